Source: an optimization exercise on an open RTL-to-GDS flow (aim: small area and a short achievable clock period). Production flows keep margins and buffers that such runs may drop. Only simulation tests tie the RTL to the original design; equivalence was not proved. Runs are listed by start time; runs that overlapped did not see each other's results, and the first one shown may already differ from the original design. Not every run is shown, and edits may drop behaviour that the tests do not exercise. In runs 7 to 10 the design's own scripts or RTL, not TritonCTS, make the clock network. The flow treats the clock pin as an ideal source. Dropping or thinning the clock tree relies on that and would not hold on a real chip.

File: design/flow/design.v
module INTERFAZ_PSPL #(
    parameter   DATA_WIDTH=32,
    parameter   BUFFER_IN_WIDTH=16,
    parameter   BUFFER_OUT_WIDTH=16
    ) (
    input                           clock,
    input                           rst,         
    input[7:0]                      ctrl_in,     
    output reg[7:0]                 ctrl_out,    
    input[DATA_WIDTH-1:0]           data_in,     
    output reg[DATA_WIDTH-1:0]      data_out,    
    output reg                      sync,       
    input                           ack,         
    output reg[BUFFER_IN_WIDTH-1:0] buffer_in,   
    input[BUFFER_OUT_WIDTH-1:0]     buffer_out   
    );
    reg[3:0] state;
    reg[1:0] busy_frontend;
    reg[1:0] busy_backend;
    reg[7:0] ctrl_in_reg;
    reg[DATA_WIDTH-1:0] data_in_reg;
    reg[7:0] contador_std;
    always @(posedge clock) begin
        if(rst) begin
            ctrl_in_reg <= 0;
            data_in_reg <= 0;
        end
        else begin
            ctrl_in_reg <= ctrl_in;
            data_in_reg <= data_in;
        end
    end
    always @(posedge clock) begin
        if(rst) begin
            busy_frontend <= 2'b00;
            sync <= 0;
        end
        else begin
        busy_frontend[1] <= busy_frontend[0];
        case (state)
            1: begin
                if(!sync && !ack) busy_frontend[0] <= 1;
                else busy_frontend[0] <= 0;
                sync <= 0;
            end
            2: begin
                if(ack) busy_frontend[0] <= 1;
                else busy_frontend[0] <= 0;
                sync <= 1;
            end
        endcase
        end
    end
    always @(posedge clock) begin
        if(rst) begin
            state <= 1;
            busy_backend <= 2'b00;
            ctrl_out <= 0;
            data_out <= 0;
            buffer_in <= 0;
            contador_std <= 0;
        end
        else begin
        busy_backend[1] <= busy_backend[0];  
        case(state)
            1: begin
                ctrl_out <= 1;
                contador_std <= 0;
                case(ctrl_in_reg)
                    2: begin
                        state <= 2;
                        busy_backend[0] <= 0;
                    end
                    4: begin
                        state <= 4;
                        busy_backend[0] <= 0;
                    end
                    6: begin
                        state <= 6;
                        busy_backend[0] <= 0;
                    end
                    default: begin
                        state <= 1;
                        busy_backend[0] <= 1;
                    end
                endcase
            end
            2: begin
                if(busy_frontend==2'b11 && busy_backend==2'b11) begin
                    state <= 3;
                    busy_backend[0] <= 0;
                end
                else begin
                    state <= 2;
                    busy_backend[0] <= 1;
                end             
            end
            3: begin
                ctrl_out <= 3;
                if(ctrl_in_reg==0) begin
                    state <= 1;
                    busy_backend[0] <= 0;
                end
                else begin
                    state <= 3;
                    busy_backend[0] <= 1;
                end
            end
            4: begin
                ctrl_out <= 4;
                if(ctrl_in_reg==5) begin
                        buffer_in <= data_in;
                    state <= 5;
                    busy_backend[0] <= 0;
                end
                else begin
                    state <= 4;
                    busy_backend[0] <= 1;
                end
            end
            5: begin
                ctrl_out <= 5;
                if(ctrl_in_reg==0) begin
                    state <= 1;
                    busy_backend[0] <= 0;
                end
                else if(ctrl_in_reg==4) begin
                    state <= 4;
                    contador_std <= contador_std + 1;
                    busy_backend[0] <= 0;
                end
                else begin
                    state <= 5;
                    busy_backend[0] <= 1;
                end
            end
            6: begin
                ctrl_out <= 6;
                    data_out <= buffer_out;
                if(ctrl_in_reg==7) begin
                    state <= 7;
                    busy_backend[0] <= 0;
                end
                else begin
                    state <= 6;
                    busy_backend[0] <= 1;
                end
            end
            7: begin
                ctrl_out <= 7;
                if(ctrl_in_reg==0) begin
                    state <= 1;
                    busy_backend[0] <= 0;
                end
                else if(ctrl_in_reg==6) begin
                    state <= 6;
                    contador_std <= contador_std + 1;
                    busy_backend[0] <= 0;
                end
                else begin
                    state <= 7;
                    busy_backend[0] <= 1;
                end
            end
        endcase
        end
    end
endmodule
module CLOCK_DIVIDER (
	input clock_in,
	input rst,
	input[4:0] fdiv,  
	output reg clock_out,
	output tick
);
	reg[31:0] contador;
	assign tick = !clock_out && !(contador<(32'b1<<fdiv));
	always @(posedge clock_in) begin
		if(rst) begin
			clock_out <= 0;
			contador <= 1;
		end
		else if(contador<(32'b1<<fdiv))
			contador <= contador+1;
		else begin
			clock_out <= ~clock_out;
			contador <= 1;
		end
	end
endmodule
module MEDIDOR_BIAS #(
    parameter OUT_WIDTH=32
) (
    input                       clock,
    input                       rst,
    input                       tick,
    input                       enable,
    input                       muestra,
    input[4:0]                  resol,
    output reg                  lock,
    output reg[OUT_WIDTH-1:0]   out
);
    reg[31:0] contador;
    reg[31:0] contador_b;
    always @(posedge clock) begin
        if(rst) begin
            contador <= 0;
            contador_b <= 0;
            lock <= 0;
            out <= 0;
        end
        else if(tick) begin
        if(enable) begin
            if(contador[resol]==1'b0) begin
                contador <= contador+32'b1;
                if(muestra)
                    contador_b <= contador_b+32'b1;
            end
            else begin
                out <= contador_b;
                lock <= 1;
            end
        end
        else begin
            contador <= 0;
            contador_b <= 0;
            lock <= 0;      
        end
        end
    end
endmodule
module garo_bias (
    input           clock,
    input           rst,
    input[7:0]      ctrl_in,
    output[7:0]     ctrl_out,
    input[31:0]     data_in,
    output[31:0]    data_out,
    input[15:0]     ro_out
);
    wire[13:0] buffer_in;
    wire[31:0] buffer_out;
    wire sync;
    wire ack;
    wire out_ro;
    wire clock_s;
    wire tick_s;
    reg enable_medidor;
    reg[15:0] out_sampled;
    wire lock;
    assign ack = lock;
    always @(posedge clock) begin
        if(rst)
            enable_medidor <= 0;
        else
        case ({sync,ack})
            2'b10:
                enable_medidor <= 1;
            default:
                enable_medidor <= 0;
        endcase
    end
    INTERFAZ_PSPL #(
        .DATA_WIDTH(32),
        .BUFFER_IN_WIDTH(14),
        .BUFFER_OUT_WIDTH(32)
    ) interfaz_pspl (
        .clock(clock),
        .rst(rst),
        .ctrl_in(ctrl_in),
        .ctrl_out(ctrl_out),
        .data_in(data_in),
        .data_out(data_out),
        .sync(sync),
        .ack(ack),
        .buffer_in(buffer_in),
        .buffer_out(buffer_out)
    );
    CLOCK_DIVIDER clock_divider (
        .clock_in(clock),
        .rst(rst),
        .fdiv(buffer_in[13:9]),
        .clock_out(clock_s),
        .tick(tick_s)
    );
    always @(posedge clock) begin
        if(rst)
            out_sampled <= 0;
        else if(tick_s)
            out_sampled <= ro_out;
    end
    assign out_ro = out_sampled[buffer_in[3:0]];
    MEDIDOR_BIAS #(
        .OUT_WIDTH(32)
    ) medidor_bias (
        .clock(clock),
        .rst(rst),
        .tick(tick_s),
        .enable(enable_medidor),
        .muestra(out_ro),
        .resol(buffer_in[8:4]),
        .lock(lock),
        .out(buffer_out[31:0])
    );
endmodule
File: design/flow/run.sh
#!/bin/bash
# synth_recipe.tcl (not shown) runs the flow's synth.tcl, then flattens the netlist and writes it again
# the make line also repeats each setting of config.mk as NAME=value (left out here)
make -C /OpenROAD-flow-scripts/flow DESIGN_CONFIG=/design/flow/config.mk WORK_HOME=/design/flow/orfs CLKGATE_MAP_FILE= SYNTH_SCRIPT=/design/flow/synth_recipe.tcl finish
File: design/flow/config.mk
export PLATFORM = sky130hd
export DESIGN_NAME = garo_bias
export DESIGN_NICKNAME = garo_bias
export VERILOG_FILES = /design/flow/design.v
export SDC_FILE = /design/flow/constraint.sdc
export NUM_CORES = 4
export LEC_CHECK = 0
export CAP_MARGIN = 20
export CORE_MARGIN = 2
export CORE_UTILIZATION = 40
export PLACE_DENSITY = 0.6
export SLEW_MARGIN = 20
File: design/flow/constraint.sdc
create_clock -name core_clock -period 10.0 [get_ports {clock}]
set_input_delay 2.0000 -clock core_clock [delete_from_list [all_inputs] [get_ports {clock}]]
set_output_delay 2.0000 -clock core_clock [all_outputs]
set_load 0.01 [all_outputs]
==> reports/metrics.csv, run 1 <==
stage,metric,value,unit
status,run_status,timing/DRC/antenna clean,
routing,drt-wirelength-per-cell,16.3,µm
yosys,synth_area_per_cell,8.08,µm²
clock_network,clkLatencyLatePin,0.52,ns
final_layout,layout-area-overhead-vs-synth,16.1,%
die,rows,59,
final_layout,layout_common_cells,"sky130_fd_sc_hd__dfxtp_1, sky130_fd_sc_hd__nand2_1, sky130_fd_sc_hd__a21oi_1, sky130_fd_sc_hd__nor2_1, sky130_fd_sc_hd__nand3_1",
timing,hold_viol,0,
routing,wirelength,27.4,mm
clock_network,cts-buffers-inserted,25,
setup_path,critical_path.max_stage_delay,0.60,ns
timing,fin_setup_tns,0,ns
setup_path,cp-end-kind,flip-flop,
placed_design,buffer_ports.inserted,74,
final_layout,nNetsFinal,1419,
yosys,postSynthRegisterBits,212,
die,chipHeight,166,µm
clock_network,clk_transition_reported_paths,0.06,ns
clock_network,ctsResizeCount,0,
setup_path,required,10.41,ns
clock_network,cts_hold_buffers,0,
final_layout,antenna_cells_inserted,0,
clock_network,clock_sinks,212,
routing,routed_via_density,5.63,
worst_hold_path,hp-class,flip-flop to flip-flop,
setup_path,critical_path.most_common_cell,sky130_fd_sc_hd__nand2_1,
yosys,ys_seq_area_frac,0.402,
setup_path,worst_path_dominant_cell_family,simple AND/OR/NAND/NOR gates,
timing,setup_repair_after_global_routing_missed_its_margin,false,
setup_path,worst-setup-path-type,flip-flop to flip-flop,
yosys,synth_area_leader_cell,sky130_fd_sc_hd__dfxtp_1,
global_routing,grt_pass1_vias,8935,
routing,routed-via-count,9449,
yosys,synth_area,10600,µm²
setup_path,crit_buf_inv,1,
clock_network,cts_tree,done,
setup_path,timing.critical_path.cells,nor3b_1 -> nand2_1 -> ha_1 -> nand4_1 -> nor4_1 -> nand2_1 -> a21oi_1 -> o21a_2 -> buf_4 -> nand3_2 -> o32ai_1,
global_routing,grt_pass1_wl,46.1,mm
yosys,post_syn_instances,1307,
routing,postRouteAntennaNets,0,
global_routing,grt_start_max_net_pins,90,
routing,drt_iter0_markers,768,
yosys,ys_dominant_reg_cell,sky130_fd_sc_hd__dfxtp_1,
yosys,number_of_distinct_standard_cells_referenced_by_the_synthesized_netlist,71,
clock_network,cts_htree_levels,1,
die,floorplan.initialDensity,0.406,
setup_path,cp.arrival,5.23,ns
clock_network,post-cts-setup-buffers,0,
global_routing,grt_overflow,0,
routing,drc,0,
timing,fmax,208,MHz
timing,maximum_clock_skew_at_final_layout,0.0108,ns
yosys,synth_enable_flop_cells,0,
setup_path,cp_slowest_cell,sky130_fd_sc_hd__o21a_2,
setup_path,worstPathMaxFanout,53,
clock_network,clockBufferDepth,3,
yosys,synth.yosys.warnings,4,
die,fp.coreArea,26000,µm²
yosys,netlist_top_cells_area,"sky130_fd_sc_hd__dfxtp_1, sky130_fd_sc_hd__nand2_1, sky130_fd_sc_hd__a21oi_1",
clock_network,clock-root-buffer,sky130_fd_sc_hd__clkbuf_16,
timing,tightestPinTransition,1.07,ns
placed_design,place_congestion,0.826,
global_routing,grt_util_all_layers,0.194,
yosys,synth.top_cell.area_share,0.402,
routing,drt-pass1-iter-count,5,
timing,setup_viol,0,
final_layout,final_common_cell,sky130_fd_sc_hd__dfxtp_1,
timing,layout_worst_path_cycle_share,0.481,
yosys,postSynth.asyncResetShare,0,
placed_design,place.detailed.hpwl,17.5,mm
timing,slew_headroom,0.286,
global_routing,antenna_violations_before_repair,0,
die,die-area,27700,µm²
setup_path,start_kind,flip-flop,
die,io-pin-count,98,
flow_run,drv_cap,0,
timing,timing_max_transition_violations_final,0,
die,fp.dieW,166,µm
final_layout,drive_gt1_frac,0.0655,
timing,finalCriticalPeriod,4.81,ns
[final cells by class]
class | instances | area, µm²
Timing Repair Buffer | 85 | 841
Clock inverter | 11 | 93.8
Clock buffer | 33 | 696
Fill cell | 2582 | 13700
Inverter | 19 | 71.3
Multi-Input combinational cell | 984 | 5890
Sequential cell | 212 | 4240
Tap cell | 335 | 419
[cell usage after synthesis (4+ instances only)]
| cell | n |
|---|---|
| sky130_fd_sc_hd__o2bb2ai_1 | 10 |
| sky130_fd_sc_hd__nand3_1 | 82 |
| sky130_fd_sc_hd__nor2_1 | 103 |
| sky130_fd_sc_hd__o22ai_1 | 5 |
| sky130_fd_sc_hd__a31oi_1 | 8 |
| sky130_fd_sc_hd__nand4_1 | 29 |
| sky130_fd_sc_hd__o31ai_1 | 9 |
| sky130_fd_sc_hd__buf_2 | 25 |
| sky130_fd_sc_hd__a31o_2 | 4 |
| sky130_fd_sc_hd__nor4_1 | 7 |
| sky130_fd_sc_hd__clkbuf_1 | 58 |
| sky130_fd_sc_hd__and3_1 | 30 |
| sky130_fd_sc_hd__and2_1 | 12 |
| sky130_fd_sc_hd__o21ai_0 | 62 |
| sky130_fd_sc_hd__a211oi_1 | 23 |
| sky130_fd_sc_hd__nor3b_1 | 4 |
| sky130_fd_sc_hd__ha_1 | 34 |
| sky130_fd_sc_hd__a21oi_1 | 121 |
| sky130_fd_sc_hd__o211ai_1 | 5 |
| sky130_fd_sc_hd__or3_1 | 5 |
| sky130_fd_sc_hd__dfxtp_1 | 212 |
| sky130_fd_sc_hd__nor3_1 | 24 |
| sky130_fd_sc_hd__o32ai_1 | 12 |
| sky130_fd_sc_hd__mux4_2 | 4 |
| sky130_fd_sc_hd__xor2_1 | 20 |
| sky130_fd_sc_hd__o311ai_0 | 16 |
| sky130_fd_sc_hd__mux2i_1 | 36 |
| sky130_fd_sc_hd__and4_1 | 5 |
| sky130_fd_sc_hd__buf_1 | 5 |
| sky130_fd_sc_hd__o41ai_1 | 8 |
| sky130_fd_sc_hd__inv_1 | 19 |
| sky130_fd_sc_hd__buf_4 | 7 |
| sky130_fd_sc_hd__xnor2_1 | 12 |
| sky130_fd_sc_hd__o21a_1 | 5 |
| sky130_fd_sc_hd__a22oi_1 | 5 |
| sky130_fd_sc_hd__nor2b_1 | 16 |
| sky130_fd_sc_hd__nand2_1 | 213 |
[path summary, 6_finish.rpt]
path                                from                           to  slack (ns)  cells past startpoint
min            clock_divider.contador[0]    clock_divider.contador[0]        0.44                      1
max reg2reg  interfaz_pspl.buffer_in[12]  medidor_bias.contador_b[21]        5.19                     11
min reg2reg    clock_divider.contador[0]    clock_divider.contador[0]        0.44                      1
max          interfaz_pspl.buffer_in[12]  medidor_bias.contador_b[21]        5.19                     11
[cells by family (layout without fill, tap and decap cells)]
family / after synthesis / count (layout) / synth area share
AND/OR/NAND/NOR: 555 / 555 / 0.250
AO/OA/AOI/OAI: 317 / 317 / 0.190
flip-flops: 212 / 212 / 0.402
buffers and inverters: 115 / 148 / 0.0465
multiplexers: 41 / 41 / 0.0437
adder cells (fa/ha/maj): 34 / 34 / 0.0403
XOR/XNOR: 32 / 32 / 0.0266
other: 1 / 5 / 0.000355
[through the flow]
stage,instances,hold WS (ns),setup slack [ns],area (µm²),util
after floorplan,1311,0.398,6.81,10600,-
after global placement,1633,0.423,5.18,11400,0.440
after detailed placement,1633,0.428,5.15,11400,0.440
after CTS,1677,0.443,5.22,12200,0.470
after global routing,1679,0.465,4.75,12300,0.472
final,1679,0.441,5.19,12300,0.472
[layer usage]
metal  GRT usage  vias to the layer above  share of wire  wire, µm
met5           0                        -              0         0
met3      0.0278                       34          0.048      1310
li1            -                     4742              -         -
met1       0.285                     4458           0.50     13700
met4      0.0465                        0          0.013       362
met2       0.301                      215           0.44     12000
Power of run 1 is not shown: the default activity estimate is doubtful for this run.
==> inputs of run 2 (changes only) <==
==> design/flow/design.v (replaced) <==
module garo_bias (
    input           clock,
    input           rst,
    input[7:0]      ctrl_in,
    output[7:0]     ctrl_out,
    input[31:0]     data_in,
    output[31:0]    data_out,
    input[15:0]     ro_out
);
    localparam S_IDLE       = 3'd1;
    localparam S_CALC       = 3'd2;
    localparam S_CALC_SWAP  = 3'd3;
    localparam S_SCAN       = 3'd4;
    localparam S_SCAN_SWAP  = 3'd5;
    localparam S_PRINT      = 3'd6;
    localparam S_PRINT_SWAP = 3'd7;
    reg[7:0]  cmd;           
    reg[2:0]  state;
    reg[2:0]  status;        
    reg       sync;
    reg       f0, f1;        
    reg[13:0] cfg;
    reg       clock_s;
    reg[31:0] div_cnt;
    reg[15:0] sampled;
    reg       enable;
    reg[31:0] cnt;           
    reg[31:0] cnt_b;         
    reg[31:0] result;
    reg       lock;
    reg       pend;          
    wire[3:0] sel_ro = cfg[3:0];
    wire[4:0] resol  = cfg[8:4];
    wire[4:0] fdiv   = cfg[13:9];
    assign ctrl_out = {5'b0, status};
    assign data_out = result;
    wire cmd0 = cmd == 8'd0;
    always @(posedge clock) begin
        cmd    <= rst ? 8'd0 : ctrl_in;
        status <= (state == S_CALC) ? 3'd1 : state;
        f0     <= (state == S_CALC) & lock;
        f1     <= f0;
        enable <= !rst & sync & !lock;
        if(rst) begin
            state <= S_IDLE;
            sync  <= 0;
            cfg   <= 0;
        end
        else case(state)
            S_IDLE: begin
                sync <= 0;
                if(cmd == 8'd2)      state <= S_CALC;
                else if(cmd == 8'd4) state <= S_SCAN;
                else if(cmd == 8'd6) state <= S_PRINT;
            end
            S_CALC: begin
                sync <= 1;
                if(f0 & f1) state <= S_CALC_SWAP;
            end
            S_CALC_SWAP:
                if(cmd0) state <= S_IDLE;
            S_SCAN:
                if(cmd == 8'd5) begin
                    cfg   <= data_in[13:0];
                    state <= S_SCAN_SWAP;
                end
            S_SCAN_SWAP:
                if(cmd0)             state <= S_IDLE;
                else if(cmd == 8'd4) state <= S_SCAN;
            S_PRINT:
                if(cmd == 8'd7) state <= S_PRINT_SWAP;
            S_PRINT_SWAP:
                if(cmd0)             state <= S_IDLE;
                else if(cmd == 8'd6) state <= S_PRINT;
            default: ;
        endcase
    end
    reg[31:0] fdiv_mask;
    integer i;
    always @* for(i = 0; i < 32; i = i + 1) fdiv_mask[i] = (i >= fdiv);
    wire div_end = |(div_cnt & fdiv_mask);
    wire tick = !clock_s & div_end;
    always @(posedge clock) begin
        if(rst) begin
            clock_s <= 0;
            div_cnt <= 32'd1;
        end
        else if(div_end) begin
            clock_s <= !clock_s;
            div_cnt <= 32'd1;
        end
        else
            div_cnt <= div_cnt + 32'd1;
    end
    always @(posedge clock)
        if(tick) sampled <= ro_out;
    wire muestra = sampled[sel_ro];
    wire done = cnt[resol];
    wire complete = tick & enable & done;
    wire printing = state[2] & state[1];                   
    wire resolve = pend & (state == S_PRINT || state == S_IDLE);
    always @(posedge clock) begin
        if(tick) begin
            if(enable) begin
                if(!done) begin
                    cnt <= cnt + 32'd1;
                    if(muestra) cnt_b <= cnt_b + 32'd1;
                end
                else
                    lock <= 1;
            end
            else begin
                cnt  <= 0;
                lock <= 0;
                if(!pend) cnt_b <= 0;
            end
        end
        if(resolve) cnt_b <= 0;
    end
    always @(posedge clock) begin
        if(rst) begin
            result <= 0;
            pend   <= 0;
        end
        else if(complete) begin
            if(printing) pend   <= 1;
            else         result <= cnt_b;
        end
        else if(resolve) begin
            result <= cnt_b;
            pend   <= 0;
        end
    end
endmodule
==> run 2 against run 1 <==
Synthesized cell count down 31%. Non-clock buffer count decreased by 4. Register-to-register slack better by 1.2 ns. Highest routed layer is now met5. Hold slack worse by 0.085 ns. Die area fell by 19%. Fmax is 32% higher. Routed wire length decreased by 35%.
==> reports/metrics.csv, run 2 <==
stage,metric,value,unit,change
clock_network,ctsResizeCount,0,,unchanged
yosys,synth.yosys.warnings,1,,-3
yosys,number_of_distinct_standard_cells_referenced_by_the_synthesized_netlist,65,,-8.5%
timing,maximum_clock_skew_at_final_layout,0.0184,ns,+0.00763 ns
die,io-pin-count,98,,unchanged
clock_network,clkLatencyLatePin,0.44,ns,-0.08 ns
setup_path,required,10.37,ns,-0.04 ns
routing,drt-pass1-iter-count,5,,unchanged
routing,drc,0,,unchanged
yosys,netlist_top_cells_area,"sky130_fd_sc_hd__dfxtp_1, sky130_fd_sc_hd__edfxtp_1, sky130_fd_sc_hd__mux2i_1",,
final_layout,layout_common_cells,"sky130_fd_sc_hd__dfxtp_1, sky130_fd_sc_hd__nor2_1, sky130_fd_sc_hd__clkdlybuf4s50_1, sky130_fd_sc_hd__nand2b_1, sky130_fd_sc_hd__mux2i_1",,
global_routing,grt_start_max_net_pins,96,,+6.7%
clock_network,clock_sinks,179,,-16%
timing,finalCriticalPeriod,3.63,ns,-1.18 ns
status,run_status,timing/DRC/antenna clean,,
setup_path,cp-end-kind,flip-flop,,
clock_network,cts_hold_buffers,0,,unchanged
clock_network,cts_tree,done,,
setup_path,start_kind,flip-flop,,
routing,postRouteAntennaNets,0,,unchanged
global_routing,grt_pass1_wl,29.5,mm,-36%
yosys,synth_area_per_cell,9.52,µm²,+18%
timing,setup_viol,0,,unchanged
global_routing,grt_overflow,0,,unchanged
setup_path,cp.arrival,4.00,ns,-1.23 ns
final_layout,layout-area-overhead-vs-synth,17.5,%,
clock_network,post-cts-setup-buffers,0,,unchanged
die,fp.coreArea,21000,µm²,-19%
global_routing,globalRouteMet2Util,0.259,,-0.0422
timing,tightestPinTransition,1.00,ns,-0.0641 ns
yosys,synth.most_common_cell,sky130_fd_sc_hd__dfxtp_1,,
timing,hold_viol,0,,unchanged
placed_design,place.detailed.hpwl,11.8,mm,-33%
die,floorplan.initialDensity,0.407,,+0.000772
clock_network,clockBufferDepth,2,,-1
routing,routed-via-count,6412,,-32%
yosys,postSynth.asyncResetShare,0,,unchanged
worst_hold_path,hp-class,flip-flop to flip-flop,,
yosys,synth_area,8530,µm²,-19%
global_routing,grtUsageMet1,0.224,,-0.0615
clock_network,cts_htree_levels,4,,+3
global_routing,global_route.usage.met3,0.0375,,+0.00970
setup_path,worstPathMaxFanout,29,,-45%
die,die-area,22500,µm²,-19%
routing,routed_via_density,5.18,,-8.0%
placed_design,place_congestion,0.789,,-4.4%
setup_path,cp_slowest_cell,sky130_fd_sc_hd__dfxtp_1,,
global_routing,antenna_violations_before_repair,2,,+2
yosys,synth.top_cell.area_share,0.305,,-0.0969
setup_path,critical_path.most_common_cell,sky130_fd_sc_hd__nand3_1,,
final_layout,final_common_cell,sky130_fd_sc_hd__dfxtp_1,,
routing,wirelength,17.8,mm,-35%
placed_design,buffer_ports.inserted,74,,unchanged
timing,setup_repair_after_global_routing_missed_its_margin,false,,
yosys,post_syn_instances,896,,-31%
timing,slew_headroom,0.330,,+0.0447
die,fp.dieW,150,µm,-9.9%
global_routing,grt_pass1_vias,5939,,-34%
die,chipHeight,150,µm,-9.9%
global_routing,grt_busiest_layer,met2,,
clock_network,cts-buffers-inserted,17,,-32%
yosys,synth_area_leader_cell,sky130_fd_sc_hd__dfxtp_1,,
setup_path,worst-setup-path-type,flip-flop to flip-flop,,
clock_network,clock-root-buffer,sky130_fd_sc_hd__clkbuf_16,,
yosys,ys_seq_area_frac,0.478,,+0.0756
timing,layout_worst_path_cycle_share,0.363,,-0.118
final_layout,nFillCells,2043,,-21%
final_layout,nNetsFinal,1010,,-29%
yosys,post_synth_most_frequent_cells,"sky130_fd_sc_hd__dfxtp_1, sky130_fd_sc_hd__nor2_1, sky130_fd_sc_hd__nand2b_1",,
timing,timing_max_transition_violations_final,0,,unchanged
setup_path,timing.critical_path.cells,mux2i_1 -> a211oi_1 -> nand3_1 -> and4_1 -> a31o_2 -> nand3_1 -> or4_1 -> a21oi_1,,
die,rows,53,,-10%
routing,drt-wirelength-per-cell,14.4,µm,-12%
timing,fin_setup_tns,0,ns,unchanged
routing,drt_iter0_markers,445,,-42%
yosys,ys_dominant_reg_cell,sky130_fd_sc_hd__dfxtp_1,,
clock_network,clk_transition_reported_paths,0.08,ns,+0.02 ns
timing,fmax,275,MHz,+32%
setup_path,critical_path.max_stage_delay,0.95,ns,+0.35 ns
global_routing,grt_util_all_layers,0.164,,-0.0305
final_layout,drive_gt1_frac,0.0593,,-0.00622
yosys,synth_enable_flop_cells,49,,+49
yosys,postSynthRegisterBits,179,,-16%
flow_run,drv_cap,0,,unchanged
-- run 2: logic make-up after synthesis --
| family | count (synthesis) | share of synthesized area |
|---|---|---|
| AOI/OAI and AO/OA | 128 | 0.0940 |
| xor gates and xnor gates | 61 | 0.0626 |
| adders and majority gates | 4 | 0.00558 |
| buffers and inverters | 69 | 0.0357 |
| DFF | 179 | 0.478 |
| muxes | 67 | 0.0860 |
| other | 1 | 0.000440 |
| and+or+nand+nor | 387 | 0.238 |
-- run 2: area by class of cell --
| class | count | area (µm²) | share of cell area |
|---|---|---|---|
| clock inverter | 15 | 139 | 0.0139 |
| inverter | 18 | 67.6 | 0.00674 |
| clock buffer | 17 | 425 | 0.0424 |
| multi-input combinational | 652 | 4170 | 0.416 |
| tap | 275 | 344 | 0.0343 |
| antenna | 1 | 2.50 | 0.000250 |
| timing repair buffer | 81 | 796 | 0.0794 |
| sequential | 179 | 4070 | 0.406 |
-- run 2: worst max-delay path: cells and delay by family, from the launching register on --
kind            cells  cell delay, ns
mux                 1            0.30
simple gates        4            1.82
flops               1            0.95
compound gates      3            0.49
-- run 2: layer usage --
layer / up-vias / wire length (µm)
met2: 100 / 8300
li1: 3267 / -
met3: 18 / 659
met4: 4 / 219
met5: - / 27
met1: 3023 / 8630
-- run 2: through the flow --
stage / hold slack (ns) / std cells / cell area (µm²) / setup WS (ns) / util
global placement: 0.340 / 1204 / 9440 / 6.34 / 0.451
global route: 0.373 / 1237 / 10000 / 5.95 / 0.478
detailed placement: 0.342 / 1204 / 9440 / 6.25 / 0.451
finish: 0.356 / 1238 / 10000 / 6.37 / 0.478
floorplan: 0.331 / 900 / 8540 / 6.31 / -
CTS: 0.356 / 1236 / 10000 / 6.25 / 0.477
-- run 2: final timing paths --
check	start	endpoint	slack (ns)	depth (start not counted)
worst max-delay path	cfg[5]	cnt_b[25]	6.37	8
worst min-delay path	f0	f1	0.36	0
worst max register to register	cfg[5]	cnt_b[25]	6.37	8
worst min register to register	f0	f1	0.36	0
Power of run 2 is not shown: the default activity estimate is doubtful for this run.
==> inputs of run 3 (changes only) <==
==> design/flow/design.v (replaced) <==
module garo_bias (
    input           clock,
    input           rst,
    input[7:0]      ctrl_in,
    output[7:0]     ctrl_out,
    input[31:0]     data_in,
    output[31:0]    data_out,
    input[15:0]     ro_out
);
    localparam S_IDLE       = 3'd1;
    localparam S_CALC       = 3'd2;
    localparam S_CALC_SWAP  = 3'd3;
    localparam S_SCAN       = 3'd4;
    localparam S_SCAN_SWAP  = 3'd5;
    localparam S_PRINT      = 3'd6;
    localparam S_PRINT_SWAP = 3'd7;
    reg       rst_q;
    reg[2:0]  cmd;           
    reg[2:0]  state;
    reg[2:0]  status;        
    reg       sync;
    reg       f0, f1;        
    reg[13:0] cfg;
    reg       clock_s;
    reg[31:0] div_cnt;
    reg[15:0] sampled;
    reg       enable;
    reg[31:0] cnt;           
    reg[31:0] cnt_b;         
    reg[31:0] result;
    reg       lock;
    reg       pend;          
    reg       done;          
    reg       muestra;       
    wire[3:0] sel_ro = cfg[3:0];
    wire[4:0] resol  = cfg[8:4];
    wire[4:0] fdiv   = cfg[13:9];
    assign ctrl_out = {5'b0, status};
    assign data_out = result;
    wire cmd_other = |ctrl_in[7:3];
    always @(posedge clock) begin
        rst_q  <= rst;
        cmd    <= cmd_other ? 3'd3 : ctrl_in[2:0];
        status <= (rst_q || state == S_CALC) ? 3'd1 : state;
        f0     <= (state == S_CALC) & lock;
        f1     <= f0;
        enable <= !rst_q & sync & !lock;
        if(rst_q) begin
            state <= S_IDLE;
            sync  <= 0;
            cfg   <= 0;
        end
        else case(state)
            S_IDLE: begin
                sync <= 0;
                if(cmd == 3'd2)      state <= S_CALC;
                else if(cmd == 3'd4) state <= S_SCAN;
                else if(cmd == 3'd6) state <= S_PRINT;
            end
            S_CALC: begin
                sync <= 1;
                if(f0 & f1) state <= S_CALC_SWAP;
            end
            S_CALC_SWAP:
                if(cmd == 3'd0) state <= S_IDLE;
            S_SCAN:
                if(cmd == 3'd5) begin
                    cfg   <= data_in[13:0];
                    state <= S_SCAN_SWAP;
                end
            S_SCAN_SWAP:
                if(cmd == 3'd0)      state <= S_IDLE;
                else if(cmd == 3'd4) state <= S_SCAN;
            S_PRINT:
                if(cmd == 3'd7) state <= S_PRINT_SWAP;
            S_PRINT_SWAP:
                if(cmd == 3'd0)      state <= S_IDLE;
                else if(cmd == 3'd6) state <= S_PRINT;
            default: ;
        endcase
    end
    reg[31:0] fdiv_mask;
    integer i;
    always @* for(i = 0; i < 32; i = i + 1) fdiv_mask[i] = (i >= fdiv);
    wire div_end = |(div_cnt & fdiv_mask);
    wire tick = !clock_s & div_end;
    wire[31:0] div_inc = div_cnt + 32'd1;
    always @(posedge clock) begin
        if(rst_q) begin
            clock_s <= 1;                
            div_cnt <= 32'd1;
        end
        else if(div_end) begin
            clock_s <= !clock_s;
            div_cnt <= 32'd1;
        end
        else
            div_cnt <= div_inc;
    end
    always @(posedge clock)
        if(tick) sampled <= ro_out;
    always @(posedge clock) begin
        muestra <= sampled[sel_ro];
        done    <= cnt[resol];
    end
    wire count    = tick & enable & !done;
    wire complete = tick & enable & done;
    wire clear    = tick & !enable;
    wire printing = state[2] & state[1];                   
    wire resolve  = pend & (state == S_PRINT || state == S_IDLE);
    wire[31:0] cnt_inc   = cnt + 32'd1;
    wire[31:0] cnt_b_inc = cnt_b + 32'd1;
    always @(posedge clock) begin
        if(clear)      cnt <= 0;
        else if(count) cnt <= cnt_inc;
        if(clear & !pend | resolve) cnt_b <= 0;
        else if(count & muestra)    cnt_b <= cnt_b_inc;
        if(clear | rst_q)  lock <= 0;
        else if(complete)  lock <= 1;
    end
    always @(posedge clock) begin
        if(rst_q) begin
            result <= 0;
            pend   <= 0;
        end
        else if(complete) begin
            if(printing) pend   <= 1;
            else         result <= cnt_b;
        end
        else if(resolve) begin
            result <= cnt_b;
            pend   <= 0;
        end
    end
endmodule
==> run 3 against run 2 <==
Routed wire length decreased by 6.0%. Global-route usage decreased by 0.44 points. Fmax decreased by 10%. Clock skew decreased by 0.0096 ns. Cell count decreased by 0.81%. Non-clock buffer count decreased by 2. Sequential cell count decreased by 2. Worst setup slack got worse by 0.43 ns. Die area decreased by 1.8%. Final area decreased by 1.8%. Synthesized area decreased by 1.9%.
==> reports/metrics.csv, run 3 <==
stage,metric,value,unit,change
die,fp.coreArea,20400,µm²,-2.8%
timing,hold_viol,0,,unchanged
setup_path,cp_slowest_cell,sky130_fd_sc_hd__o41ai_4,,
timing,fmax,246,MHz,-10%
worst_hold_path,hold_path_depth,0,,unchanged
setup_path,timing.critical_path.cells,nand3_1 -> o311ai_1 -> o211ai_1 -> or4_4 -> o41ai_4 -> buf_4 -> o31ai_4 -> buf_4 -> nor3_1 -> a21o_1,,
placed_design,detailedPlace.worstSlack,5.94,ns,-0.308 ns
die,die-area,22100,µm²,-1.8%
clock_network,cts_hold_buffers,0,,unchanged
setup_path,reg2reg_slack,5.94,ns,-0.43 ns
setup_path,cp.arrival,4.43,ns,+0.43 ns
placed_design,place_congestion,0.869,,+10%
final_layout,layout_common_cells,"sky130_fd_sc_hd__dfxtp_1, sky130_fd_sc_hd__nor2_1, sky130_fd_sc_hd__clkdlybuf4s50_1, sky130_fd_sc_hd__nand2b_1, sky130_fd_sc_hd__xnor2_1",,
yosys,synth_area_leader_cell,sky130_fd_sc_hd__dfxtp_1,,
setup_path,cp-end-kind,flip-flop,,
die,floorplan.initialDensity,0.411,,+0.00400
global_routing,antenna_violations_before_repair,0,,-2
timing,finalCriticalPeriod,4.06,ns,+0.425 ns
yosys,synth_area,8370,µm²,-1.9%
final_layout,final_common_cell,sky130_fd_sc_hd__dfxtp_1,,
yosys,synth.top_cell.area_share,0.385,,+0.0799
clock_network,post-cts-setup-buffers,0,,unchanged
placed_design,place.detailed.hpwl,11.1,mm,-5.7%
yosys,postSynth.asyncResetShare,0,,unchanged
routing,drt-pass1-iter-count,5,,unchanged
setup_path,worst_path_dominant_cell_family,compound AO/OA/AOI/OAI gates,,
worst_hold_path,hp-class,flip-flop to flip-flop,,
routing,routed-via-count,6215,,-3.1%
yosys,synth.yosys.warnings,1,,unchanged
yosys,synth-compound-area-share,0.0599,,-0.0341
yosys,postSynthRegisterBits,177,,-1.1%
clock_network,cts_htree_levels,4,,unchanged
timing,maximum_clock_skew_at_final_layout,0.00889,ns,-0.00956 ns
clock_network,cts-buffers-inserted,17,,unchanged
worst_hold_path,timing.hold.worst.start,f0,,
setup_path,start_kind,flip-flop,,
yosys,synth_enable_flop_cells,16,,-67%
setup_path,crit_buf_inv,2,,+2
yosys,synthSimpleGateAreaFrac,0.256,,+0.0178
global_routing,grt_start_max_net_pins,91,,-5.2%
yosys,largest_family_of_logic_cells_by_synthesized_area,simple AND/OR/NAND/NOR gates,,
yosys,netlist_top_cells_area,"sky130_fd_sc_hd__dfxtp_1, sky130_fd_sc_hd__xnor2_1, sky130_fd_sc_hd__mux2i_1",,
timing,setup_repair_after_global_routing_missed_its_margin,false,,
die,rows,52,,-1.9%
final_layout,antenna_cells_inserted,0,,-1
routing,postRouteAntennaNets,0,,unchanged
yosys,synthMuxAreaShare,0.103,,+0.0167
routing,drt-wirelength-per-cell,13.7,µm,-5.2%
setup_path,worst_r2r_startpoint,cfg[11],,
setup_path,regToRegEndpoint,cnt_b[29],,
yosys,post_syn_instances,897,,+0.11%
die,fp.dieW,149,µm,-0.91%
placed_design,cell_area_after_placement,9250,µm²,-2.0%
setup_path,critical_path.max_stage_delay,0.90,ns,-0.05 ns
final_layout,layout-area-overhead-vs-synth,17.5,%,about the same
final_layout,nNetsFinal,1006,,-0.40%
yosys,synth-adder-area-share,0.00568,,+0.000106
placed_design,buffer_ports.inserted,74,,unchanged
yosys,ys_dominant_reg_cell,sky130_fd_sc_hd__dfxtp_1,,
setup_path,worstPathMaxFanout,44,,+52%
clock_network,cts_tree,done,,
clock_network,clk_transition_reported_paths,0.07,ns,about the same
yosys,ys_seq_area_frac,0.443,,-0.0352
flow_run,drv_cap,0,,unchanged
yosys,number_of_distinct_standard_cells_referenced_by_the_synthesized_netlist,64,,-1.5%
setup_path,required,10.37,ns,about the same
timing,fin_setup_tns,0,ns,unchanged
yosys,synthXorXnorAreaFrac,0.0890,,+0.0263
timing,slew_headroom,0.381,,+0.0509
setup_path,critical_path.most_common_cell,sky130_fd_sc_hd__buf_4,,
timing,setup_viol,0,,unchanged
yosys,post_synth_most_frequent_cells,"sky130_fd_sc_hd__dfxtp_1, sky130_fd_sc_hd__nor2_1, sky130_fd_sc_hd__nand2b_1",,
die,chipHeight,149,µm,-0.91%
clock_network,clock_sinks,177,,-1.1%
timing,fin_ws,5.94,ns,-0.425 ns
timing,tightestPinTransition,0.925,ns,-0.0766 ns
clock_network,clkLatencyLatePin,0.42,ns,-0.02 ns
final_layout,drive_gt1_frac,0.0647,,+0.00547
routing,wirelength,16.8,mm,-6.0%
yosys,synth_area_per_cell,9.33,µm²,-2.0%
setup_path,worst-setup-path-type,flip-flop to flip-flop,,
worst_hold_path,worst_hold_path.endpoint,f1,,
routing,routed_via_density,5.06,,-2.3%
timing,layout_worst_path_cycle_share,0.406,,+0.0425
die,io-pin-count,98,,unchanged
clock_network,ctsResizeCount,0,,unchanged
routing,drc,0,,unchanged
global_routing,grt_pass1_wl,29.0,mm,-1.8%
global_routing,grt_overflow,0,,unchanged
timing,timing_max_transition_violations_final,0,,unchanged
clock_network,clockBufferDepth,2,,unchanged
setup_path,number_of_cells_on_the_worst_reg_to_reg_path,10,,+2
global_routing,grt_pass1_vias,5903,,-0.61%
clock_network,clock-root-buffer,sky130_fd_sc_hd__clkbuf_16,,
routing,drt_iter0_markers,400,,-10%
status,run_status,timing/DRC/antenna clean,,
global_routing,grt_util_all_layers,0.159,,-0.00440
final_layout,finalInstanceArea,9840,µm²,-1.8%
yosys,synth.most_common_cell,sky130_fd_sc_hd__dfxtp_1,,
-- run 3: changes by cell type in the layout (fill, tap and decap cells not counted), sizes merged, moves of 19 or more --
cell,change
xnor2,+43
nor2,+19
nor3,+20
xor2,-19
nor4,+21
a21oi,-29
edfxtp,-33
dfxtp,+31
-- run 3: cells by family (layout without fill, tap and decap cells) --
| family | count (synthesis) | after routing |
|---|---|---|
| AOI/OAI and AO/OA | 72 | 72 |
| xor gates and xnor gates | 85 | 85 |
| adders and majority gates | 4 | 4 |
| buffers and inverters | 81 | 138 |
| DFF | 177 | 177 |
| muxes | 67 | 67 |
| other | 1 | 5 |
| and+or+nand+nor | 410 | 410 |
-- run 3: metal layers --
layer	global-route usage	routed length [µm]	up-vias
met2	0.241	7440	118
li1	-	-	3196
met5	0	0	-
met3	0.0322	596	15
met4	0.0490	210	0
met1	0.230	8530	2886
-- run 3: per-stage QoR --
stage	instances	hold slack, ns	util
final	1228	0.353	0.483
after global routing	1228	0.373	0.483
after CTS	1228	0.353	0.483
after detailed placement	1196	0.341	0.454
after global placement	1196	0.336	0.454
after floorplan	901	0.331	-
-- run 3: final cells by class --
| type | count | area (µm²) |
|---|---|---|
| clock inverters | 7 | 98.8 |
| inverters | 27 | 101 |
| repair buffers | 79 | 778 |
| fillers | 1949 | 10500 |
| clock buffers | 25 | 487 |
| well taps | 270 | 338 |
| flip-flops and latches | 177 | 3700 |
| multi-input cells | 643 | 4330 |
-- run 3: worst max path at each step --
| stage | startpoint | end | slack (ns) | cells past startpoint |
|---|---|---|---|---|
| floorplan | ctrl_in[3] | cmd[0] | 7.04 | 2 |
| global placement | cfg[10] | cnt_b[29] | 5.97 | 10 |
| detailed placement | cfg[11] | cnt_b[29] | 5.94 | 10 |
| CTS | cfg[11] | cnt_b[29] | 5.93 | 10 |
| global route | cfg[11] | cnt_b[29] | 5.62 | 10 |
| finish | cfg[11] | cnt_b[29] | 5.94 | 10 |
Power of run 3 is not shown: the default activity estimate is doubtful for this run.
==> inputs of run 4 (changes only) <==
--- a/design/flow/config.mk
+++ b/design/flow/config.mk
@@ -5,8 +5,10 @@
 export SDC_FILE = /design/flow/constraint.sdc
 export NUM_CORES = 4
 export LEC_CHECK = 0
+export ABC_CLOCK_PERIOD_IN_PS = 2500
 export CAP_MARGIN = 20
 export CORE_MARGIN = 2
 export CORE_UTILIZATION = 40
 export PLACE_DENSITY = 0.6
+export SETUP_SLACK_MARGIN = 5
 export SLEW_MARGIN = 20
==> run 4 against run 3 <==
First-iteration DRC count stayed put. Utilization did not move. Synthesized area unchanged. Die area is the same. Register-to-register slack is essentially flat. Cell count unchanged. Clock skew is the same. Critical endpoint unchanged.
==> reports/metrics.csv, run 4 <==
stage,metric,value,unit,change
clock_network,cts-buffers-inserted,17,,unchanged
setup_path,number_of_cells_on_the_worst_reg_to_reg_path,10,,unchanged
timing,tightestPinTransition,0.925,ns,unchanged
global_routing,grt_start_max_net_pins,91,,unchanged
clock_network,clockBufferDepth,2,,unchanged
global_routing,grt_busiest_layer,met2,,
worst_hold_path,hold_path_depth,0,,unchanged
clock_network,clock_sinks,177,,unchanged
clock_network,post-cts-setup-buffers,0,,unchanged
routing,wirelength,16.8,mm,unchanged
final_layout,layout-area-overhead-vs-synth,17.5,%,unchanged
timing,hold-worst-slack,0.353,ns,unchanged
timing,layout_worst_path_cycle_share,0.406,,unchanged
final_layout,final_cell_count_no_fill,1228,,unchanged
placed_design,place.detailed.hpwl,11.1,mm,unchanged
routing,drt-wirelength-per-cell,13.7,µm,unchanged
yosys,post_syn_instances,897,,unchanged
flow_run,drv_cap,0,,unchanged
die,fp.dieW,149,µm,unchanged
placed_design,dpl.cell_count,1196,,unchanged
placed_design,buffer_ports.inserted,74,,unchanged
yosys,postSynthRegisterBits,177,,unchanged
routing,routed_via_density,5.06,,unchanged
worst_hold_path,timing.hold.worst.start,f0,,
status,run_status,timing/DRC/antenna clean,,
final_layout,nNetsFinal,1006,,unchanged
timing,fin_setup_tns,0,ns,unchanged
global_routing,global_route.usage.met3,0.0322,,unchanged
timing,timing_max_transition_violations_final,0,,unchanged
clock_network,cts_hold_buffers,0,,unchanged
setup_path,worst_r2r_startpoint,cfg[11],,
setup_path,worst-setup-path-type,flip-flop to flip-flop,,
worst_hold_path,worst_hold_path.endpoint,f1,,
yosys,synth.yosys.warnings,1,,unchanged
timing,setup_repair_after_global_routing_missed_its_margin,false,,
setup_path,cp-end-kind,flip-flop,,
routing,drt_iter0_markers,400,,unchanged
clock_network,ctsResizeCount,0,,unchanged
final_layout,final_common_cell,sky130_fd_sc_hd__dfxtp_1,,
setup_path,worstPathMaxFanout,44,,unchanged
yosys,ys_dominant_reg_cell,sky130_fd_sc_hd__dfxtp_1,,
timing,slew_headroom,0.381,,unchanged
clock_network,cts_htree_levels,4,,unchanged
timing,maximum_clock_skew_at_final_layout,0.00889,ns,unchanged
placed_design,place_congestion,0.869,,unchanged
clock_network,cts_tree,done,,
yosys,netlist_top_cells_area,"sky130_fd_sc_hd__dfxtp_1, sky130_fd_sc_hd__xnor2_1, sky130_fd_sc_hd__mux2i_1",,
die,chipHeight,149,µm,unchanged
die,floorplan.initialDensity,0.411,,unchanged
die,io-pin-count,98,,unchanged
global_routing,globalRouteMet2Util,0.241,,unchanged
global_routing,grtUsageMet1,0.230,,unchanged
yosys,post_synth_most_frequent_cells,"sky130_fd_sc_hd__dfxtp_1, sky130_fd_sc_hd__nor2_1, sky130_fd_sc_hd__nand2b_1",,
timing,setup_viol,0,,unchanged
final_layout,drive_gt1_frac,0.0647,,unchanged
routing,postRouteAntennaNets,0,,unchanged
yosys,synth_enable_flop_cells,16,,unchanged
yosys,number_of_distinct_standard_cells_referenced_by_the_synthesized_netlist,64,,unchanged
setup_path,regToRegEndpoint,cnt_b[29],,
global_routing,grt_pass1_wl,29.0,mm,unchanged
final_layout,layout_common_cells,"sky130_fd_sc_hd__dfxtp_1, sky130_fd_sc_hd__nor2_1, sky130_fd_sc_hd__clkdlybuf4s50_1, sky130_fd_sc_hd__nand2b_1, sky130_fd_sc_hd__xnor2_1",,
worst_hold_path,hp-class,flip-flop to flip-flop,,
final_layout,antenna_cells_inserted,0,,unchanged
global_routing,grt_overflow,0,,unchanged
setup_path,cp.arrival,4.43,ns,about the same
global_routing,grt_pass1_vias,5903,,unchanged
timing,hold_viol,0,,unchanged
final_layout,fin_util,0.483,,unchanged
global_routing,antenna_violations_before_repair,0,,unchanged
yosys,postSynth.asyncResetShare,0,,unchanged
die,rows,52,,unchanged
timing,fmax,246,MHz,unchanged
setup_path,start_kind,flip-flop,,
clock_network,clock-root-buffer,sky130_fd_sc_hd__clkbuf_16,,
setup_path,required,10.37,ns,about the same
clock_network,clk_transition_reported_paths,0.07,ns,about the same
yosys,synth_area_leader_cell,sky130_fd_sc_hd__dfxtp_1,,
routing,routed-via-count,6215,,unchanged
routing,drt-pass1-iter-count,5,,unchanged
global_routing,grt_util_all_layers,0.159,,unchanged
setup_path,reg2reg_slack,5.94,ns,about the same
timing,finalCriticalPeriod,4.06,ns,unchanged
yosys,synth.most_common_cell,sky130_fd_sc_hd__dfxtp_1,,
die,fp.coreArea,20400,µm²,unchanged
yosys,ys_seq_area_frac,0.443,,unchanged
yosys,synth_area,8370,µm²,unchanged
yosys,synth.top_cell.area_share,0.385,,unchanged
yosys,synth_area_per_cell,9.33,µm²,unchanged
routing,drc,0,,unchanged
die,die-area,22100,µm²,unchanged
clock_network,clkLatencyLatePin,0.42,ns,about the same
run 4: cell counts after synthesis:
Identical to the previous run, type by type.
run 4: worst max-delay path: stages (launching register included):
cell                       delay (ns)
sky130_fd_sc_hd__dfxtp_1         0.71
sky130_fd_sc_hd__nand3_1         0.14
sky130_fd_sc_hd__o311ai_1        0.28
sky130_fd_sc_hd__o211ai_1        0.14
sky130_fd_sc_hd__or4_4           0.61
sky130_fd_sc_hd__o41ai_4         0.90
sky130_fd_sc_hd__buf_4           0.56
sky130_fd_sc_hd__o31ai_4         0.07
sky130_fd_sc_hd__buf_4           0.25
sky130_fd_sc_hd__nor3_1          0.21
sky130_fd_sc_hd__a21o_1          0.10
run 4: metrics by stage:
step / worst slack [ns] / instance area [µm²]
CTS: 5.93 / 9840
finish: 5.94 / 9840
global placement: 5.97 / 9250
global route: 5.62 / 9840
detailed placement: 5.94 / 9250
floorplan: 7.04 / 8380
run 4: metal layers:
| metal | share of wire | wire length [µm] | vias up |
|---|---|---|---|
| li1 | - | - | 3196 |
| met5 | 0 | 0 | - |
| met2 | 0.44 | 7440 | 118 |
| met3 | 0.036 | 596 | 15 |
| met1 | 0.51 | 8530 | 2886 |
| met4 | 0.013 | 210 | 0 |
run 4: worst max-delay path by stage:
stage               startpoint   endpoint  slack, ns  cells after the start
detailed placement     cfg[11]  cnt_b[29]       5.94                     10
global placement       cfg[10]  cnt_b[29]       5.97                     10
global route           cfg[11]  cnt_b[29]       5.62                     10
floorplan           ctrl_in[3]     cmd[0]       7.04                      2
finish                 cfg[11]  cnt_b[29]       5.94                     10
CTS                    cfg[11]  cnt_b[29]       5.93                     10
run 4: cell families after synthesis:
group,Yosys count,share of synthesized area
flip-flops,177,0.443
multiplexers,67,0.103
AO/OA/AOI/OAI,72,0.0600
buffers and inverters,81,0.0440
other,1,0.000448
adder cells (fa/ha/maj),4,0.00568
XOR/XNOR,85,0.0890
AND/OR/NAND/NOR,410,0.256
run 4: area by class of cell:
| class | count | area [µm²] |
|---|---|---|
| inverters | 27 | 101 |
| multi-input cells | 643 | 4330 |
| flip-flops and latches | 177 | 3700 |
| clock buffers | 25 | 487 |
| fillers | 1949 | 10500 |
| repair buffers | 79 | 778 |
| well taps | 270 | 338 |
| clock inverters | 7 | 98.8 |
Power of run 4 is not shown: the default activity estimate is doubtful for this run.
==> inputs of run 5 (changes only) <==
==> design/flow/flow/run.sh (new file) <==
#!/bin/bash
# Layout flow: the standard ORFS flow (standard.sh, unchanged synthesis,
# SDC, floorplan, power grid, CTS and routing) with two changes:
#  * ports are buffered with buf_2 cells;
#  * repair_timing aims for a setup slack of SETUP_SLACK_MARGIN ns against the
#    10 ns clock, i.e. it keeps improving paths down to a ~3 ns period.
# Each step's full output is in synth.log / layout.log here and in orfs/logs.
set -euo pipefail
export BUFFER_PORTS_ARGS="-buffer_cell sky130_fd_sc_hd__buf_2"
export SETUP_SLACK_MARGIN=7
bash standard.sh synth > synth.log 2>&1
bash standard.sh > layout.log 2>&1
==> design/flow/standard.sh (new file) <==
#!/bin/bash
# synth_recipe.tcl (not shown) runs the flow's synth.tcl, then flattens the netlist and writes it again
# the make line also repeats each setting of config.mk as NAME=value (left out here)
make -C /OpenROAD-flow-scripts/flow DESIGN_CONFIG=/design/flow/config.mk WORK_HOME=/design/flow/orfs CLKGATE_MAP_FILE= SYNTH_SCRIPT=/design/flow/synth_recipe.tcl "${@:-finish}"
==> design/flow/config.mk (replaced) <==
export PLATFORM = sky130hd
export DESIGN_NAME = garo_bias
export DESIGN_NICKNAME = garo_bias
export VERILOG_FILES = /design/flow/design.v
export SDC_FILE = /design/flow/constraint.sdc
export NUM_CORES = 4
export LEC_CHECK = 0
export CAP_MARGIN = 20
export CORE_MARGIN = 2
export CORE_UTILIZATION = 40
export PLACE_DENSITY = 0.6
export SLEW_MARGIN = 20
removed: design/flow/run.sh
==> run 5 against run 4 <==
Clock skew grew 0.00052 ns. Highest routed layer unchanged. Global-route usage rose by 0.92 points. Fmax is 36% higher. Routed wire length grew 9.6%. Worst setup slack better by 1.1 ns. Synthesized cell count did not move. Cell count up 2.4%. Register-to-register slack improved by 1.1 ns. Non-clock buffer count rose by 30. Via count up 5.3%. Synthesized area stayed put. Sequential cell count is the same.
==> reports/metrics.csv, run 5 <==
stage,metric,value,unit,change
timing,hold_viol,0,,unchanged
yosys,ys_seq_area_frac,0.443,,unchanged
timing,fmax,335,MHz,+36%
yosys,synth_enable_flop_cells,16,,unchanged
setup_path,worstPathMaxFanout,5,,-89%
yosys,number_of_distinct_standard_cells_referenced_by_the_synthesized_netlist,64,,unchanged
timing,slew_headroom,0.413,,+0.0323
final_layout,antenna_cells_inserted,0,,unchanged
clock_network,clockBufferDepth,2,,unchanged
die,die-area,22100,µm²,unchanged
yosys,post_syn_instances,897,,unchanged
flow_run,drv_cap,0,,unchanged
placed_design,place.detailed.hpwl,11.2,mm,+0.49%
yosys,post_synth_most_frequent_cells,"sky130_fd_sc_hd__dfxtp_1, sky130_fd_sc_hd__nor2_1, sky130_fd_sc_hd__nand2b_1",,
clock_network,clock-root-buffer,sky130_fd_sc_hd__clkbuf_16,,
placed_design,buffer_ports.inserted,74,,unchanged
setup_path,required,10.36,ns,about the same
routing,postRouteAntennaNets,0,,unchanged
timing,finalCriticalPeriod,2.99,ns,-1.07 ns
setup_path,timing.critical_path.cells,buf_4 -> a21boi_1 -> a31oi_1 -> or3_1 -> a41oi_4 -> o41ai_4 -> buf_12 -> buf_4 -> or3_4 -> or4_1 -> a21oi_1,,
die,fp.coreArea,20400,µm²,unchanged
timing,setup_viol,0,,unchanged
yosys,synth_area,8370,µm²,unchanged
routing,drc,0,,unchanged
clock_network,cts-buffers-inserted,17,,unchanged
timing,layout_worst_path_cycle_share,0.299,,-0.107
yosys,synth_area_leader_cell,sky130_fd_sc_hd__dfxtp_1,,
global_routing,grt_overflow,0,,unchanged
clock_network,cts_htree_levels,4,,unchanged
die,fp.dieW,149,µm,unchanged
setup_path,cp_slowest_cell,sky130_fd_sc_hd__or4_1,,
clock_network,clk_transition_reported_paths,0.07,ns,about the same
routing,drt-pass1-iter-count,7,,+2
clock_network,cts_hold_buffers,0,,unchanged
worst_hold_path,hp-class,flip-flop to flip-flop,,
status,run_status,timing/DRC/antenna clean,,
final_layout,layout-area-overhead-vs-synth,19.1,%,
clock_network,clkLatencyLatePin,0.43,ns,about the same
yosys,synth.most_common_cell,sky130_fd_sc_hd__dfxtp_1,,
routing,wirelength,18.4,mm,+9.6%
routing,drt-wirelength-per-cell,14.6,µm,+7.0%
setup_path,critical_path.max_stage_delay,0.48,ns,-0.42 ns
timing,maximum_clock_skew_at_final_layout,0.00942,ns,+0.000523 ns
global_routing,grt_start_max_net_pins,91,,unchanged
die,rows,52,,unchanged
yosys,ys_dominant_reg_cell,sky130_fd_sc_hd__dfxtp_1,,
yosys,synth_area_per_cell,9.33,µm²,unchanged
routing,drt_iter0_markers,441,,+10%
yosys,postSynthRegisterBits,177,,unchanged
clock_network,clock_sinks,177,,unchanged
timing,timing_max_transition_violations_final,0,,unchanged
final_layout,fin_util,0.490,,+0.00651
routing,routed-via-count,6545,,+5.3%
setup_path,reg2reg_slack,7.01,ns,+1.07 ns
global_routing,antenna_violations_before_repair,0,,unchanged
placed_design,place_congestion,0.856,,-1.5%
setup_path,cp.arrival,3.34,ns,-1.09 ns
final_layout,final_common_cell,sky130_fd_sc_hd__dfxtp_1,,
yosys,synth.yosys.warnings,1,,unchanged
timing,setup_repair_after_global_routing_missed_its_margin,true,,
clock_network,cts_tree,done,,
die,io-pin-count,98,,unchanged
yosys,synth.top_cell.area_share,0.385,,unchanged
timing,tightestPinTransition,0.878,ns,-0.0474 ns
global_routing,grt_pass1_vias,6117,,+3.6%
yosys,postSynth.asyncResetShare,0,,unchanged
setup_path,start_kind,flip-flop,,
timing,fin_setup_tns,0,ns,unchanged
global_routing,grt_util_all_layers,0.169,,+0.00915
die,floorplan.initialDensity,0.411,,unchanged
final_layout,layout_common_cells,"sky130_fd_sc_hd__dfxtp_1, sky130_fd_sc_hd__nor2_1, sky130_fd_sc_hd__buf_2, sky130_fd_sc_hd__nand2b_1, sky130_fd_sc_hd__xnor2_1",,
yosys,netlist_top_cells_area,"sky130_fd_sc_hd__dfxtp_1, sky130_fd_sc_hd__xnor2_1, sky130_fd_sc_hd__mux2i_1",,
final_layout,drive_gt1_frac,0.186,,+0.122
final_layout,nNetsFinal,1036,,+3.0%
setup_path,cp-end-kind,flip-flop,,
global_routing,grt_pass1_wl,30.4,mm,+4.8%
setup_path,critical_path.most_common_cell,sky130_fd_sc_hd__buf_4,,
routing,routed_via_density,5.20,,+2.8%
die,chipHeight,149,µm,unchanged
setup_path,worst-setup-path-type,flip-flop to flip-flop,,
[run 5: path summary, 6_finish.rpt]
kind	startpoint	to	cells after the start
worst max register to register	cfg[10]	cnt[31]	11
worst max-delay path	cfg[10]	cnt[31]	11
worst min-delay path	f0	f1	0
worst min register to register	f0	f1	0
[run 5: kinds of logic (layout without fill, tap and decap cells)]
kind of cell / Yosys count / count (layout) / synth area share
AO/OA/AOI/OAI: 72 / 72 / 0.0600
XOR/XNOR: 85 / 85 / 0.0890
adder cells (fa/ha/maj): 4 / 4 / 0.00568
buffers and inverters: 81 / 168 / 0.0440
flip-flops: 177 / 177 / 0.443
multiplexers: 67 / 67 / 0.103
other: 1 / 5 / 0.000448
AND/OR/NAND/NOR: 410 / 410 / 0.256
[run 5: what timing repair did]
action,in CTS,in global routing
setup buffers,9,15
endpoints found under the hold margin,0,0
resized for setup,18,17
setup endpoints to repair,146,75
pin swaps,3,8
cloned,3,2
[run 5: metal layers]
layer / GRT usage / up-vias / share of wire
li1: - / 3250 / -
met1: 0.235 / 3111 / 0.48
met2: 0.266 / 159 / 0.46
met3: 0.0337 / 25 / 0.046
met4: 0.0481 / 0 / 0.015
met5: 0 / - / 0
[run 5: worst max-delay path, delay by kind of cell, from the launching register on]
kind | cells | cell delay [ns]
AND/OR/NAND/NOR | 3 | 1.26
buffers and inverters | 3 | 0.42
flip-flops | 1 | 0.36
AO/OA/AOI/OAI | 5 | 0.87
[run 5: final cells by class]
cell class / count / area, µm²
Fill cell: 1885 / 10400
Clock inverter: 15 / 205
Inverter: 27 / 101
Timing Repair Buffer: 109 / 779
Sequential cell: 177 / 3720
Clock buffer: 17 / 425
Multi-Input combinational cell: 643 / 4400
Tap cell: 270 / 338
[run 5: per-stage QoR]
step                      setup WS (ns)  cells  instance area, µm²  hold slack, ns
after floorplan                    7.04    901                8380           0.331
after global placement             6.10   1197                8890           0.336
after detailed placement           6.06   1197                8890           0.339
after CTS                          7.01   1241                9750           0.352
after global routing               6.92   1258                9970           0.356
final                              7.01   1258                9970           0.351
Power of run 5 is not shown: the default activity estimate is doubtful for this run.
==> inputs of run 6 (changes only) <==
--- a/design/flow/design.v
+++ b/design/flow/design.v
@@ -14,7 +14,7 @@
     localparam S_SCAN_SWAP  = 3'd5;
     localparam S_PRINT      = 3'd6;
     localparam S_PRINT_SWAP = 3'd7;
-    reg       rst_q;
+    reg       rst_q, rst_qq;
     reg[2:0]  cmd;           
     reg[2:0]  state;
     reg[2:0]  status;        
@@ -40,6 +40,7 @@
     wire cmd_other = |ctrl_in[7:3];
     always @(posedge clock) begin
         rst_q  <= rst;
+        rst_qq <= rst_q;
         cmd    <= cmd_other ? 3'd3 : ctrl_in[2:0];
         status <= (rst_q || state == S_CALC) ? 3'd1 : state;
         f0     <= (state == S_CALC) & lock;
@@ -113,23 +114,17 @@
     always @(posedge clock) begin
         if(clear)      cnt <= 0;
         else if(count) cnt <= cnt_inc;
-        if(clear & !pend | resolve) cnt_b <= 0;
+        if(clear & !pend | resolve | rst_q) cnt_b <= 0;
         else if(count & muestra)    cnt_b <= cnt_b_inc;
         if(clear | rst_q)  lock <= 0;
         else if(complete)  lock <= 1;
     end
     always @(posedge clock) begin
-        if(rst_q) begin
-            result <= 0;
-            pend   <= 0;
-        end
-        else if(complete) begin
-            if(printing) pend   <= 1;
-            else         result <= cnt_b;
-        end
-        else if(resolve) begin
+        if(rst_qq | complete & !printing | resolve)
             result <= cnt_b;
-            pend   <= 0;
-        end
+        if(rst_q | resolve)
+            pend <= 0;
+        else if(complete & printing)
+            pend <= 1;
     end
 endmodule
==> design/flow/flow/run.sh (replaced) <==
#!/bin/bash
# Layout flow: the standard ORFS flow (standard.sh: the standard synthesis
# unchanged, the same SDC, floorplan, power grid, placement and routing) with
# three settings changed:
#  * ports are buffered with buf_2 cells;
#  * repair_timing aims for a setup slack of 7 ns against the 10 ns clock
#    (SETUP_SLACK_MARGIN), so it keeps improving paths down to a ~3 ns period;
#  * the clock tree is built from clkbuf_8 cells without dummy loads.
# Each step's full output is in synth.log / layout.log here and in orfs/logs.
set -euo pipefail
export BUFFER_PORTS_ARGS="-buffer_cell sky130_fd_sc_hd__buf_2"
export SETUP_SLACK_MARGIN=7
export CTS_ARGS="-sink_clustering_enable -repair_clock_nets -dont_use_dummy_load -buf_list sky130_fd_sc_hd__clkbuf_8"
bash standard.sh synth > synth.log 2>&1
bash standard.sh > layout.log 2>&1
==> run 6 against run 5 <==
Still clean on timing, DRC and antenna. Global-route usage is 1.1 points lower. Critical path depth is 10 lower. Non-clock buffer count is 22 lower. Critical path type is now flip-flop to primary output.
==> reports/metrics.csv, run 6 <==
stage,metric,value,unit,change
status,run_status,timing/DRC/antenna clean,,
routing,drt-wirelength-per-cell,14.3,µm,-1.8%
placed_design,place_congestion,0.818,,-4.5%
yosys,synth.yosys.warnings,1,,unchanged
final_layout,nNetsFinal,924,,-11%
final_layout,finalInstanceArea,8910,µm²,-11%
routing,drt_iter0_markers,539,,+22%
routing,drt-pass1-iter-count,6,,-1
timing,fin_setup_tns,0,ns,unchanged
global_routing,grt_busiest_layer,met2,,
yosys,synth_area_leader_cell,sky130_fd_sc_hd__dfxtp_1,,
global_routing,global_route.usage.met3,0.0336,,-0.0000945
worst_hold_path,worst_hold_path.endpoint,f1,,
setup_path,worst_path_dominant_cell_family,flip-flops,,
timing,slew_headroom,0.432,,+0.0185
setup_path,worst_r2r_startpoint,cfg[9],,
yosys,synth_area_per_cell,10.0,µm²,+7.7%
timing,setup_viol,0,,unchanged
setup_path,cp.arrival,1.03,ns,-2.31 ns
die,chipHeight,145,µm,-2.4%
global_routing,antenna_violations_before_repair,0,,unchanged
timing,fmax,330,MHz,-1.6%
final_layout,layout-area-overhead-vs-synth,11.8,%,
setup_path,worstPathMaxFanout,1,,-4
clock_network,clkLatencyLatePin,0.46,ns,+0.03 ns
setup_path,reg2reg_slack,7.12,ns,+0.11 ns
die,fp.coreArea,19500,µm²,-4.1%
global_routing,grt_overflow,0,,unchanged
yosys,synth_area,7970,µm²,-4.8%
global_routing,grt_pass1_wl,27.3,mm,-10%
clock_network,cts-buffers-inserted,17,,unchanged
worst_hold_path,hp-class,flip-flop to flip-flop,,
routing,routed-via-count,5947,,-9.1%
final_layout,drive_gt1_frac,0.168,,-0.0178
placed_design,dpl.cell_count,1103,,-7.9%
clock_network,clock-root-buffer,sky130_fd_sc_hd__clkbuf_8,,
clock_network,clockBufferDepth,2,,unchanged
yosys,number_of_distinct_standard_cells_referenced_by_the_synthesized_netlist,63,,-1.6%
routing,routed_via_density,5.28,,+1.5%
die,rows,51,,-1.9%
routing,postRouteAntennaNets,0,,unchanged
yosys,post_syn_instances,793,,-12%
timing,layout_worst_path_cycle_share,0.303,,+0.00472
timing,finalCriticalPeriod,3.03,ns,+0.0472 ns
setup_path,number_of_cells_on_the_worst_reg_to_reg_path,7,,-4
clock_network,cts_hold_buffers,0,,unchanged
die,io-pin-count,98,,unchanged
timing,setup_repair_after_global_routing_missed_its_margin,true,,
setup_path,worst-setup-path-type,flip-flop to primary output,,
flow_run,drv_cap,0,,unchanged
placed_design,place.detailed.hpwl,10.9,mm,-2.5%
clock_network,cts_tree,done,,
global_routing,grt_util_all_layers,0.157,,-0.0111
final_layout,nFillCells,1915,,+1.6%
timing,timing_max_transition_violations_final,0,,unchanged
final_layout,final_common_cell,sky130_fd_sc_hd__dfxtp_1,,
global_routing,grtUsageMet1,0.222,,-0.0138
setup_path,start_kind,flip-flop,,
die,die-area,21100,µm²,-4.7%
setup_path,cp-end-kind,primary output,,
final_layout,final_cell_count_no_fill,1126,,-10%
final_layout,antenna_cells_inserted,0,,unchanged
yosys,ys_seq_area_frac,0.508,,+0.0650
global_routing,grt_pass1_vias,5379,,-12%
global_routing,grt_start_max_net_pins,33,,-64%
setup_path,regToRegEndpoint,div_cnt[2],,
setup_path,required,8.00,ns,-2.36 ns
setup_path,timing.critical_path.cells,buf_2,,
yosys,postSynth.asyncResetShare,0,,unchanged
worst_hold_path,timing.hold.worst.start,f0,,
final_layout,fin_util,0.456,,-0.0334
final_layout,layout_common_cells,"sky130_fd_sc_hd__dfxtp_1, sky130_fd_sc_hd__nor2_1, sky130_fd_sc_hd__buf_2, sky130_fd_sc_hd__a21oi_1, sky130_fd_sc_hd__edfxtp_1",,
yosys,netlist_top_cells_area,"sky130_fd_sc_hd__dfxtp_1, sky130_fd_sc_hd__edfxtp_1, sky130_fd_sc_hd__nor2_1",,
setup_path,cp_slowest_cell,sky130_fd_sc_hd__edfxtp_1,,
die,floorplan.initialDensity,0.408,,-0.00293
yosys,postSynthRegisterBits,178,,+0.56%
routing,wirelength,16.2,mm,-12%
timing,maximum_clock_skew_at_final_layout,0.0284,ns,+0.0190 ns
yosys,synth_enable_flop_cells,48,,+32
yosys,synth.top_cell.area_share,0.327,,-0.0585
worst_hold_path,hold_path_depth,0,,unchanged
yosys,ys_dominant_reg_cell,sky130_fd_sc_hd__dfxtp_1,,
placed_design,buffer_ports.inserted,74,,unchanged
clock_network,clk_transition_reported_paths,0.08,ns,about the same
timing,tightestPinTransition,0.846,ns,-0.0321 ns
clock_network,cts_htree_levels,4,,unchanged
timing,hold_viol,0,,unchanged
setup_path,critical_path_depth,1,,-10
yosys,synth.most_common_cell,sky130_fd_sc_hd__dfxtp_1,,
clock_network,clock_sinks,178,,+0.56%
placed_design,cell_area_after_placement,8530,µm²,-4.0%
setup_path,critical_path.max_stage_delay,0.43,ns,-0.05 ns
routing,drc,0,,unchanged
yosys,post_synth_most_frequent_cells,"sky130_fd_sc_hd__dfxtp_1, sky130_fd_sc_hd__nor2_1, sky130_fd_sc_hd__a21oi_1",,
global_routing,globalRouteMet2Util,0.242,,-0.0236
setup_path,crit_buf_inv,1,,-2
die,fp.dieW,145,µm,-2.4%
-- run 6: changes by cell type after synthesis, sizes merged, moves of 18 or more --
cell    before  now
a21oi       13   52
dfxtp      161  130
edfxtp      16   48
mux2i       51   24
nand2b      69    7
nor2       127  102
nor3        31   11
o21ai       19   46
or3         11   29
xnor2       67   17
-- run 6: repair_timing --
item / 4_1_cts / 5_1_grt
endpoints found under the setup margin: 163 / 171
pin swaps: 0 / 4
endpoints found under the hold margin: 0 / 0
setup buffers: 0 / 5
gates resized for setup: 6 / 9
-- run 6: layer usage --
metal	up-vias	wire, µm
li1	3012	-
met1	2788	7990
met2	130	7370
met3	17	608
met4	0	181
met5	-	0
-- run 6: how the worst max path moves through the flow --
stage                    start           to  slack [ns]
floorplan           ctrl_in[3]       cmd[0]        7.04
global placement       cfg[12]    cnt_b[15]        6.38
detailed placement     cfg[12]    cnt_b[15]        6.45
CTS                    cfg[12]      cnt[25]        6.86
global route         result[1]  data_out[1]        6.92
finish               result[1]  data_out[1]        6.97
-- run 6: final cells by class --
class	count	area, µm²	share of cell area
sequential	178	4050	0.455
clock buffer	17	234	0.0263
tap	265	332	0.0372
multi-input combinational	559	3700	0.416
timing repair buffer	87	513	0.0576
inverter	20	75.1	0.00843
-- run 6: logic make-up after synthesis --
| kind of cell | after synthesis | share of synthesized area |
|---|---|---|
| compound gates | 163 | 0.130 |
| simple gates | 297 | 0.189 |
| xor+xnor | 50 | 0.0550 |
| other cells | 1 | 0.000471 |
| buf+inv | 60 | 0.0380 |
| flops | 178 | 0.508 |
| fa+ha+maj | 4 | 0.00597 |
| mux | 40 | 0.0740 |
-- run 6: metrics by stage --
| step | setup slack (ns) | hold slack [ns] |
|---|---|---|
| detailed placement | 6.45 | 0.345 |
| finish | 6.97 | 0.348 |
| global route | 6.92 | 0.347 |
| CTS | 6.86 | 0.343 |
| global placement | 6.38 | 0.348 |
| floorplan | 7.04 | 0.331 |
Power of run 6 is not shown: the default activity estimate is doubtful for this run.
==> inputs of run 7 (changes only) <==
--- a/design/flow/design.v
+++ b/design/flow/design.v
@@ -15,7 +15,8 @@
     localparam S_PRINT      = 3'd6;
     localparam S_PRINT_SWAP = 3'd7;
     reg       rst_q, rst_qq;
-    reg[2:0]  cmd;           
+    reg[2:0]  cmd_lo;        
+    reg       cmd_hi;        
     reg[2:0]  state;
     reg[2:0]  status;        
     reg       sync;
@@ -32,16 +33,18 @@
     reg       pend;          
     reg       done;          
     reg       muestra;       
+    reg       load_d;        
     wire[3:0] sel_ro = cfg[3:0];
     wire[4:0] resol  = cfg[8:4];
     wire[4:0] fdiv   = cfg[13:9];
     assign ctrl_out = {5'b0, status};
     assign data_out = result;
-    wire cmd_other = |ctrl_in[7:3];
+    wire[2:0] cmd = cmd_hi ? 3'd3 : cmd_lo;    
     always @(posedge clock) begin
         rst_q  <= rst;
         rst_qq <= rst_q;
-        cmd    <= cmd_other ? 3'd3 : ctrl_in[2:0];
+        cmd_lo <= ctrl_in[2:0];
+        cmd_hi <= |ctrl_in[7:3];
         status <= (rst_q || state == S_CALC) ? 3'd1 : state;
         f0     <= (state == S_CALC) & lock;
         f1     <= f0;
@@ -120,7 +123,8 @@
         else if(complete)  lock <= 1;
     end
     always @(posedge clock) begin
-        if(rst_qq | complete & !printing | resolve)
+        load_d <= complete & !printing;
+        if(rst_qq | load_d | resolve)
             result <= cnt_b;
         if(rst_q | resolve)
             pend <= 0;
==> design/flow/flow/run.sh (replaced) <==
#!/bin/bash
# Layout flow: the standard ORFS flow (standard.sh: the standard synthesis
# unchanged, the same SDC, floorplan, power grid, placement and routing) with
# these changes:
#  * ports are buffered with buf_2 cells;
#  * repair_timing aims for a setup slack of 7.2 ns against the 10 ns clock
#    (SETUP_SLACK_MARGIN), so it keeps improving paths down to a ~2.8 ns period;
#  * the clock tree is built by flow/cts_tree.tcl instead of TritonCTS: the
#    clock port drives 4 clkbuf_16, each of those 4 clkbuf_8, each of those one
#    sixteenth of the flip-flops, grouped by place. Every flip-flop is two
#    buffers from the clock port.
# Each step's full output is in synth.log / layout.log here and in orfs/logs.
set -euo pipefail
here=$(cd "$(dirname "$0")" && pwd)
export BUFFER_PORTS_ARGS="-buffer_cell sky130_fd_sc_hd__buf_2"
export SETUP_SLACK_MARGIN=7.2
export PRE_CTS_TCL="$here/cts_tree.tcl"
export CTS_NROOT=4
export CTS_NLEAF=16
export CTS_ROOT_BUF=sky130_fd_sc_hd__clkbuf_16
export CTS_LEAF_BUF=sky130_fd_sc_hd__clkbuf_8
bash standard.sh synth > synth.log 2>&1
bash standard.sh > layout.log 2>&1
==> design/flow/flow/cts_tree.tcl (new file) <==
# Sourced before ORFS's CTS step (PRE_CTS_TCL). It replaces TritonCTS with a
# two-level clock tree built by recursive bisection of the flip-flops' places
# (at the median y, then x, then y ...): the clock port drives CTS_NROOT root
# buffers (CTS_ROOT_BUF), each drives CTS_NLEAF/CTS_NROOT leaf buffers
# (CTS_LEAF_BUF), and each leaf drives the clock pins of one group of
# flip-flops. With CTS_NLEAF equal to CTS_NROOT the roots drive the flip-flops. Each buffer sits at the centre of the flip-flops below it, and
# every flip-flop is two buffers from the clock port.
rename clock_tree_synthesis triton_clock_tree_synthesis

proc cts_split {sinks axis} {
  set sorted [lsort -real -index $axis $sinks]
  set h [expr {[llength $sorted] / 2}]
  return [list [lrange $sorted 0 [expr {$h - 1}]] [lrange $sorted $h end]]
}

proc cts_centre {sinks} {
  set sx 0.0; set sy 0.0
  foreach s $sinks { set sx [expr {$sx + [lindex $s 1]}]; set sy [expr {$sy + [lindex $s 2]}] }
  set n [llength $sinks]
  return [list [expr {int($sx / $n)}] [expr {int($sy / $n)}]]
}

proc cts_buffer {name cell in_net out_name sinks} {
  set block [ord::get_db_block]
  set master [[ord::get_db] findMaster $cell]
  set inst [odb::dbInst_create $block $master $name]
  set net [odb::dbNet_create $block $out_name]
  $net setSigType CLOCK
  [$inst findITerm A] connect $in_net
  [$inst findITerm X] connect $net
  lassign [cts_centre $sinks] x y
  $inst setLocation [expr {$x - [$master getWidth] / 2}] [expr {$y - [$master getHeight] / 2}]
  $inst setPlacementStatus PLACED
  puts "cts_tree: $name ($cell) below [llength $sinks] flip-flops at ([expr {$x / 1000.0}], [expr {$y / 1000.0}])"
  return $net
}

proc clock_tree_synthesis {args} {
  set block [ord::get_db_block]
  set clk [$block findNet clock]
  set sinks {}
  foreach it [$clk getITerms] {
    set bb [[$it getInst] getBBox]
    lappend sinks [list $it [expr {([$bb xMin] + [$bb xMax]) / 2.0}] \
      [expr {([$bb yMin] + [$bb yMax]) / 2.0}]]
  }
  puts "cts_tree: [llength $sinks] clock sinks"
  set groups [list $sinks]
  set axis 2
  while {[llength $groups] < $::env(CTS_NLEAF)} {
    set next {}
    foreach g $groups { lappend next {*}[cts_split $g $axis] }
    set groups $next
    set axis [expr {3 - $axis}]
  }
  if {$::env(CTS_NLEAF) == $::env(CTS_NROOT)} {
    # one level: the root buffers drive the flip-flops
    set r 0
    foreach g $groups {
      set rnet [cts_buffer clkbuf_root_$r $::env(CTS_ROOT_BUF) $clk clknet_root_$r $g]
      foreach s $g {
        set it [lindex $s 0]
        $it disconnect
        $it connect $rnet
      }
      incr r
    }
    $clk setSigType CLOCK
    global_connect
    set_propagated_clock [all_clocks]
    return
  }
  set per [expr {$::env(CTS_NLEAF) / $::env(CTS_NROOT)}]
  for {set r 0} {$r < $::env(CTS_NROOT)} {incr r} {
    set leaves [lrange $groups [expr {$r * $per}] [expr {$r * $per + $per - 1}]]
    set below [concat {*}$leaves]
    set rnet [cts_buffer clkbuf_root_$r $::env(CTS_ROOT_BUF) $clk clknet_root_$r $below]
    set l 0
    foreach g $leaves {
      set lnet [cts_buffer clkbuf_leaf_${r}_$l $::env(CTS_LEAF_BUF) $rnet clknet_leaf_${r}_$l $g]
      foreach s $g {
        set it [lindex $s 0]
        $it disconnect
        $it connect $lnet
      }
      incr l
    }
  }
  $clk setSigType CLOCK
  global_connect
  set_propagated_clock [all_clocks]
}
==> run 7 against run 6 <==
Clock skew down 0.010 ns. Routed wire length up 15%. Worst setup slack better by 0.19 ns. Synthesized area up 4.0%. Fmax up 6.5%. Sequential cell count up 2. Cell count up 3.1%. Still clean.
==> reports/metrics.csv, run 7 <==
stage,metric,value,unit,change
timing,setup_repair_after_global_routing_missed_its_margin,true,,
timing,fin_setup_tns,0,ns,unchanged
timing,timing_max_transition_violations_final,0,,unchanged
yosys,number_of_distinct_standard_cells_referenced_by_the_synthesized_netlist,65,,+3.2%
status,run_status,timing/DRC/antenna clean,,
placed_design,buffer_ports.inserted,74,,unchanged
yosys,synth.most_common_cell,sky130_fd_sc_hd__dfxtp_1,,
clock_network,clkLatencyLatePin,0.29,ns,-0.17 ns
yosys,post_syn_instances,830,,+4.7%
yosys,synth.yosys.warnings,1,,unchanged
yosys,synth_area,8290,µm²,+4.0%
timing,fmax,351,MHz,+6.5%
setup_path,cp-end-kind,primary output,,
final_layout,layout-area-overhead-vs-synth,11.9,%,
yosys,synthSimpleGateAreaFrac,0.217,,+0.0277
setup_path,crit_buf_inv,1,,unchanged
timing,hold_viol,0,,unchanged
timing,layout_worst_path_cycle_share,0.285,,-0.0186
setup_path,cp_slowest_cell,sky130_fd_sc_hd__edfxtp_1,,
timing,setup_viol,0,,unchanged
yosys,synth_enable_flop_cells,48,,unchanged
worst_hold_path,hp-class,flip-flop to flip-flop,,
final_layout,multi_input_area,3880,µm²,+4.8%
setup_path,critical_path.max_stage_delay,0.41,ns,-0.02 ns
yosys,post_synth_most_frequent_cells,"sky130_fd_sc_hd__dfxtp_1, sky130_fd_sc_hd__nor2_1, sky130_fd_sc_hd__a21oi_1",,
yosys,netlist_top_cells_area,"sky130_fd_sc_hd__dfxtp_1, sky130_fd_sc_hd__edfxtp_1, sky130_fd_sc_hd__o31ai_1",,
timing,tightestPinTransition,0.700,ns,-0.146 ns
routing,routed-via-count,6534,,+9.9%
die,io-pin-count,98,,unchanged
global_routing,grt_start_max_net_pins,52,,+58%
final_layout,finalInstanceArea,9280,µm²,+4.2%
yosys,postSynthRegisterBits,180,,+1.1%
clock_network,clk_transition_reported_paths,0.08,ns,about the same
yosys,postSynth.asyncResetShare,0,,unchanged
global_routing,antenna_violations_before_repair,0,,unchanged
global_routing,grt_pass1_wl,30.4,mm,+11%
die,floorplan.initialDensity,0.408,,about the same
die,fp.coreArea,20300,µm²,+4.0%
flow_run,drv_cap,0,,unchanged
yosys,synth-compound-area-share,0.142,,+0.0125
global_routing,grt_pass1_vias,5886,,+9.4%
routing,postRouteAntennaNets,0,,unchanged
setup_path,timing.critical_path.cells,buf_2,,
global_routing,grt_util_all_layers,0.162,,+0.00483
setup_path,cp.arrival,0.85,ns,-0.18 ns
routing,drc,0,,unchanged
yosys,synthMuxAreaShare,0.0614,,-0.0125
final_layout,layout_common_cells,"sky130_fd_sc_hd__dfxtp_1, sky130_fd_sc_hd__buf_2, sky130_fd_sc_hd__nor2_1, sky130_fd_sc_hd__a21oi_1, sky130_fd_sc_hd__nand2_1",,
setup_path,required,8.00,ns,about the same
final_layout,antenna_cells_inserted,0,,unchanged
timing,maximum_clock_skew_at_final_layout,0.0183,ns,-0.0101 ns
yosys,synth.top_cell.area_share,0.319,,-0.00784
yosys,ys_dominant_reg_cell,sky130_fd_sc_hd__dfxtp_1,,
die,die-area,21900,µm²,+3.9%
die,rows,52,,+2.0%
yosys,synth_area_leader_cell,sky130_fd_sc_hd__dfxtp_1,,
routing,drt-wirelength-per-cell,16.0,µm,+12%
final_layout,nFillCells,1984,,+3.6%
setup_path,start_kind,flip-flop,,
die,chipHeight,148,µm,+1.9%
placed_design,place.detailed.hpwl,11.7,mm,+7.2%
final_layout,final_common_cell,sky130_fd_sc_hd__dfxtp_1,,
final_layout,drive_gt1_frac,0.175,,+0.00668
setup_path,worstPathMaxFanout,1,,unchanged
yosys,ys_seq_area_frac,0.493,,-0.0149
setup_path,worst-setup-path-type,flip-flop to primary output,,
yosys,synthXorXnorAreaFrac,0.0317,,-0.0233
placed_design,cell_area_after_placement,8770,µm²,+2.8%
yosys,synth-adder-area-share,0.00694,,+0.000976
die,fp.dieW,148,µm,+1.9%
placed_design,place_congestion,0.825,,+0.84%
timing,slew_headroom,0.532,,+0.100
final_layout,fin_util,0.457,,+0.000930
timing,finalCriticalPeriod,2.85,ns,-0.186 ns
setup_path,worst_path_dominant_cell_family,flip-flops,,
routing,drt-pass1-iter-count,7,,+1
routing,wirelength,18.6,mm,+15%
global_routing,grt_overflow,0,,unchanged
final_layout,nNetsFinal,954,,+3.2%
routing,drt_iter0_markers,311,,-42%
yosys,synth_area_per_cell,9.99,µm²,-0.60%
routing,routed_via_density,5.63,,+6.6%
yosys,largest_family_of_logic_cells_by_synthesized_area,simple AND/OR/NAND/NOR gates,,
final_layout,layout.area.seq,4100,µm²,+1.2%
## run 7: repair_timing
| item | in CTS | in global routing |
|---|---|---|
| cloned | 2 | 0 |
| buffers inserted | 1 | 9 |
| resized for setup | 14 | 10 |
| endpoints found under the setup margin | 129 | 110 |
| hold buffers | 0 | 0 |
| pin swaps | 2 | 4 |
## run 7: metal layers
metal | wire, µm | vias up | share of wire | track usage
met5 | 0 | - | 0 | 0
met4 | 329 | 0 | 0.018 | 0.0300
met3 | 896 | 29 | 0.048 | 0.0179
met2 | 8290 | 137 | 0.45 | 0.254
met1 | 9060 | 3126 | 0.49 | 0.244
li1 | - | 3242 | - | -
## run 7: worst paths after layout
kind                            slack, ns      start     endpoint  cells after the start
worst min register to register       0.35         f0           f1                      0
worst max register to register       7.36    cfg[12]      cnt[10]                      9
worst min-delay path                 0.35         f0           f1                      0
worst max-delay path                 7.15  result[0]  data_out[0]                      1
## run 7: through the flow
stage / instances / hold WS, ns / setup WS (ns)
after detailed placement: 1129 / 0.345 / 6.32
after floorplan: 834 / 0.329 / 7.54
after global routing: 1161 / 0.368 / 7.11
after global placement: 1129 / 0.342 / 6.35
after CTS: 1152 / 0.353 / 7.14
final: 1161 / 0.355 / 7.15
## run 7: cells by family (layout without fill, tap and decap cells)
group,Yosys count,after routing
flip-flops,180,180
XOR/XNOR,30,30
AO/OA/AOI/OAI,182,182
AND/OR/NAND/NOR,323,324
buffers and inverters,77,133
adder cells (fa/ha/maj),5,5
multiplexers,32,32
other,1,5
## run 7: cell type report
type / instances / share of cell area
inverter: 20 / 0.00836
sequential: 180 / 0.442
timing repair buffer: 93 / 0.0607
multi-input combinational: 578 / 0.418
buffer: 20 / 0.0345
tap: 270 / 0.0364
Power of run 7 is not shown: the default activity estimate is doubtful for this run.
==> inputs of run 8 (changes only) <==
--- a/design/flow/design.v
+++ b/design/flow/design.v
@@ -28,10 +28,11 @@
     reg       enable;
     reg[31:0] cnt;           
     reg[31:0] cnt_b;         
+    reg       cnt_c;         
+    reg       cnt_b_c;       
     reg[31:0] result;
     reg       lock;
     reg       pend;          
-    reg       done;          
     reg       muestra;       
     reg       load_d;        
     wire[3:0] sel_ro = cfg[3:0];
@@ -83,6 +84,20 @@
             default: ;
         endcase
     end
+    function [27:0] inc28(input[27:0] x, input e);
+        reg[6:0] all1;
+        reg[27:0] t;
+        integer k, j;
+        begin
+            for(k = 0; k < 7; k = k + 1) all1[k] = &x[4*k +: 4];
+            for(k = 0; k < 7; k = k + 1) begin
+                t[4*k] = e;
+                for(j = 0; j < k; j = j + 1) t[4*k] = t[4*k] & all1[j];
+                for(j = 1; j < 4; j = j + 1) t[4*k+j] = t[4*k+j-1] & x[4*k+j-1];
+            end
+            inc28 = x ^ t;
+        end
+    endfunction
     reg[31:0] fdiv_mask;
     integer i;
     always @* for(i = 0; i < 32; i = i + 1) fdiv_mask[i] = (i >= fdiv);
@@ -103,22 +118,24 @@
     end
     always @(posedge clock)
         if(tick) sampled <= ro_out;
-    always @(posedge clock) begin
+    wire[27:0] cnt_hi   = inc28(cnt[31:4], cnt_c);
+    wire[27:0] cnt_b_hi = inc28(cnt_b[31:4], cnt_b_c);
+    always @(posedge clock)
         muestra <= sampled[sel_ro];
-        done    <= cnt[resol];
-    end
+    wire done = cnt[resol];
     wire count    = tick & enable & !done;
     wire complete = tick & enable & done;
     wire clear    = tick & !enable;
     wire printing = state[2] & state[1];                   
     wire resolve  = pend & (state == S_PRINT || state == S_IDLE);
-    wire[31:0] cnt_inc   = cnt + 32'd1;
-    wire[31:0] cnt_b_inc = cnt_b + 32'd1;
+    wire[4:0] cnt_lo   = {1'b0, cnt[3:0]} + count;
+    wire[4:0] cnt_b_lo = {1'b0, cnt_b[3:0]} + (count & muestra);
+    wire cnt_b_zero = clear & !pend | resolve | rst_q;
     always @(posedge clock) begin
-        if(clear)      cnt <= 0;
-        else if(count) cnt <= cnt_inc;
-        if(clear & !pend | resolve | rst_q) cnt_b <= 0;
-        else if(count & muestra)    cnt_b <= cnt_b_inc;
+        cnt     <= clear ? 32'd0 : {cnt_hi, cnt_lo[3:0]};
+        cnt_c   <= !clear & cnt_lo[4];
+        cnt_b   <= cnt_b_zero ? 32'd0 : {cnt_b_hi, cnt_b_lo[3:0]};
+        cnt_b_c <= !cnt_b_zero & cnt_b_lo[4];
         if(clear | rst_q)  lock <= 0;
         else if(complete)  lock <= 1;
     end
==> design/flow/flow/run.sh (replaced) <==
#!/bin/bash
# Layout flow: the standard ORFS flow (standard.sh: the standard synthesis
# unchanged, the same SDC, floorplan, power grid, placement and routing) with
# these changes:
#  * ports are buffered with buf_2 cells;
#  * repair_timing aims for a setup slack of 7.2 ns against the 10 ns clock
#    (SETUP_SLACK_MARGIN), so it keeps improving paths down to a ~2.8 ns period;
#  * the clock tree is built by flow/cts_tree.tcl instead of TritonCTS: the
#    clock port drives 4 clkbuf_8, each of those 2 clkbuf_16, each of those one
#    eighth of the flip-flops, grouped by place. Every flip-flop is two
#    buffers from the clock port.
# Each step's full output is in synth.log / layout.log here and in orfs/logs.
set -euo pipefail
here=$(cd "$(dirname "$0")" && pwd)
export BUFFER_PORTS_ARGS="-buffer_cell sky130_fd_sc_hd__buf_2"
export SETUP_SLACK_MARGIN=7.2
export PRE_CTS_TCL="$here/cts_tree.tcl"
export CTS_NROOT=4
export CTS_NLEAF=8
export CTS_ROOT_BUF=sky130_fd_sc_hd__clkbuf_8
export CTS_LEAF_BUF=sky130_fd_sc_hd__clkbuf_16
bash standard.sh synth > synth.log 2>&1
bash standard.sh > layout.log 2>&1
==> run 8 against run 7 <==
Sequential cell count rose by 1. Clock skew fell by 0.0068 ns. Final area fell by 6.5%. Synthesized cell count fell by 18%. Sequential share of layout area rose by 3.3 points. Synthesized area fell by 6.0%. Global-route usage fell by 2.7 points. Worst setup slack improved by 0.0076 ns. Fmax rose by 0.27%. Hold slack improved by 0.0041 ns. Die area fell by 5.8%.
==> reports/metrics.csv, run 8 <==
stage,metric,value,unit,change
global_routing,antenna_violations_before_repair,0,,unchanged
final_layout,drive_gt1_frac,0.209,,+0.0336
clock_network,cts_hold_buffers,0,,unchanged
global_routing,grt_pass1_vias,5087,,-14%
setup_path,crit_buf_inv,1,,unchanged
setup_path,worst_r2r_startpoint,cfg[10],,
routing,routed-via-count,5059,,-23%
yosys,netlist_top_cells_area,"sky130_fd_sc_hd__dfxtp_1, sky130_fd_sc_hd__edfxtp_1, sky130_fd_sc_hd__ha_1",,
placed_design,buffer_ports.inserted,74,,unchanged
yosys,synth_area_per_cell,11.5,µm²,+15%
global_routing,global_route.usage.met3,0.00966,,-0.00824
die,chipHeight,144,µm,-3.0%
global_routing,grtUsageMet1,0.172,,-0.0724
yosys,synth.yosys.warnings,1,,unchanged
timing,setup_viol,0,,unchanged
yosys,synth_enable_flop_cells,48,,unchanged
timing,slew_headroom,0.378,,-0.154
yosys,ys_dominant_reg_cell,sky130_fd_sc_hd__dfxtp_1,,
yosys,postSynthRegisterBits,181,,+0.56%
yosys,number_of_distinct_standard_cells_referenced_by_the_synthesized_netlist,66,,+1.5%
placed_design,place.detailed.hpwl,9.91,mm,-15%
yosys,post_synth_most_frequent_cells,"sky130_fd_sc_hd__dfxtp_1, sky130_fd_sc_hd__nor2_1, sky130_fd_sc_hd__edfxtp_1",,
die,fp.coreArea,19300,µm²,-5.1%
final_layout,final_common_cell,sky130_fd_sc_hd__dfxtp_1,,
global_routing,grt_start_max_net_pins,62,,+19%
setup_path,cp.arrival,0.84,ns,about the same
timing,fin_setup_tns,0,ns,unchanged
setup_path,worst-setup-path-type,flip-flop to primary output,,
worst_hold_path,hp-class,flip-flop to flip-flop,,
die,io-pin-count,98,,unchanged
yosys,post_syn_instances,677,,-18%
routing,routed_via_density,5.04,,-10%
timing,hold-worst-slack,0.359,ns,+0.00406 ns
timing,setup_repair_after_global_routing_missed_its_margin,true,,
global_routing,grt_busiest_layer,met2,,
routing,drc,0,,unchanged
final_layout,antenna_cells_inserted,0,,unchanged
placed_design,place_congestion,0.852,,+3.3%
setup_path,timing.critical_path.cells,buf_2,,
die,die-area,20600,µm²,-5.8%
routing,drt_iter0_markers,204,,-34%
die,fp.dieW,144,µm,-3.0%
global_routing,grt_util_all_layers,0.135,,-0.0275
timing,tightestPinTransition,0.926,ns,+0.226 ns
yosys,postSynth.asyncResetShare,0,,unchanged
setup_path,critical_path.max_stage_delay,0.40,ns,about the same
worst_hold_path,timing.hold.worst.start,f0,,
global_routing,grt_overflow,0,,unchanged
yosys,synth_area_leader_cell,sky130_fd_sc_hd__dfxtp_1,,
final_layout,nNetsFinal,845,,-11%
setup_path,worstPathMaxFanout,1,,unchanged
setup_path,required,8.00,ns,about the same
timing,timing_max_transition_violations_final,0,,unchanged
routing,drt-wirelength-per-cell,13.9,µm,-13%
timing,finalCriticalPeriod,2.84,ns,-0.00762 ns
clock_network,clkLatencyLatePin,0.29,ns,about the same
routing,wirelength,14.0,mm,-25%
setup_path,reg2reg_slack,7.34,ns,-0.02 ns
yosys,ys_seq_area_frac,0.527,,+0.0340
status,run_status,timing/DRC/antenna clean,,
die,rows,51,,-1.9%
die,floorplan.initialDensity,0.404,,-0.00398
yosys,synth.top_cell.area_share,0.342,,+0.0229
routing,drt-pass1-iter-count,4,,-3
setup_path,start_kind,flip-flop,,
final_layout,layout_common_cells,"sky130_fd_sc_hd__dfxtp_1, sky130_fd_sc_hd__buf_2, sky130_fd_sc_hd__nor2_1, sky130_fd_sc_hd__edfxtp_1, sky130_fd_sc_hd__ha_1",,
timing,layout_worst_path_cycle_share,0.284,,-0.000762
setup_path,cp-end-kind,primary output,,
timing,maximum_clock_skew_at_final_layout,0.0115,ns,-0.00681 ns
timing,fmax,352,MHz,+0.27%
setup_path,critical_path_start,result[25],,
setup_path,worst_path_dominant_cell_family,flip-flops,,
timing,hold_viol,0,,unchanged
clock_network,clk_transition_reported_paths,0.09,ns,about the same
global_routing,globalRouteMet2Util,0.251,,-0.00304
global_routing,grt_pass1_wl,23.6,mm,-22%
final_layout,layout-area-overhead-vs-synth,11.3,%,
yosys,synth_area,7790,µm²,-6.0%
final_layout,nFillCells,1821,,-8.2%
routing,postRouteAntennaNets,0,,unchanged
flow_run,drv_cap,0,,unchanged
setup_path,cp_slowest_cell,sky130_fd_sc_hd__edfxtp_1,,
yosys,synth.most_common_cell,sky130_fd_sc_hd__dfxtp_1,,
run 8: routing by layer:
layer,vias to the layer above,part of all wire
li1,2512,-
met1,2422,0.45
met2,107,0.50
met3,18,0.036
met4,0,0.020
met5,-,0
run 8: logic make-up after synthesis:
group | share of synthesized area
AOI/OAI and AO/OA | 0.0519
xor gates and xnor gates | 0.0528
adders and majority gates | 0.0755
buffers and inverters | 0.0328
DFF | 0.527
muxes | 0.0596
other | 0.000481
and+or+nand+nor | 0.200
run 8: path summary, 6_finish.rpt:
path	cells past startpoint	end
setup / recovery	1	data_out[25]
hold / removal	0	f1
setup reg to reg	12	cnt[2]
hold reg to reg	0	f1
run 8: worst register-to-register path, stage by stage (launching register included):
cell and delay (ns):
sky130_fd_sc_hd__dfxtp_2 0.51, sky130_fd_sc_hd__nor2_1 0.11, sky130_fd_sc_hd__a221oi_1 0.27, sky130_fd_sc_hd__nand4_1 0.18
sky130_fd_sc_hd__nor4b_4 0.31, sky130_fd_sc_hd__buf_4 0.18, sky130_fd_sc_hd__a41oi_4 0.10, sky130_fd_sc_hd__nand2_1 0.15
sky130_fd_sc_hd__nor2_1 0.06, sky130_fd_sc_hd__ha_1 0.20, sky130_fd_sc_hd__ha_1 0.20, sky130_fd_sc_hd__xor2_1 0.16
sky130_fd_sc_hd__and2_1 0.15
run 8: what timing repair did:
action                     in CTS  in global routing
setup endpoints to repair     106                 93
buffers inserted                1                  1
gates resized for setup         9                  3
gates cloned                    0                  0
pin swaps                       1                  2
run 8: area by class of cell:
class                   instances  area (µm²)  share of cell area
repair buffers                 80         415              0.0479
inverters                      16        60.1             0.00693
multi-input cells             449        3490               0.403
flip-flops and latches        181        4120               0.475
plain buffers                  12         255              0.0294
well taps                     265         332              0.0382
run 8: stage by stage:
step	cell area, µm²	utilization	setup WS [ns]	cells
floorplan	7820	-	7.23	681
global placement	8360	0.434	6.56	989
detailed placement	8360	0.434	6.45	989
CTS	8660	0.449	7.15	1002
global route	8670	0.450	7.13	1003
finish	8670	0.450	7.16	1003
Power of run 8 is not shown: the default activity estimate is doubtful for this run.
==> inputs of run 9 (changes only) <==
--- a/design/flow/design.v
+++ b/design/flow/design.v
@@ -14,7 +14,7 @@
     localparam S_SCAN_SWAP  = 3'd5;
     localparam S_PRINT      = 3'd6;
     localparam S_PRINT_SWAP = 3'd7;
-    reg       rst_q, rst_qq;
+    reg       rst_q;
     reg[2:0]  cmd_lo;        
     reg       cmd_hi;        
     reg[2:0]  state;
@@ -43,7 +43,6 @@
     wire[2:0] cmd = cmd_hi ? 3'd3 : cmd_lo;    
     always @(posedge clock) begin
         rst_q  <= rst;
-        rst_qq <= rst_q;
         cmd_lo <= ctrl_in[2:0];
         cmd_hi <= |ctrl_in[7:3];
         status <= (rst_q || state == S_CALC) ? 3'd1 : state;
@@ -130,7 +129,7 @@
     wire resolve  = pend & (state == S_PRINT || state == S_IDLE);
     wire[4:0] cnt_lo   = {1'b0, cnt[3:0]} + count;
     wire[4:0] cnt_b_lo = {1'b0, cnt_b[3:0]} + (count & muestra);
-    wire cnt_b_zero = clear & !pend | resolve | rst_q;
+    wire cnt_b_zero = clear & !pend | resolve;
     always @(posedge clock) begin
         cnt     <= clear ? 32'd0 : {cnt_hi, cnt_lo[3:0]};
         cnt_c   <= !clear & cnt_lo[4];
@@ -140,8 +139,10 @@
         else if(complete)  lock <= 1;
     end
     always @(posedge clock) begin
-        load_d <= complete & !printing;
-        if(rst_qq | load_d | resolve)
+        load_d <= !rst_q & complete & !printing;
+        if(rst_q)
+            result <= 0;
+        else if(load_d | resolve)
             result <= cnt_b;
         if(rst_q | resolve)
             pend <= 0;
==> run 9 against run 8 <==
Critical path type unchanged. Sequential cell count fell by 1. Cell count increased by 6.6%. Critical path depth stayed put. Still clean on timing, DRC and antenna.
==> reports/metrics.csv, run 9 <==
stage,metric,value,unit,change
setup_path,required,8.00,ns,about the same
clock_network,clkLatencyLatePin,0.30,ns,about the same
routing,route.top_layer_used,met4,,
die,rows,50,,-2.0%
yosys,synth.yosys.warnings,1,,unchanged
timing,tightestPinTransition,1.06,ns,+0.136 ns
yosys,synth.most_common_cell,sky130_fd_sc_hd__dfxtp_1,,
yosys,number_of_distinct_standard_cells_referenced_by_the_synthesized_netlist,54,,-18%
global_routing,grt_pass1_wl,24.2,mm,+2.3%
placed_design,detailedPlace.worstSlack,7.07,ns,+0.619 ns
routing,routed-via-count,5322,,+5.2%
timing,setup_repair_after_global_routing_missed_its_margin,false,,
routing,met2_length,6.34,mm,-8.9%
setup_path,worst-setup-path-type,flip-flop to primary output,,
global_routing,grt_start_max_net_pins,61,,-1.6%
final_layout,layout-area-overhead-vs-synth,11.3,%,about the same
final_layout,nFillCells,1800,,-1.2%
routing,met3RoutedLength,423,µm,-15%
setup_path,cp_slowest_cell,sky130_fd_sc_hd__dfxtp_2,,
setup_path,timing.critical_path.cells,buf_6,,
setup_path,worst_path_dominant_cell_family,flip-flops,,
yosys,post_syn_instances,779,,+15%
yosys,synth_area_per_cell,9.78,µm²,-15%
clock_network,cts_hold_buffers,0,,unchanged
final_layout,antenna_cells_inserted,0,,unchanged
setup_path,cp.arrival,0.78,ns,-0.06 ns
die,fp.coreArea,18700,µm²,-2.9%
yosys,synth.top_cell.area_share,0.431,,+0.0892
die,die-area,20200,µm²,-2.2%
global_routing,grt_overflow,0,,unchanged
final_layout,nNetsFinal,942,,+11%
placed_design,place_congestion,0.848,,-0.54%
status,run_status,timing/DRC/antenna clean,,
routing,routed_via_density,4.98,,-1.3%
final_layout,layout_common_cells,"sky130_fd_sc_hd__dfxtp_1, sky130_fd_sc_hd__nor2_1, sky130_fd_sc_hd__nand2_1, sky130_fd_sc_hd__buf_2, sky130_fd_sc_hd__ha_1",,
placed_design,buffer_ports.inserted,74,,unchanged
yosys,netlist_top_cells_area,"sky130_fd_sc_hd__dfxtp_1, sky130_fd_sc_hd__ha_1, sky130_fd_sc_hd__edfxtp_1",,
global_routing,grt_util_all_layers,0.140,,+0.00551
clock_network,clk_transition_reported_paths,0.09,ns,about the same
final_layout,final_common_cell,sky130_fd_sc_hd__dfxtp_1,,
global_routing,grt_pass1_vias,5020,,-1.3%
final_layout,drive_gt1_frac,0.176,,-0.0326
yosys,ys_seq_area_frac,0.494,,-0.0327
yosys,synth_enable_flop_cells,16,,-67%
routing,drt-pass1-iter-count,4,,unchanged
routing,detail_route.wirelength.met1,7.26,mm,+17%
timing,fmax,360,MHz,+2.2%
die,floorplan.initialDensity,0.407,,+0.00299
timing,fin_setup_tns,0,ns,unchanged
yosys,post_synth_most_frequent_cells,"sky130_fd_sc_hd__dfxtp_1, sky130_fd_sc_hd__nor2_1, sky130_fd_sc_hd__nand2_1",,
final_layout,multi_input_area,3630,µm²,+4.0%
timing,setup_viol,0,,unchanged
routing,drt-wirelength-per-cell,13.3,µm,-4.3%
timing,hold_viol,0,,unchanged
timing,fin_ws,7.22,ns,+0.0610 ns
final_layout,layout.area.seq,3800,µm²,-7.6%
setup_path,crit_buf_inv,1,,unchanged
yosys,postSynthRegisterBits,180,,-0.55%
routing,drt_iter0_markers,240,,+18%
timing,finalCriticalPeriod,2.78,ns,-0.0610 ns
setup_path,cp-end-kind,primary output,,
routing,drc,0,,unchanged
timing,maximum_clock_skew_at_final_layout,0.0140,ns,+0.00255 ns
placed_design,place.detailed.hpwl,10.0,mm,+0.99%
die,fp.dieW,142,µm,-1.1%
flow_run,drv_cap,0,,unchanged
timing,layout_worst_path_cycle_share,0.278,,-0.00610
yosys,ys_dominant_reg_cell,sky130_fd_sc_hd__dfxtp_1,,
global_routing,antenna_violations_before_repair,0,,unchanged
die,io-pin-count,98,,unchanged
timing,timing_max_transition_violations_final,0,,unchanged
setup_path,critical_path.max_stage_delay,0.37,ns,-0.03 ns
die,chipHeight,142,µm,-1.1%
setup_path,worstPathMaxFanout,1,,unchanged
yosys,synth_area_leader_cell,sky130_fd_sc_hd__dfxtp_1,,
routing,postRouteAntennaNets,0,,unchanged
yosys,postSynth.asyncResetShare,0,,unchanged
routing,wirelength,14.2,mm,+2.0%
yosys,synth_area,7620,µm²,-2.2%
timing,slew_headroom,0.290,,-0.0880
worst_hold_path,hp-class,flip-flop to flip-flop,,
setup_path,start_kind,flip-flop,,
run 9: cell types whose count changed in the layout (fill, tap and decap cells not counted), sizes merged, moves of 21 or more:
| cell | delta |
|---|---|
| a21oi | +35 |
| dfxtp | +31 |
| edfxtp | -32 |
| nand2 | +62 |
| nor2 | +21 |
| nor3b | -23 |
run 9: metal layers:
layer / vias to the layer above / global-route usage
met3: 16 / 0.00841
met2: 88 / 0.235
met1: 2458 / 0.205
met4: 0 / 0.0189
li1: 2760 / -
met5: - / 0
run 9: kinds of logic (layout without fill, tap and decap cells):
logic type,Yosys count,after routing,share of synthesized area
simple gates,317,317,0.198
mux,31,31,0.0593
xor+xnor,49,49,0.0563
flops,180,180,0.494
buf+inv,56,108,0.0325
other cells,1,5,0.000492
compound gates,98,98,0.0824
fa+ha+maj,47,47,0.0772
run 9: layout make-up:
cell class / instances / area share
Buffer: 12 / 0.0301
Timing Repair Buffer: 82 / 0.0515
Sequential cell: 180 / 0.449
Multi-Input combinational cell: 547 / 0.429
Inverter: 14 / 0.00664
Tap cell: 234 / 0.0345
run 9: worst paths after layout:
check / cells past startpoint / startpoint / slack (ns) / to
max: 1 / status[0] / 7.22 / ctrl_out[0]
min reg2reg: 0 / f0 / 0.35 / f1
max reg2reg: 12 / cfg[12] / 7.36 / cnt[2]
min: 0 / f0 / 0.35 / f1
run 9: stage by stage:
step                      hold slack [ns]   util  instances  area (µm²)
after floorplan                     0.331      -        783        7630
after global placement              0.335  0.435       1052        8140
after detailed placement            0.342  0.435       1052        8140
after CTS                           0.356  0.450       1065        8410
after global routing                0.370  0.453       1069        8480
final                               0.354  0.453       1069        8480
run 9: what timing repair did:
item                                    in CTS  in global routing
endpoints found under the setup margin      75                 79
pin swaps                                    1                  1
gates resized for setup                     13                 19
gates cloned                                 0                  0
buffers inserted                             1                  4
Power of run 9 is not shown: the default activity estimate is doubtful for this run.
==> inputs of run 10 (changes only) <==
==> design/flow/flow/run.sh (replaced) <==
#!/bin/bash
# Layout flow: the standard ORFS flow (standard.sh: the standard synthesis
# unchanged, the same SDC, floorplan, power grid, placement and routing) with
# these changes:
#  * ports are buffered with buf_2 cells;
#  * repair_timing aims for a setup slack of 7.25 ns against the 10 ns clock
#    (SETUP_SLACK_MARGIN), so it keeps improving paths down to a ~2.75 ns period;
#  * the clock tree is built by flow/cts_tree.tcl instead of TritonCTS: the
#    clock port drives 4 clkbuf_16, each of those 4 clkbuf_8, each of those one
#    sixteenth of the flip-flops, grouped by place. Every flip-flop is two
#    buffers from the clock port.
# Each step's full output is in synth.log / layout.log here and in orfs/logs.
set -euo pipefail
here=$(cd "$(dirname "$0")" && pwd)
export BUFFER_PORTS_ARGS="-buffer_cell sky130_fd_sc_hd__buf_2"
export SETUP_SLACK_MARGIN=7.25
export PRE_CTS_TCL="$here/cts_tree.tcl"
export CTS_NROOT=4
export CTS_NLEAF=16
export CTS_ROOT_BUF=sky130_fd_sc_hd__clkbuf_16
export CTS_LEAF_BUF=sky130_fd_sc_hd__clkbuf_8
bash standard.sh synth > synth.log 2>&1
bash standard.sh > layout.log 2>&1
==> run 10 against run 9 <==
Register-to-register slack better by 0.02 ns. Via count up 2.2%. Cell count up 1.3%. Hold slack worse by 0.0017 ns. Sequential share of layout area down 1.4 points. Sequential cell count unchanged. Routed wire length up 4.9%. Critical path type unchanged. Largest cell class unchanged.
==> reports/metrics.csv, run 10 <==
stage,metric,value,unit,change
final_layout,fin_util,0.472,,+0.0185
yosys,synth.yosys.warnings,1,,unchanged
yosys,synth-compound-area-share,0.0824,,unchanged
global_routing,grt_util_all_layers,0.143,,+0.00294
setup_path,worstPathMaxFanout,1,,unchanged
yosys,post_syn_instances,779,,unchanged
clock_network,clk_transition_reported_paths,0.07,ns,-0.02 ns
routing,drt-pass1-iter-count,5,,+1
setup_path,cp_slowest_cell,sky130_fd_sc_hd__dfxtp_2,,
yosys,ys_dominant_reg_cell,sky130_fd_sc_hd__dfxtp_1,,
setup_path,worst_path_dominant_cell_family,flip-flops,,
clock_network,clkLatencyLatePin,0.29,ns,about the same
yosys,ys_seq_area_frac,0.494,,unchanged
setup_path,number_of_cells_on_the_worst_reg_to_reg_path,12,,unchanged
die,fp.dieW,142,µm,unchanged
yosys,synth.top_cell.area_share,0.431,,unchanged
final_layout,antenna_cells_inserted,0,,unchanged
final_layout,layout-area-overhead-vs-synth,15.8,%,
timing,hold_viol,0,,unchanged
global_routing,grt_start_max_net_pins,61,,unchanged
routing,drt_iter0_markers,253,,+5.4%
setup_path,critical_path_depth,1,,unchanged
yosys,synthMuxAreaShare,0.0593,,unchanged
setup_path,required,8.00,ns,about the same
die,floorplan.initialDensity,0.407,,unchanged
yosys,synth_area_per_cell,9.78,µm²,unchanged
setup_path,critical_path.max_stage_delay,0.37,ns,about the same
routing,routed-via-count,5437,,+2.2%
routing,wirelength,14.9,mm,+4.9%
final_layout,nFillCells,1783,,-0.94%
global_routing,grt_pass1_vias,5084,,+1.3%
timing,setup_viol,0,,unchanged
yosys,postSynth.asyncResetShare,0,,unchanged
timing,setup_repair_after_global_routing_missed_its_margin,true,,
timing,fmax,363,MHz,+0.88%
setup_path,crit_buf_inv,1,,unchanged
die,chipHeight,142,µm,unchanged
routing,routed_via_density,5.02,,+0.84%
setup_path,worst-setup-path-type,flip-flop to primary output,,
final_layout,drive_gt1_frac,0.211,,+0.0348
die,rows,50,,unchanged
global_routing,antenna_violations_before_repair,0,,unchanged
timing,fin_setup_tns,0,ns,unchanged
die,fp.coreArea,18700,µm²,unchanged
yosys,synth.most_common_cell,sky130_fd_sc_hd__dfxtp_1,,
worst_hold_path,hp-class,flip-flop to flip-flop,,
setup_path,timing.critical_path.cells,buf_6,,
routing,drc,0,,unchanged
flow_run,drv_cap,0,,unchanged
yosys,synthSimpleGateAreaFrac,0.198,,unchanged
placed_design,place.detailed.hpwl,10.0,mm,unchanged
yosys,synth_area,7620,µm²,unchanged
setup_path,start_kind,flip-flop,,
yosys,synth-adder-area-share,0.0772,,unchanged
setup_path,cp-end-kind,primary output,,
status,run_status,timing/DRC/antenna clean,,
final_layout,layout_common_cells,"sky130_fd_sc_hd__dfxtp_1, sky130_fd_sc_hd__nor2_1, sky130_fd_sc_hd__nand2_1, sky130_fd_sc_hd__ha_1, sky130_fd_sc_hd__a21oi_1",,
timing,maximum_clock_skew_at_final_layout,0.0167,ns,+0.00269 ns
yosys,largest_family_of_logic_cells_by_synthesized_area,simple AND/OR/NAND/NOR gates,,
routing,drt-wirelength-per-cell,13.8,µm,+3.5%
placed_design,buffer_ports.inserted,74,,unchanged
yosys,number_of_distinct_standard_cells_referenced_by_the_synthesized_netlist,54,,unchanged
timing,tightestPinTransition,1.01,ns,-0.0552 ns
die,die-area,20200,µm²,unchanged
yosys,synth_enable_flop_cells,16,,unchanged
timing,layout_worst_path_cycle_share,0.275,,-0.00241
die,io-pin-count,98,,unchanged
worst_hold_path,hold_path_depth,0,,unchanged
global_routing,grt_pass1_wl,24.6,mm,+1.9%
yosys,synthXorXnorAreaFrac,0.0563,,unchanged
yosys,synth_area_leader_cell,sky130_fd_sc_hd__dfxtp_1,,
final_layout,nNetsFinal,956,,+1.5%
final_layout,final_common_cell,sky130_fd_sc_hd__dfxtp_1,,
placed_design,detailedPlace.worstSlack,7.07,ns,unchanged
yosys,post_synth_most_frequent_cells,"sky130_fd_sc_hd__dfxtp_1, sky130_fd_sc_hd__nor2_1, sky130_fd_sc_hd__nand2_1",,
timing,finalCriticalPeriod,2.75,ns,-0.0241 ns
yosys,netlist_top_cells_area,"sky130_fd_sc_hd__dfxtp_1, sky130_fd_sc_hd__ha_1, sky130_fd_sc_hd__edfxtp_1",,
timing,slew_headroom,0.329,,+0.0391
setup_path,cp.arrival,0.75,ns,-0.03 ns
yosys,postSynthRegisterBits,180,,unchanged
timing,timing_max_transition_violations_final,0,,unchanged
placed_design,place_congestion,0.848,,unchanged
global_routing,grt_overflow,0,,unchanged
routing,postRouteAntennaNets,0,,unchanged
timing,fin_ws,7.25,ns,+0.0241 ns
-- run 10: cell types whose count changed in the layout (fill, tap and decap cells not counted), moves of 4 or more --
cell,change
sky130_fd_sc_hd__buf_2,-31
sky130_fd_sc_hd__buf_4,+6
sky130_fd_sc_hd__buf_6,+31
sky130_fd_sc_hd__clkbuf_16,-4
sky130_fd_sc_hd__clkbuf_8,+12
sky130_fd_sc_hd__dfxtp_1,-17
sky130_fd_sc_hd__dfxtp_2,+14
-- run 10: per-layer routing --
metal	track usage	wire [µm]	up-vias
li1	-	-	2787
met1	0.204	7260	2521
met2	0.237	6740	103
met3	0.0175	660	26
met4	0.0247	268	0
met5	0	0	-
-- run 10: layout make-up --
type | instances | area, µm² | share of cell area
flip-flops and latches | 180 | 3830 | 0.434
multi-input cells | 547 | 3650 | 0.413
plain buffers | 20 | 320 | 0.0363
inverters | 14 | 56.3 | 0.00638
repair buffers | 88 | 676 | 0.0766
well taps | 234 | 293 | 0.0332
-- run 10: kinds of logic (layout without fill, tap and decap cells) --
logic type,after synthesis,after routing
compound gates,98,98
xor+xnor,49,49
fa+ha+maj,47,47
buf+inv,56,122
flops,180,180
mux,31,31
other cells,1,5
simple gates,317,317
-- run 10: path summary, 6_finish.rpt --
check,from,end,slack [ns]
worst max-delay path,status[0],ctrl_out[0],7.25
worst min-delay path,f0,f1,0.35
worst max register to register,cfg[12],cnt[2],7.38
worst min register to register,f0,f1,0.35
-- run 10: what timing repair did --
| action | 4_1_cts | 5_1_grt |
|---|---|---|
| endpoints found under the setup margin | 87 | 103 |
| setup buffers | 1 | 10 |
| pin swaps | 1 | 4 |
| hold buffers | 0 | 0 |
| resized for setup | 33 | 52 |
-- run 10: through the flow --
step / hold slack [ns] / area, µm² / instances
final: 0.352 / 8830 / 1083
after detailed placement: 0.342 / 8140 / 1052
after global routing: 0.369 / 8830 / 1083
after CTS: 0.355 / 8550 / 1073
after global placement: 0.335 / 8140 / 1052
after floorplan: 0.331 / 7630 / 783
Power of run 10 is not shown: the default activity estimate is doubtful for this run.

## static timing again, ports no longer ideal
Ports are ideal in the flow. The routed layouts listed here were re-timed in OpenROAD. Step 1 (the two cells are an assumption about what drives the block):
set clk [get_ports {clock}]
set_driving_cell -lib_cell sky130_fd_sc_hd__clkbuf_16 $clk
set_driving_cell -lib_cell sky130_fd_sc_hd__buf_2 [delete_from_list [all_inputs] $clk]
Step 2, shift: input delay + t, output delay - t, t = (earliest + latest rising clock arrival at the registers) / 2. This alone moves slack from input paths to output paths. Slacks: no drivers / after step 1 / after step 2; pairs: no drivers / after step 1.
run	shift t [ns]	setup WS [ns]	worst hold slack (ns)
run 1	0.567	5.189 / 5.189 / 5.098	0.441 / 0.441 / 0.441
run 2	0.478	6.367 / 6.367 / 6.367	0.356 / 0.356 / 0.356
run 3	0.457	5.942 / 5.942 / 5.942	0.353 / 0.353 / 0.353
run 4	0.457	5.942 / 5.942 / 5.942	0.353 / 0.353 / 0.353
run 5	0.473	7.015 / 7.004 / 6.912	0.351 / 0.351 / 0.351
run 6	0.482	6.968 / 6.929 / 6.899	0.348 / 0.348 / 0.348
run 7	0.373	7.154 / 7.060 / 7.359	0.355 / 0.355 / 0.355
run 8	0.362	7.162 / 7.087 / 7.336	0.359 / 0.359 / 0.359
run 9	0.361	7.223 / 7.151 / 7.357	0.354 / 0.354 / 0.354
run 10	0.367	7.247 / 7.156 / 7.380	0.352 / 0.352 / 0.352
After both steps every run listed still meets setup and hold. The setup slack of run 5, which loses most, moves by -0.011 ns with the drivers and by -0.103 ns with both steps.
